This design comes from an exercise in tuning for small area on the open sky130 flow, not from production work.
Only simulation tests tie the RTL to the original design; equivalence was not proved.
Order is by start time. A run may have started before the one above it ended, and the first run may already hold edits.
The series may have gaps, and a smaller design here may also do less where the tests do not look.
The flow treats the clock pin as an ideal source, which a real chip does not have.

File: flow/run.sh
#!/bin/bash
# synth_recipe.tcl (not shown) runs the flow's synth.tcl, then flattens the netlist and writes it again
# the make line also repeats each setting of config.mk as NAME=value (left out here)
make -C /OpenROAD-flow-scripts/flow DESIGN_CONFIG=/design/flow/config.mk WORK_HOME=/design/flow/orfs CLKGATE_MAP_FILE= SYNTH_SCRIPT=/design/flow/synth_recipe.tcl finish
File: flow/config.mk
export PLATFORM = sky130hd
export DESIGN_NAME = com_top
export DESIGN_NICKNAME = com_top
export VERILOG_FILES = /design/flow/design.v
export SDC_FILE = /design/flow/constraint.sdc
export NUM_CORES = 4
export LEC_CHECK = 0
export CAP_MARGIN = 20
export CORE_MARGIN = 2
export CORE_UTILIZATION = 40
export SLEW_MARGIN = 20
File: flow/constraint.sdc
create_clock -name core_clock -period 10.0 [get_ports {clk}]
set_input_delay 2.0000 -clock core_clock [delete_from_list [all_inputs] [get_ports {clk}]]
set_output_delay 2.0000 -clock core_clock [all_outputs]
set_load 0.01 [all_outputs]
File: flow/design.v
`timescale 1ns / 1ps
module lfsr_tmr #(parameter N = 14, K = 0, L1V = 0, L2V = 0, TV = 0, TM = 0) (
    input  clk,
    input  l1,
    output hit
    );
    reg [N-1:0] q;
    assign hit = ((q ^ TV) & TM) == 0;
    always @(posedge clk)
        if (l1)       q <= L1V;
        else if (hit) q <= L2V;
        else          q <= {~q[N-2:0], q[N-1] ^ q[K]};
endmodule
module com_top(
    input [10:0]    iSW,
    input           clk,
    input           rst,
    input           btn,
    output          rxd_out,
    input           txd_in,
    output          cts,
    input           rts,
    output [7:0]    iSEG,
    output [7:0]    iSEGSEL,
    output [10:0]    oLED
    );
    assign cts = 1'b0;
    reg  [2:0] ss;
    reg  [3:0] r;
    reg  [7:0] rxb;
    reg        err, p;
    wire       samp;
    wire       ridle = r == 4'd3;
    wire       start = ss[2] & ~ss[1];
    wire       rxv   = r == 4'd2;
    lfsr_tmr #(.N(14),.K(0),.L1V(14'd8057),.L2V(14'd0),.TV(14'd10054),.TM(14'd6143)) rxt (clk, ridle, samp);
    always @(posedge clk) begin
        ss <= rst ? 3'b111 : {ss[1:0], txd_in};
        if (rst)                     r <= 4'd3;
        else if (ridle)              r <= start ? 4'd7 : 4'd3;
        else if (samp | rxv)         r <= r + 4'd1;
        p <= ridle ? 1'b0 : p ^ (samp & txd_in);
        if (rst)
            err <= 1'b0;
        else if (samp & ((r == 4'd7 & txd_in) | (r == 4'd0 & ~(p ^ txd_in)) | (r == 4'd1 & ~txd_in)))
            err <= 1'b1;
    end
    genvar gi;
    generate for (gi = 0; gi < 8; gi = gi + 1) begin : rb
        always @(posedge clk)
            if (rst | (ridle & start))              rxb[gi] <= 1'b0;
            else if (samp & (r == 4'd8 + gi))       rxb[gi] <= txd_in;
    end endgenerate
    reg  [7:0] mydata;
    reg  [7:0] slot [0:3];
    reg  [1:0] rxp, txp;      
    reg        ovf;
    reg  [3:0] s;
    reg        pt;
    wire       tick;
    wire       tidle = s == 4'd4;
    wire       full  = txp == rxp;
    wire       empty = txp + 2'd1 == rxp;
    wire [7:0] tdat  = slot[txp];
    wire       dbit  = tdat[s[2:0]];
    lfsr_tmr #(.N(14),.K(0),.L1V(14'd14230),.L2V(14'd0),.TV(14'd10054),.TM(14'd6143)) txt (clk, rst, tick);
    always @(posedge clk) begin
        if (rst) begin
            mydata <= 8'd0;
            rxp <= 2'd0;
            txp <= 2'd3;
            ovf <= 1'b0;
        end
        else if (rxv) begin
            mydata <= rxb;
            if (!full) begin
                slot[rxp] <= rxb;
                rxp <= rxp + 2'd1;
                ovf <= 1'b0;
            end
            else
                ovf <= 1'b1;
        end
        else if (!empty & tidle) begin
            txp <= txp + 2'd1;
            ovf <= 1'b0;
        end
        if (rst)                      s <= 4'd4;
        else if (tidle)               s <= (!rxv & !empty) ? 4'd5 : 4'd4;
        else if (tick)                s <= (s == 4'd1) ? 4'd4 : s + 4'd1;
        pt <= s[3] ? pt ^ (tick & dbit) : (s == 4'd0) ? pt : 1'b1;
    end
    assign rxd_out = s[3] ? dbit : (s == 4'd7) ? 1'b0 : (s == 4'd0) ? pt : 1'b1;
    reg  [1:0] sel;
    wire       dtick;
    lfsr_tmr #(.N(17),.K(1),.L1V(17'd118479),.L2V(17'd84301),.TV(17'd98274),.TM(17'd131051)) dpt (clk, rst, dtick);
    always @(posedge clk)
        sel <= rst ? 2'd0 : sel + {1'b0, dtick};
    wire [3:0] nib = sel[1] ? 4'd0 : sel[0] ? mydata[7:4] : mydata[3:0];
    reg  [6:0] seg;
    always @(*)
        case (nib)
            4'd0: seg = 7'h40;  4'd1: seg = 7'h79;  4'd2: seg = 7'h24;  4'd3: seg = 7'h30;
            4'd4: seg = 7'h19;  4'd5: seg = 7'h12;  4'd6: seg = 7'h02;  4'd7: seg = 7'h78;
            4'd8: seg = 7'h00;  4'd9: seg = 7'h10;  4'd10: seg = 7'h08; 4'd11: seg = 7'h03;
            4'd12: seg = 7'h46; 4'd13: seg = 7'h21; 4'd14: seg = 7'h06; default: seg = 7'h0e;
        endcase
    assign iSEG    = {1'b1, seg};
    assign iSEGSEL = {4'b1111, ~(4'b0001 << sel)};
    assign oLED    = {ovf, err, rxb, rxd_out};
endmodule
==> run_results.csv, run 1 <==
group,metric,value,unit
clocking,cts_buffer_depth,2,
timing,fin_worst_skew,8.39,ps
clocking,post_cts_hold_buffer_count,0,
clocking,clock_latency,410,ps
global_route,grt_max_degree,53,
global_route,grt_pass1_vias,2933,
drt,dr.max_layer_used,"met4",
drt,drtAntennaViolNets,0,
yosys,yosys_warnings,4,
placement,dpl.hpwl,5.85,mm
worst_setup_path,critical_path_class,"flop to primary output",
yosys,syn_inst,426,
drt,wl_met1,4.08,mm
yosys,async_flop_share,0,
drt,routed_wirelength,8.76,mm
floorplanning,io_pins,45,
final_layout,syn2layout_area_growth,18.2,%
floorplanning,rows,39,
drt,wl_met3,298,um
worst_setup_path,cp_top_family,"multiplexers",
clocking,cts_tree,"yes",
drt,drtPass1Iterations,4,
worst_setup_path,cp_max_fo,9,
placement,port_buffers,25,
global_route,grt_pass1_wl,14.5,mm
floorplanning,die_h,113,um
timing,grt_setup_unrepaired,"false",
run,cap_viol_max_count,0,
placement,gp_congestion,0.747,
timing,finalSetupViolCount,0,
clocking,clk_pin_slew,50,ps
drt,wire_per_inst,14.6,um
worst_setup_path,critPathArrivalTime,3060,ps
worst_setup_path,max_stage_delay,660,ps
floorplanning,initial_core_util,0.412,
worst_setup_path,worstPathRequired,8000,ps
worst_setup_path,critPathBufInv,1,
timing,min_period_over_period,0.506,
drt,first_iter_violations,159,
final_layout,antenna_cells,0,
yosys,synth_area_leader_cell,"dfxtp_1",
timing,hold_violations,0,
final_layout,num-fill-cells,1022,
yosys,synth_edf_count,32,
timing,worst_pin_slew,882,ps
yosys,yosys_register_bits,116,
final_layout,final_nets,475,
clocking,clock-sinks,116,
yosys,yosys_most_used_dff,"dfxtp_1",
timing,tns,0,ps
clocking,cts_made_buffers,17,
worst_setup_path,cp-start-kind,"flop",
worst_setup_path,reg2reg_from,"txt.q[0]",
global_route,grt_overflow,0,
drt,route.vias.total,2963,
clocking,htree_levels,4,
timing,drv_slew,0,
drt,drc,0,
worst_setup_path,cp_common_cell,"mux4_2",
drt,vias_per_cell,4.94,
yosys,syn_area,0.00472,mm^2
global_route,antenna_found_initial,0,
worst_setup_path,crit_slowest_cell,"dfxtp_1",
status,status,"no timing/DRC/antenna violations",
drt,wl_met2,4.28,mm
yosys,synth.distinct_cells,55,
timing,min_period,5060,ps
timing,relSlewSlack,0.409,
yosys,syn_area_per_cell,11.1,um^2
yosys,seq_area_frac_synth,0.560,
worst_hold_path,hold_path_class,"flop to flop",
clocking,cts_resized,0,
floorplanning,dieArea,0.0127,mm^2
timing,fmaxAchievable,0.198,GHz
worst_hold_path,worstHoldStart,"dpt.q[2]",
final_layout,drive_above_1_share,0.114,
clocking,cts_setup_buffers,0,
worst_setup_path,path_cells,"mux4_2, mux4_2, or2_1, nand2_1, a21oi_1, clkdlybuf4s50_1",
global_route,grt_use_total,0.149,
floorplanning,core_area,0.0115,mm^2
worst_setup_path,worstSetupEndpointType,"primary output",
floorplanning,die_x,113,um
clocking,root_buffer,"clkbuf_16",
yosys,netlist_top_cells_area,"dfxtp_1 36%, edfxtp_1 20%, mux4_2 4.3%",
yosys,yosysTopAreaCellShare,0.356,
[through the flow]
stage | std cells | utilization | instance area [um^2] | hold slack (ps) | worst slack [ps]
CTS | 600 | 0.487 | 5580 | 365 | 4860
global placement | 568 | 0.437 | 5010 | 349 | 5340
floorplan | 430 | - | 4740 | 343 | 6020
detailed placement | 568 | 0.437 | 5010 | 354 | 5330
global route | 600 | 0.487 | 5580 | 387 | 4770
finish | 600 | 0.487 | 5580 | 365 | 4940
[cell families after synthesis]
kind of cell,count (synthesis),synth area share
AOI/OAI and AO/OA,52,0.0713
buffers and inverters,44,0.0448
DFF,116,0.560
and+or+nand+nor,158,0.179
muxes,27,0.0816
adders and majority gates,15,0.0397
other,2,0.00159
xor gates and xnor gates,12,0.0223
[Yosys cell counts, types with 2 or more instances]
| library cell | count |
|---|---|
| nor3b_1 | 2 |
| o21ai_0 | 10 |
| mux2i_1 | 16 |
| a21oi_1 | 20 |
| conb_1 | 2 |
| and2_1 | 5 |
| a31oi_1 | 2 |
| nor2_1 | 36 |
| nand4b_1 | 7 |
| buf_4 | 10 |
| nand2b_1 | 14 |
| nand2_1 | 41 |
| o22ai_1 | 4 |
| nor3_1 | 10 |
| o21bai_1 | 8 |
| inv_1 | 13 |
| nand4_1 | 7 |
| mux4_2 | 9 |
| or2b_1 | 2 |
| nor2b_1 | 2 |
| xnor2_1 | 11 |
| or2_2 | 7 |
| nand3_1 | 7 |
| edfxtp_1 | 32 |
| dfxtp_1 | 84 |
| ha_1 | 15 |
| nand3b_1 | 2 |
| nor4bb_1 | 3 |
| mux2_2 | 2 |
| clkbuf_1 | 18 |
[cells in the final DEF, fill, tap and decap left out, types with 7 or more instances in the layout]
cell type / synthesis / layout
mux4_2: 9 / 9
nor3_1: 10 / 10
o21bai_1: 8 / 8
nand2b_1: 14 / 14
xnor2_1: 11 / 11
clkbuf_16: 0 / 17
or2_2: 7 / 7
o21ai_0: 10 / 10
a21oi_1: 20 / 20
nand2_1: 41 / 41
edfxtp_1: 32 / 32
dfxtp_1: 84 / 84
nand3_1: 7 / 7
inv_1: 13 / 13
nand4_1: 7 / 7
clkdlybuf4s50_1: 0 / 25
mux2i_1: 16 / 16
ha_1: 15 / 15
nor2_1: 36 / 36
nand4b_1: 7 / 7
[sequential cells by signal, indices dropped and copies added (netlist names), 3 cells and up, named ones only]
signal and flops:
r 4, txt.q 14, mydata 8, dpt.q 17
rxt.q 14, ss 3, s 4, slot 32
rxb 8
[final timing paths]
path / endpoint / slack (ps) / cells after the start
worst max-delay path: rxd_out / 4940 / 6
worst min-delay path: dpt.q[3] / 360 / 1
worst max register to register: s[1] / 7560 / 5
worst min register to register: dpt.q[3] / 360 / 1
[worst register-to-register path, delay by kind of cell (launching register included)]
family / cells / cell delay (ps)
simple gates: 3 / 1620
flops: 1 / 330
compound gates: 2 / 420
[per-layer routing]
| layer | up-vias | track usage |
|---|---|---|
| met4 | 0 | 0.0756 |
| met1 | 1409 | 0.180 |
| li1 | 1515 | - |
| met3 | 7 | 0.0540 |
| met5 | - | 0 |
| met2 | 32 | 0.235 |
[area by class of cell]
cell class,count,area [um^2],area share
repair buffers,26,258,0.0462
clock inverters,3,40.0,0.00717
well taps,143,179,0.0321
clock buffers,29,531,0.0950
multi-input cells,270,1880,0.337
inverters,13,48.8,0.00874
flip-flops and latches,116,2640,0.473
Power of run 1 is not shown: the default activity estimate is doubtful for this run.
==> inputs of run 2 (changes only) <==
--- a/flow/config.mk
+++ b/flow/config.mk
@@ -9,3 +9,6 @@
 export CORE_MARGIN = 2
 export CORE_UTILIZATION = 40
+export CTS_BUF_LIST = sky130_fd_sc_hd__clkbuf_4
+export CTS_CLUSTER_DIAMETER = 100
+export CTS_CLUSTER_SIZE = 30
 export SLEW_MARGIN = 20
==> run 2 against run 1 <==
Compared with the run above:
- count of clock-buffer cells in the layout decreased by 6
- clock skew up 9.2 ps
- synthesized area unchanged
- setup slack got worse by 110 ps
- critical path depth unchanged
- register-to-register slack got worse by 20 ps
- final cell count is 0.17% higher
- non-clock buffer count stayed put
==> run_results.csv, run 2 <==
group,metric,value,unit
placement,dpl.hpwl,5.85,mm
worst_setup_path,ff2ff_setup_slack,7540,ps
drt,vias_per_cell,4.96,
timing,min_period_over_period,0.517,
clocking,clock-sinks,116,
timing,hold_violations,0,
yosys,ys_top_cells_by_count,"84 x dfxtp_1, 41 x nand2_1, 36 x nor2_1",
yosys,synth.distinct_cells,55,
yosys,syn_area_per_cell,11.1,um^2
yosys,syn_inst,426,
final_layout,largest_register_ffs,32,
final_layout,layout_common_cells,"84 x dfxtp_1, 41 x nand2_1, 36 x nor2_1",
final_layout,largestRegisters,"slot x32, dpt.q x17",
yosys,synth_top_family_by_area,"simple AND/OR/NAND/NOR gates",
status,status,"no timing/DRC/antenna violations",
clocking,clk_pin_slew,90,ps
final_layout,final_nets,475,
yosys,syn_area,0.00472,mm^2
global_route,grt_overflow,0,
final_layout,syn2layout_area_growth,11.2,%
placement,dp_cells,568,
yosys,netlist_top_cells_area,"dfxtp_1 36%, edfxtp_1 20%, mux4_2 4.3%",
floorplanning,dieArea,0.0127,mm^2
timing,relSlewSlack,0.405,
worst_setup_path,timing.rr.end,"slot[0][2]",
yosys,yosys_warnings,4,
global_route,grt_pass1_vias,2940,
timing,fmaxAchievable,0.194,GHz
placement,port_buffers,25,
drt,drc,0,
clocking,cts_tree,"yes",
timing,finalSetupViolCount,0,
placement,gp_congestion,0.747,
yosys,synth.most_common_cell,"dfxtp_1",
yosys,async_flop_share,0,
global_route,grt_max_degree,53,
timing,min_period,5170,ps
yosys,yosysTopAreaCellShare,0.356,
final_layout,postLayoutCellArea,0.00525,mm^2
final_layout,layout_commonest_cell,"dfxtp_1",
worst_setup_path,worstSetupEndpointType,"primary output",
timing,worst_pin_slew,888,ps
yosys,synth_simple_gate_area_share,0.179,
yosys,synthAdderAreaFrac,0.0397,
run,cap_viol_max_count,0,
final_layout,top_register,"slot",
timing,tns,0,ps
clocking,htree_levels,4,
floorplanning,core_area,0.0115,mm^2
global_route,antenna_found_initial,1,
final_layout,fin_cells,601,
drt,routed_wirelength,8.65,mm
floorplanning,rows,39,
worst_setup_path,cp_max_fo,9,
yosys,seq_area_frac_synth,0.560,
clocking,root_buffer,"clkbuf_4",
global_route,grt_use_total,0.147,
clocking,cts_setup_buffers,0,
drt,drtAntennaViolNets,0,
floorplanning,initial_core_util,0.412,
floorplanning,die_x,113,um
yosys,yosys_register_bits,116,
timing,fin_worst_skew,17.6,ps
worst_hold_path,hold_path_class,"flop to flop",
final_layout,drive_above_1_share,0.118,
floorplanning,io_pins,45,
placement,placed_area,0.00501,mm^2
worst_setup_path,worstRegToRegCells,5,
yosys,synth_xor_area_frac,0.0223,
yosys,synthMuxAreaShare,0.0816,
final_layout,post-route-util,0.458,
drt,first_iter_violations,179,
drt,route.vias.total,2981,
timing,drv_slew,0,
clocking,post_cts_hold_buffer_count,0,
clocking,cts_buffer_depth,2,
global_route,grt_pass1_wl,14.4,mm
worst_setup_path,critical_path_class,"flop to primary output",
timing,grt_setup_unrepaired,"false",
worst_hold_path,worstHoldStart,"dpt.q[2]",
clocking,cts_made_buffers,17,
clocking,clock_latency,510,ps
worst_hold_path,holdPathStages,1,
worst_setup_path,cp-start-kind,"flop",
yosys,synth_compound_area_frac,0.0713,
yosys,synth_area_leader_cell,"dfxtp_1",
worst_setup_path,critPathArrivalTime,3170,ps
drt,drtPass1Iterations,6,
worst_setup_path,reg2reg_from,"r[3]",
worst_setup_path,worstPathRequired,8000,ps
yosys,yosys_most_used_dff,"dfxtp_1",
floorplanning,die_h,113,um
clocking,cts_resized,0,
yosys,synth_edf_count,32,
drt,wire_per_inst,14.4,um
worst_hold_path,whs_endpoint,"dpt.q[3]",
[run 2: cell counts after synthesis]
Identical to the previous run, type by type.
[run 2: metal layers]
| layer | routed length, um | GRT usage | vias up | part of all wire |
|---|---|---|---|---|
| met4 | 151 | 0.0699 | 0 | 0.017 |
| met3 | 320 | 0.0556 | 10 | 0.037 |
| li1 | - | - | 1521 | - |
| met5 | 0 | 0 | - | 0 |
| met2 | 4170 | 0.232 | 41 | 0.48 |
| met1 | 4010 | 0.177 | 1409 | 0.46 |
[run 2: critical path: stages, from the launching register on]
cell and delay (ps):
dfxtp_1 680, mux4_2 580, mux4_2 490, or2_1 260, nand2_1 70, a21oi_1 90
clkdlybuf4s50_1 500
[run 2: worst max path at each step]
stage,endpoint,slack (ps)
floorplan,oLED[0],6020
global placement,oLED[0],5340
detailed placement,rxd_out,5330
CTS,rxd_out,4740
global route,oLED[0],4610
finish,rxd_out,4830
[run 2: cells by family (layout without fill, tap and decap cells)]
logic type,Yosys count,count (layout)
other,2,7
muxes,27,27
buffers and inverters,44,71
and+or+nand+nor,158,158
adders and majority gates,15,15
DFF,116,116
AOI/OAI and AO/OA,52,52
xor gates and xnor gates,12,12
[run 2: layout make-up]
cell class / count / area (um^2)
Clock inverter: 9 / 62.6
Antenna cell: 1 / 2.50
Sequential cell: 116 / 2640
Timing Repair Buffer: 26 / 258
Tap cell: 143 / 179
Multi-Input combinational cell: 270 / 1880
Inverter: 13 / 48.8
Clock buffer: 23 / 173
Fill cell: 1082 / 6220
[run 2: stage by stage]
| step | worst slack (ps) | hold WS (ps) |
|---|---|---|
| after CTS | 4740 | 375 |
| final | 4830 | 381 |
| after detailed placement | 5330 | 354 |
| after global placement | 5340 | 349 |
| after global routing | 4610 | 396 |
| after floorplan | 6020 | 343 |
Power of run 2 is not shown: the default activity estimate is doubtful for this run.
==> inputs of run 3 (changes only) <==
--- a/flow/config.mk
+++ b/flow/config.mk
@@ -9,6 +9,6 @@
 export CORE_MARGIN = 2
 export CORE_UTILIZATION = 40
-export CTS_BUF_LIST = sky130_fd_sc_hd__clkbuf_4
-export CTS_CLUSTER_DIAMETER = 100
-export CTS_CLUSTER_SIZE = 30
+export CTS_BUF_LIST = sky130_fd_sc_hd__clkbuf_8
+export CTS_CLUSTER_DIAMETER = 200
+export CTS_CLUSTER_SIZE = 60
 export SLEW_MARGIN = 20
==> run 3 against run 2 <==
Compared with the run above:
- synthesized area is the same
- non-clock buffer count unchanged
- critical path depth did not move
- global-route usage increased by 0.080 points
- die area stayed put
- via count decreased by 0.81%
- critical endpoint unchanged
- largest cell class unchanged
- highest routed layer unchanged
==> run_results.csv, run 3 <==
group,metric,value,unit
status,status,"no timing/DRC/antenna violations",
final_layout,drive_above_1_share,0.114,
drt,route.vias.total,2957,
timing,relSlewSlack,0.411,
yosys,yosys_warnings,4,
timing,fmaxAchievable,0.197,GHz
yosys,synth.distinct_cells,55,
timing,drv_slew,0,
drt,routed_wirelength,8.72,mm
clocking,cts_made_buffers,17,
placement,dpl.hpwl,5.85,mm
clocking,cts_resized,0,
drt,drtPass1Iterations,4,
yosys,seq_area_frac_synth,0.560,
placement,gp_congestion,0.747,
clocking,htree_levels,4,
timing,finalSetupViolCount,0,
worst_setup_path,worstPathRequired,8000,ps
worst_setup_path,path_cells,"mux4_2, mux4_2, or2_1, nand2_1, a21oi_1, clkdlybuf4s50_1",
floorplanning,dieArea,0.0127,mm^2
drt,first_iter_violations,163,
placement,port_buffers,25,
worst_setup_path,max_stage_delay,660,ps
drt,wire_per_inst,14.5,um
yosys,yosys_most_used_dff,"dfxtp_1",
final_layout,layout_commonest_cell,"dfxtp_1",
floorplanning,initial_core_util,0.412,
yosys,synth.most_common_cell,"dfxtp_1",
floorplanning,io_pins,45,
timing,min_period_over_period,0.507,
global_route,grt_pass1_vias,2922,
clocking,cts_tree,"yes",
worst_setup_path,critPathArrivalTime,3070,ps
clocking,cts_setup_buffers,0,
drt,drtAntennaViolNets,0,
yosys,yosysTopAreaCellShare,0.356,
global_route,grt_overflow,0,
yosys,yosys_register_bits,116,
final_layout,final_nets,475,
yosys,synth_edf_count,32,
floorplanning,rows,39,
global_route,antenna_found_initial,0,
yosys,async_flop_share,0,
clocking,cts_buffer_depth,2,
yosys,netlist_top_cells_area,"dfxtp_1 36%, edfxtp_1 20%, mux4_2 4.3%",
final_layout,syn2layout_area_growth,14.1,%
final_layout,num-fill-cells,1051,
worst_hold_path,hold_path_class,"flop to flop",
final_layout,largestRegisters,"slot x32, dpt.q x17",
clocking,clock_latency,430,ps
run,cap_viol_max_count,0,
worst_setup_path,worstSetupEndpointType,"primary output",
global_route,grt_use_total,0.148,
floorplanning,die_x,113,um
global_route,grt_pass1_wl,14.4,mm
worst_setup_path,cp-start-kind,"flop",
yosys,syn_area_per_cell,11.1,um^2
yosys,ys_top_cells_by_count,"84 x dfxtp_1, 41 x nand2_1, 36 x nor2_1",
floorplanning,core_area,0.0115,mm^2
timing,fin_worst_skew,10.2,ps
final_layout,top_register,"slot",
drt,drc,0,
clocking,clk_pin_slew,60,ps
timing,worst_pin_slew,879,ps
worst_setup_path,crit_slowest_cell,"dfxtp_1",
yosys,syn_inst,426,
final_layout,antenna_cells,0,
clocking,clock-sinks,116,
timing,min_period,5070,ps
clocking,root_buffer,"clkbuf_8",
worst_setup_path,critical_path_class,"flop to primary output",
final_layout,layout_common_cells,"84 x dfxtp_1, 41 x nand2_1, 36 x nor2_1",
timing,grt_setup_unrepaired,"false",
yosys,synth_area_leader_cell,"dfxtp_1",
final_layout,largest_register_ffs,32,
clocking,post_cts_hold_buffer_count,0,
drt,vias_per_cell,4.93,
yosys,syn_area,0.00472,mm^2
timing,hold_violations,0,
timing,tns,0,ps
global_route,grt_max_degree,53,
worst_setup_path,cp_max_fo,9,
floorplanning,die_h,113,um
worst_setup_path,cp_common_cell,"mux4_2",
==> run 3: cell families (layout without fill, tap and decap cells) <==
group | Yosys count | after routing | synth area share
simple gates | 158 | 158 | 0.179
flops | 116 | 116 | 0.560
compound gates | 52 | 52 | 0.0713
buf+inv | 44 | 71 | 0.0448
mux | 27 | 27 | 0.0816
fa+ha+maj | 15 | 15 | 0.0397
xor+xnor | 12 | 12 | 0.0223
other cells | 2 | 6 | 0.00159
==> run 3: worst max-delay path, delay by kind of cell, from the launching register on <==
family / cells / cell delay (ps)
multiplexers: 2 / 1060
flip-flops: 1 / 660
AND/OR/NAND/NOR: 2 / 320
AO/OA/AOI/OAI: 1 / 90
buffers and inverters: 1 / 500
==> run 3: stage by stage <==
step	utilization	instance area [um^2]	instances	setup WS, ps	hold WS [ps]
floorplan	-	4740	430	6020	343
global placement	0.437	5010	568	5340	349
detailed placement	0.437	5010	568	5330	354
CTS	0.470	5390	600	4850	368
global route	0.470	5390	600	4740	389
finish	0.470	5390	600	4930	371
==> run 3: final timing paths <==
kind | startpoint | to | slack [ps] | cells past startpoint
max | flop | rxd_out | 4930 | 6
min | dpt.q[2] | dpt.q[3] | 370 | 1
max reg2reg | txt.q[0] | s[1] | 7560 | 5
min reg2reg | dpt.q[2] | dpt.q[3] | 370 | 1
==> run 3: routing by layer <==
layer | track usage | vias up | routed length (um)
met3 | 0.0540 | 10 | 363
met5 | 0 | - | 0
met1 | 0.178 | 1392 | 4020
met2 | 0.232 | 39 | 4190
li1 | - | 1516 | -
met4 | 0.0772 | 0 | 155
==> run 3: final cells by class <==
cell class	count	area (um^2)	share of cell area
clock buffers	23	317	0.0587
clock inverters	9	62.6	0.0116
inverters	13	48.8	0.00905
multi-input cells	270	1880	0.349
flip-flops and latches	116	2640	0.490
well taps	143	179	0.0332
repair buffers	26	258	0.0478
Power of run 3 is not shown: the default activity estimate is doubtful for this run.
==> inputs of run 4 (changes only) <==
==> flow/flow/run.sh (new file) <==
#!/bin/bash
# Standard ORFS layout with smaller port buffers and a leaner clock tree
# (no dummy clock loads). Synthesis is the standard synthesis, unchanged.
set -euo pipefail
bash standard.sh \
  BUFFER_PORTS_ARGS="-buffer_cell sky130_fd_sc_hd__buf_1" \
  CTS_ARGS="-sink_clustering_enable -sink_clustering_size 40 -sink_clustering_max_diameter 200 -buf_list sky130_fd_sc_hd__clkbuf_8 -dont_use_dummy_load" \
  finish > make_finish.log 2>&1
==> flow/standard.sh (new file) <==
#!/bin/bash
# synth_recipe.tcl (not shown) runs the flow's synth.tcl, then flattens the netlist and writes it again
# the make line also repeats each setting of config.mk as NAME=value (left out here)
make -C /OpenROAD-flow-scripts/flow DESIGN_CONFIG=/design/flow/config.mk WORK_HOME=/design/flow/orfs CLKGATE_MAP_FILE= SYNTH_SCRIPT=/design/flow/synth_recipe.tcl "${@:-finish}"
--- a/flow/config.mk
+++ b/flow/config.mk
@@ -9,6 +9,3 @@
 export CORE_MARGIN = 2
 export CORE_UTILIZATION = 40
-export CTS_BUF_LIST = sky130_fd_sc_hd__clkbuf_8
-export CTS_CLUSTER_DIAMETER = 200
-export CTS_CLUSTER_SIZE = 60
 export SLEW_MARGIN = 20
removed: flow/run.sh
==> run 4 against run 3 <==
Compared with the run above:
- still clean on timing, DRC and antenna
- utilization decreased by 2.6 points
- critical path depth did not move
- worst hold slack worse by 7.0 ps
- sequential share of layout area grew 2.9 points
- count of clock-buffer cells in the layout decreased by 6
- flip-flop and latch count unchanged
- final cell count down 2.5%
- critical path type unchanged
==> run_results.csv, run 4 <==
group,metric,value,unit
status,status,"no timing/DRC/antenna violations",
clocking,cts_tree,"yes",
timing,hold_violations,0,
timing,grt_setup_unrepaired,"false",
drt,drc,0,
clocking,root_buffer,"clkbuf_8",
yosys,syn_area,0.00472,mm^2
timing,tns,0,ps
worst_hold_path,worstHoldStart,"dpt.q[2]",
worst_hold_path,hold_path_class,"flop to flop",
clocking,clock-sinks,116,
placement,port_buffers,25,
final_layout,num-fill-cells,1076,
run,cap_viol_max_count,0,
yosys,async_flop_share,0,
timing,worst_pin_slew,853,ps
clocking,clock_latency,420,ps
worst_setup_path,cp-start-kind,"flop",
timing,fmaxAchievable,0.213,GHz
worst_setup_path,cp_max_fo,9,
timing,relSlewSlack,0.427,
worst_setup_path,critPathArrivalTime,2710,ps
final_layout,multi_input_area,0.00188,mm^2
floorplanning,die_h,113,um
clocking,cts_resized,0,
final_layout,syn2layout_area_growth,7.79,%
worst_setup_path,reg2reg_from,"r[3]",
final_layout,layout_commonest_cell,"dfxtp_1",
yosys,yosys_warnings,4,
final_layout,top_register,"slot",
timing,drv_slew,0,
final_layout,final_nets,475,
yosys,syn_inst,426,
final_layout,antenna_cells,0,
clocking,cts_buffer_depth,2,
floorplanning,dieArea,0.0127,mm^2
drt,drtPass1Iterations,4,
worst_setup_path,worstSetupEndpointType,"primary output",
floorplanning,io_pins,45,
floorplanning,rows,39,
floorplanning,die_x,113,um
global_route,antenna_found_initial,0,
timing,finalSetupViolCount,0,
drt,wire_per_inst,14.5,um
clocking,cts_made_buffers,17,
placement,dp_cells,568,
global_route,grt_use_total,0.144,
placement,gp_congestion,0.820,
global_route,grt_max_degree,53,
yosys,yosys_most_used_dff,"dfxtp_1",
final_layout,largestRegisters,"slot x32, dpt.q x17",
yosys,synth_edf_count,32,
drt,vias_per_cell,5.04,
drt,route.vias.total,2949,
worst_setup_path,worstPathRequired,8000,ps
clocking,clk_pin_slew,60,ps
placement,dpl.hpwl,5.79,mm
floorplanning,core_area,0.0115,mm^2
yosys,ys_top_cells_by_count,"84 x dfxtp_1, 41 x nand2_1, 36 x nor2_1",
global_route,grt_pass1_vias,2923,
global_route,grt_overflow,0,
clocking,htree_levels,4,
timing,fin_worst_skew,17.4,ps
yosys,synth.most_common_cell,"dfxtp_1",
drt,drtAntennaViolNets,0,
final_layout,register_area,0.00264,mm^2
final_layout,largest_register_ffs,32,
drt,routed_wirelength,8.46,mm
timing,min_period,4710,ps
floorplanning,initial_core_util,0.412,
yosys,synth.distinct_cells,55,
timing,min_period_over_period,0.471,
clocking,post_cts_hold_buffer_count,0,
yosys,netlist_top_cells_area,"dfxtp_1 36%, edfxtp_1 20%, mux4_2 4.3%",
drt,first_iter_violations,93,
final_layout,fin_cells,585,
clocking,cts_setup_buffers,0,
final_layout,drive_above_1_share,0.0995,
yosys,yosysTopAreaCellShare,0.356,
worst_setup_path,critical_path_class,"flop to primary output",
final_layout,layout_common_cells,"84 x dfxtp_1, 41 x nand2_1, 36 x nor2_1",
yosys,syn_area_per_cell,11.1,um^2
yosys,synth_area_leader_cell,"dfxtp_1",
yosys,seq_area_frac_synth,0.560,
yosys,yosys_register_bits,116,
global_route,grt_pass1_wl,14.2,mm
==> run 4: changes by cell type in the layout (fill, tap and decap cells not counted), sizes merged <==
cell / change
buf: +24
bufinv: -1
clkinv: -2
inv: -6
clkbuf: -5
clkdlybuf4s50: -25
==> run 4: layout make-up <==
| class | count | area share |
|---|---|---|
| clock buffer | 17 | 0.0460 |
| inverter | 13 | 0.00959 |
| multi-input combinational | 270 | 0.370 |
| sequential | 116 | 0.519 |
| tap | 143 | 0.0352 |
| timing repair buffer | 26 | 0.0202 |
==> run 4: worst paths after layout <==
| path | end | slack (ps) | cells after the start |
|---|---|---|---|
| hold reg to reg | dpt.q[3] | 360 | 1 |
| setup reg to reg | slot[3][4] | 7600 | 5 |
| setup / recovery | rxd_out | 5290 | 6 |
| hold / removal | dpt.q[3] | 360 | 1 |
==> run 4: critical path: stages, from the launching register on <==
cell,delay (ps)
dfxtp_1,640
mux4_2,570
mux4_2,490
or2_1,260
nand2_1,80
a21oi_1,90
buf_1,150
==> run 4: through the flow <==
step,instance area [um^2],worst slack (ps),hold WS (ps),utilization
final,5090,5290,364,0.444
after CTS,5090,5230,364,0.444
after floorplan,4740,6020,343,-
after global placement,4860,5700,349,0.423
after detailed placement,4860,5690,353,0.423
after global routing,5090,5120,388,0.444
==> run 4: cell families (layout without fill, tap and decap cells) <==
| kind of cell | Yosys count | count (layout) | share of synthesized area |
|---|---|---|---|
| flip-flops | 116 | 116 | 0.560 |
| AND/OR/NAND/NOR | 158 | 158 | 0.179 |
| XOR/XNOR | 12 | 12 | 0.0223 |
| multiplexers | 27 | 27 | 0.0816 |
| AO/OA/AOI/OAI | 52 | 52 | 0.0713 |
| adder cells (fa/ha/maj) | 15 | 15 | 0.0397 |
| other | 2 | 6 | 0.00159 |
| buffers and inverters | 44 | 56 | 0.0448 |
==> run 4: per-layer routing <==
layer,global-route usage,part of all wire,vias to the layer above
met5,0,0,-
met4,0.0593,0.014,0
met3,0.0513,0.034,12
met2,0.233,0.49,35
met1,0.174,0.47,1400
li1,-,-,1502
Power of run 4 is not shown: the default activity estimate is doubtful for this run.
==> inputs of run 5 (changes only) <==
--- a/flow/design.v
+++ b/flow/design.v
@@ -53,5 +53,5 @@
     end endgenerate
     reg  [7:0] mydata;
-    reg  [7:0] slot [0:3];
+    reg  [7:0] slot0, slot1, slot2, slot3;
     reg  [1:0] rxp, txp;      
     reg        ovf;
@@ -62,5 +62,5 @@
     wire       full  = txp == rxp;
     wire       empty = txp + 2'd1 == rxp;
-    wire [7:0] tdat  = slot[txp];
+    wire [7:0] tdat  = txp[1] ? (txp[0] ? slot3 : slot2) : (txp[0] ? slot1 : slot0);
     wire       dbit  = tdat[s[2:0]];
     lfsr_tmr #(.N(14),.K(0),.L1V(14'd14230),.L2V(14'd0),.TV(14'd10054),.TM(14'd6143)) txt (clk, rst, tick);
@@ -75,5 +75,10 @@
             mydata <= rxb;
             if (!full) begin
-                slot[rxp] <= rxb;
+                case (rxp)
+                    2'd0: slot0 <= rxb;
+                    2'd1: slot1 <= rxb;
+                    2'd2: slot2 <= rxb;
+                    default: slot3 <= rxb;
+                endcase
                 rxp <= rxp + 2'd1;
                 ovf <= 1'b0;
==> flow/flow/run.sh (replaced) <==
#!/bin/bash
# The standard ORFS layout, with three knobs changed:
#  - ADDER_MAP_FILE empty: Yosys does not extract half adders (it otherwise maps
#    plain AND gates into ha cells whose sum output is unused); registers are
#    untouched, so the registers match the standard synthesis;
#  - port buffers are buf_1 instead of clkdlybuf4s50_1;
#  - the clock tree uses clkbuf_4 and no dummy clock loads.
# make's full output goes to make_finish.log; ORFS keeps each step's log in orfs/logs.
set -euo pipefail
bash standard.sh \
  ADDER_MAP_FILE= \
  BUFFER_PORTS_ARGS="-buffer_cell sky130_fd_sc_hd__buf_1" \
  CTS_ARGS="-sink_clustering_enable -buf_list sky130_fd_sc_hd__clkbuf_4 -dont_use_dummy_load" \
  finish > make_finish.log 2>&1
==> run 5 against run 4 <==
Compared with the run above:
- critical endpoint is now oLED[0]
- fmax is 5.6% lower
- largest cell class unchanged
- global-route usage is 0.91 points lower
- highest routed layer unchanged
- synthesized cell count is 1.4% lower
- clock skew is 15 ps higher
- sequential share of layout area is 2.3 points higher
==> run_results.csv, run 5 <==
group,metric,value,unit
status,status,"no timing/DRC/antenna violations",
placement,dp_cells,559,
drt,wire_per_inst,13.6,um
final_layout,layout_commonest_cell,"dfxtp_1",
yosys,async_flop_share,0,
final_layout,layout_common_cells,"82 x dfxtp_1, 42 x nor2_1, 40 x nand2_1",
yosys,synth_edf_count,32,
timing,worst_hold_slack,359,ps
clocking,cts_tree,"yes",
drt,vias_per_cell,5.19,
floorplanning,rows,38,
worst_hold_path,holdPathStages,1,
floorplanning,initial_core_util,0.414,
yosys,synth.most_common_cell,"dfxtp_1",
yosys,ys_top_cells_by_count,"82 x dfxtp_1, 42 x nor2_1, 40 x nand2_1",
drt,drtAntennaViolNets,0,
final_layout,postLayoutCellArea,0.00480,mm^2
clocking,cts_buffer_depth,2,
worst_setup_path,cp_max_fo,14,
clocking,clock-sinks,114,
timing,fmaxAchievable,0.201,GHz
global_route,grt_pass1_vias,2817,
global_route,grt_pass1_wl,13.5,mm
clocking,cts_setup_buffers,0,
clocking,cts_resized,0,
clocking,htree_levels,4,
worst_hold_path,hold_path_class,"flop to flop",
worst_setup_path,crit_path_start,"txp[0]",
timing,worst_pin_slew,941,ps
floorplanning,io_pins,45,
final_layout,largest_register_ffs,17,
yosys,syn_inst,420,
floorplanning,die_x,110,um
yosys,yosys_warnings,4,
final_layout,top_register,"dpt.q",
global_route,antenna_found_initial,0,
floorplanning,dieArea,0.0122,mm^2
yosys,yosysTopAreaCellShare,0.362,
clocking,post_cts_hold_buffer_count,0,
clocking,cts_made_buffers,17,
drt,drtPass1Iterations,5,
worst_hold_path,worstHoldStart,"rxt.q[8]",
drt,route.vias.total,2987,
worst_setup_path,worstPathRequired,8000,ps
timing,fin_worst_skew,32.1,ps
timing,min_period,4980,ps
run,cap_viol_max_count,0,
yosys,yosys_register_bits,114,
floorplanning,core_area,0.0109,mm^2
global_route,grt_overflow,0,
drt,drc,0,
placement,port_buffers,25,
timing,hold_violations,0,
final_layout,syn2layout_area_growth,5.97,%
global_route,grt_max_degree,56,
drt,routed_wirelength,7.85,mm
placement,gp_congestion,0.747,
clocking,clock_latency,470,ps
worst_setup_path,critical_path_class,"flop to primary output",
global_route,grt_use_total,0.135,
final_layout,antenna_cells,0,
yosys,synth_area_leader_cell,"dfxtp_1",
drt,first_iter_violations,155,
timing,finalSetupViolCount,0,
timing,min_period_over_period,0.498,
yosys,netlist_top_cells_area,"dfxtp_1 36%, edfxtp_1 21%, nor2_1 3.5%",
clocking,root_buffer,"clkbuf_4",
worst_setup_path,cp-start-kind,"flop",
final_layout,drive_above_1_share,0.106,
yosys,synth.distinct_cells,51,
timing,grt_setup_unrepaired,"false",
timing,relSlewSlack,0.372,
yosys,syn_area,0.00453,mm^2
yosys,yosys_most_used_dff,"dfxtp_1",
final_layout,fin_cells,576,
timing,tns,0,ps
yosys,syn_area_per_cell,10.8,um^2
worst_setup_path,reg2reg_from,"txp[0]",
final_layout,num-fill-cells,1069,
timing,drv_slew,0,
worst_setup_path,worstSetupEndpointType,"primary output",
floorplanning,die_h,110,um
final_layout,largestRegisters,"dpt.q x17, rxt.q x14, txt.q x14",
placement,placed_area,0.00467,mm^2
clocking,clk_pin_slew,90,ps
final_layout,final_nets,454,
placement,dpl.hpwl,5.29,mm
worst_setup_path,worstRegToRegCells,5,
yosys,seq_area_frac_synth,0.574,
worst_setup_path,critPathArrivalTime,2980,ps
## run 5: changes by cell type after synthesis, moves of 5 or more
cell    delta
nor2_1     +6
inv_1      -8
or3_1      +6
ha_1      -15
nor4_1     +6
xor2_1     +5
and2_1     -5
## run 5: path summary, 6_finish.rpt
| check | end | slack (ps) |
|---|---|---|
| max | oLED[0] | 5020 |
| min | rxt.q[9] | 360 |
| max reg2reg | pt | 7420 |
| min reg2reg | rxt.q[9] | 360 |
## run 5: routing by layer
metal	wire length (um)	global-route usage
met3	360	0.0450
met2	3860	0.217
met1	3580	0.175
met4	49	0.0325
met5	0	0
## run 5: critical path, cell delays in order (launching register included)
cell,delay (ps)
dfxtp_1,780
mux4_1,650
mux4_2,470
or2_1,250
a31o_2,250
buf_1,120
## run 5: area by class of cell
type,count,area [um^2],share of cell area
inverter,5,18.8,0.00391
sequential,114,2600,0.542
clock buffer,17,128,0.0266
tap,140,175,0.0365
multi-input combinational,271,1750,0.365
timing repair buffer,29,125,0.0261
## run 5: logic make-up (layout without fill, tap and decap cells)
group | Yosys count | after routing | share of synthesized area
and+or+nand+nor | 169 | 169 | 0.196
DFF | 114 | 114 | 0.574
AOI/OAI and AO/OA | 55 | 55 | 0.0743
buffers and inverters | 39 | 51 | 0.0423
muxes | 25 | 25 | 0.0804
xor gates and xnor gates | 16 | 16 | 0.0309
other | 2 | 6 | 0.00166
## run 5: through the flow
step                      setup WS [ps]  utilization
after floorplan                    5980            -
after detailed placement           5470        0.427
after global routing               4820        0.439
after global placement             5480        0.427
final                              5020        0.439
after CTS                          4940        0.439
Power of run 5 is not shown: the default activity estimate is doubtful for this run.
==> inputs of run 6 (changes only) <==
==> flow/run.sh (new file) <==
#!/bin/bash
# synth_recipe.tcl (not shown) runs the flow's synth.tcl, then flattens the netlist and writes it again
# the make line also repeats each setting of config.mk as NAME=value (left out here)
make -C /OpenROAD-flow-scripts/flow DESIGN_CONFIG=/design/flow/config.mk WORK_HOME=/design/flow/orfs CLKGATE_MAP_FILE= SYNTH_SCRIPT=/design/flow/synth_recipe.tcl finish
--- a/flow/config.mk
+++ b/flow/config.mk
@@ -9,3 +9,4 @@
 export CORE_MARGIN = 2
 export CORE_UTILIZATION = 40
+export CTS_BUF_LIST = sky130_fd_sc_hd__clkbuf_4
 export SLEW_MARGIN = 20
removed: flow/flow/run.sh
removed: flow/standard.sh
==> run 6 against run 5 <==
Compared with the run above:
- still clean on timing, DRC and antenna
- non-clock buffer count fell by 2
- via count increased by 1.3%
- global-route usage up 0.69 points
- synthesized area is 2.8% higher
- count of clock-buffer cells in the layout unchanged
- worst hold slack gained 14 ps
- design area increased by 9.9%
- routed wire length is 7.6% higher
- setup slack worse by 350 ps
- first-iteration DRC count fell by 8.4%
==> run_results.csv, run 6 <==
group,metric,value,unit
status,status,"no timing/DRC/antenna violations",
floorplanning,io_pins,45,
drt,route.vias.total,3026,
run,cap_viol_max_count,0,
yosys,synth_simple_gate_area_share,0.181,
global_route,grt_util_met2,0.238,
floorplanning,die_x,112,um
worst_setup_path,worstSetupEndpointType,"primary output",
global_route,grt_max_degree,52,
timing,fin_ws,4670,ps
placement,dpl.hpwl,5.65,mm
yosys,seq_area_frac_synth,0.559,
final_layout,largest_register_ffs,17,
yosys,netlist_top_cells_area,"dfxtp_1 35%, edfxtp_1 21%, ha_1 4.0%",
timing,fmaxAchievable,0.188,GHz
yosys,synth.distinct_cells,54,
drt,drtAntennaViolNets,0,
yosys,yosys_warnings,4,
final_layout,antenna_cells,0,
yosys,syn_area,0.00466,mm^2
global_route,grt_overflow,0,
floorplanning,dieArea,0.0125,mm^2
timing,finalSetupViolCount,0,
timing,relSlewSlack,0.412,
floorplanning,initial_core_util,0.410,
placement,dp_slack,5160,ps
worst_setup_path,critical_path_class,"flop to primary output",
final_layout,top_register,"dpt.q",
yosys,yosysTopAreaCellShare,0.352,
final_layout,drive_above_1_share,0.110,
clocking,htree_levels,4,
timing,drv_slew,0,
yosys,synth_xor_area_frac,0.0207,
final_layout,layout_common_cells,"82 x dfxtp_1, 39 x nand2_1, 37 x nor2_1",
timing,worst_pin_slew,877,ps
clocking,root_buffer,"clkbuf_4",
global_route,grt_pass1_wl,14.0,mm
yosys,synth_edf_count,32,
yosys,async_flop_share,0,
global_route,met1_usage,0.166,
drt,wire_per_inst,14.1,um
timing,grt_setup_unrepaired,"false",
yosys,synth_top_family_by_area,"simple AND/OR/NAND/NOR gates",
yosys,syn_inst,423,
placement,gp_congestion,0.879,
drt,routed_wirelength,8.45,mm
drt,vias_per_cell,5.05,
clocking,cts_buffer_depth,2,
final_layout,fin_cells,599,
yosys,syn_area_per_cell,11.0,um^2
worst_setup_path,worstRegToRegCells,5,
clocking,clock_latency,500,ps
worst_hold_path,holdPathStages,1,
placement,port_buffers,25,
final_layout,syn2layout_area_growth,13.3,%
yosys,yosys_most_used_dff,"dfxtp_1",
final_layout,final_nets,474,
timing,min_period_over_period,0.533,
worst_setup_path,cp_max_fo,14,
floorplanning,core_area,0.0114,mm^2
global_route,grt_use_total,0.141,
timing,min_period,5330,ps
global_route,grt_pass1_vias,2955,
yosys,ys_top_cells_by_count,"82 x dfxtp_1, 39 x nand2_1, 37 x nor2_1",
final_layout,post-route-util,0.464,
global_route,grtUsageMet3,0.0425,
worst_setup_path,worstPathRequired,8000,ps
yosys,synthMuxAreaShare,0.0798,
clocking,cts_resized,0,
yosys,synthAdderAreaFrac,0.0403,
final_layout,largestRegisters,"dpt.q x17, rxt.q x14, txt.q x14",
placement,dp_cells,567,
timing,fin_worst_skew,16.5,ps
timing,hold_violations,0,
floorplanning,rows,39,
timing,tns,0,ps
clocking,cts_tree,"yes",
clocking,cts_made_buffers,17,
floorplanning,die_h,112,um
clocking,cts_setup_buffers,0,
worst_hold_path,hold_path_class,"flop to flop",
global_route,grt_busiest_layer,"met2",
clocking,clock-sinks,114,
yosys,synth.most_common_cell,"dfxtp_1",
drt,drtPass1Iterations,4,
worst_setup_path,cp-start-kind,"flop",
drt,first_iter_violations,142,
clocking,clk_pin_slew,100,ps
final_layout,layout_commonest_cell,"dfxtp_1",
drt,drc,0,
yosys,synth_area_leader_cell,"dfxtp_1",
global_route,antenna_found_initial,0,
yosys,synth_compound_area_frac,0.0757,
clocking,post_cts_hold_buffer_count,0,
yosys,yosys_register_bits,114,
worst_setup_path,critPathArrivalTime,3330,ps
-- run 6: cell types whose count changed in the layout (fill, tap and decap cells not counted), sizes merged, moves of 5 or more --
cell / change
nand4b: +5
ha: +15
clkinv: +7
clkdlybuf4s50: +25
inv: +8
nor2: -5
buf: -26
nor4: -5
and2: +5
-- run 6: kinds of logic after synthesis --
family / after synthesis
AOI/OAI and AO/OA: 57
xor gates and xnor gates: 11
adders and majority gates: 15
buffers and inverters: 41
DFF: 114
muxes: 25
other: 2
and+or+nand+nor: 158
-- run 6: area by class of cell --
type                            instances  area [um^2]
Fill cell                            1073         6090
Timing Repair Buffer                   27          265
Tap cell                              143          179
Inverter                               11         41.3
Multi-Input combinational cell        272         1880
Clock buffer                           17          128
Sequential cell                       114         2600
Clock inverter                         15          184
-- run 6: layer usage --
metal  vias up  share of wire  wire length, um
li1       1517              -                -
met4         0          0.018              148
met3        12          0.032              273
met1      1452           0.46             3870
met2        45           0.49             4160
met5         -              0                0
-- run 6: path summary, 6_finish.rpt --
path              startpoint       end  slack [ps]
setup reg to reg      txp[0]        pt        7520
hold reg to reg     dpt.q[2]  dpt.q[3]         370
hold / removal      dpt.q[2]  dpt.q[3]         370
setup / recovery      txp[0]   rxd_out        4670
-- run 6: metrics by stage --
step                hold slack, ps  area (um^2)
CTS                            377         5280
floorplan                      343         4670
detailed placement             350         4970
global route                   384         5280
global placement               348         4970
finish                         373         5280
-- run 6: worst max-delay path, stage by stage (launching register included) --
cell and delay [ps]:
dfxtp_1 730, mux4_1 660, mux4_2 490, or2_1 250
a31o_1 230, clkdlybuf4s50_1 470
Power of run 6 is not shown: the default activity estimate is doubtful for this run.
==> inputs of run 7 (changes only) <==
--- a/flow/design.v
+++ b/flow/design.v
@@ -63,5 +63,6 @@
     wire       empty = txp + 2'd1 == rxp;
     wire [7:0] tdat  = txp[1] ? (txp[0] ? slot3 : slot2) : (txp[0] ? slot1 : slot0);
-    wire       dbit  = tdat[s[2:0]];
+    wire [3:0] bsel = {slot3[s[2:0]], slot2[s[2:0]], slot1[s[2:0]], slot0[s[2:0]]};
+    wire       dbit  = bsel[txp];
     lfsr_tmr #(.N(14),.K(0),.L1V(14'd14230),.L2V(14'd0),.TV(14'd10054),.TM(14'd6143)) txt (clk, rst, tick);
     always @(posedge clk) begin
==> flow/flow/run.sh (new file) <==
#!/bin/bash
# The standard ORFS layout, with these knobs changed:
#  - synthesis maps the logic with an area-only ABC script (flow/abc_area_map.script)
#    instead of ORFS's delay-driven one; the flip-flops are mapped by the
#    standard synthesis steps before ABC runs, so the registers are unchanged;
#  - ADDER_MAP_FILE empty: Yosys does not extract half adders (it otherwise maps
#    plain AND gates into ha cells whose sum output is unused);
#  - port buffers are buf_1 instead of clkdlybuf4s50_1;
#  - the clock tree uses clkbuf_4 and no dummy clock loads.
# make's full output goes to make_finish.log; ORFS keeps each step's log in orfs/logs.
set -euo pipefail
rm -rf scripts_local
cp -r "$FLOW_HOME/scripts" scripts_local
cp flow/abc_area_map.script scripts_local/abc_speed.script
bash standard.sh \
  SCRIPTS_DIR="$PWD/scripts_local" \
  ADDER_MAP_FILE= \
  BUFFER_PORTS_ARGS="-buffer_cell sky130_fd_sc_hd__buf_1" \
  CTS_ARGS="-sink_clustering_enable -buf_list sky130_fd_sc_hd__clkbuf_4 -dont_use_dummy_load" \
  finish > make_finish.log 2>&1
==> flow/flow/abc_area_map.script (new file) <==
strash
dch -f
map -a -B 0
==> flow/standard.sh (new file) <==
#!/bin/bash
# synth_recipe.tcl (not shown) runs the flow's synth.tcl, then flattens the netlist and writes it again
# the make line also repeats each setting of config.mk as NAME=value (left out here)
make -C /OpenROAD-flow-scripts/flow DESIGN_CONFIG=/design/flow/config.mk WORK_HOME=/design/flow/orfs CLKGATE_MAP_FILE= SYNTH_SCRIPT=/design/flow/synth_recipe.tcl "${@:-finish}"
--- a/flow/config.mk
+++ b/flow/config.mk
@@ -9,4 +9,3 @@
 export CORE_MARGIN = 2
 export CORE_UTILIZATION = 40
-export CTS_BUF_LIST = sky130_fd_sc_hd__clkbuf_4
 export SLEW_MARGIN = 20
removed: flow/run.sh
==> run 7 against run 6 <==
Compared with the run above:
- first-iteration DRC count grew 30%
- synthesized cell count grew 2.4%
- global-route usage grew 1.5 points
- still clean on timing, DRC and antenna
- setup slack gained 830 ps
- fmax grew 19%
- flip-flop and latch count is the same
- highest routed layer unchanged
- non-clock buffer count grew 2
- utilization shrank 1.8 points
==> run_results.csv, run 7 <==
group,metric,value,unit
clocking,clock_latency,460,ps
floorplanning,core_area,0.0102,mm^2
drt,route.vias.total,3117,
drt,drc,0,
clocking,clock-sinks,114,
global_route,antenna_found_initial,0,
drt,drtAntennaViolNets,0,
floorplanning,rows,37,
placement,port_buffers,25,
final_layout,top_register,"dpt.q",
timing,hold_violations,0,
global_route,grt_use_total,0.156,
yosys,syn_area,0.00419,mm^2
yosys,synth_edf_count,32,
final_layout,antenna_cells,0,
floorplanning,die_x,106,um
timing,min_period,4500,ps
timing,tns,0,ps
final_layout,syn2layout_area_growth,8.81,%
floorplanning,initial_core_util,0.410,
yosys,ys_top_cells_by_count,"82 x dfxtp_1, 58 x nor2_1, 51 x nand2_1",
timing,worst_pin_slew,900,ps
worst_setup_path,ff2ff_setup_slack,7120,ps
yosys,yosys_warnings,4,
worst_setup_path,cp-start-kind,"flop",
floorplanning,dieArea,0.0113,mm^2
placement,gp_congestion,0.813,
worst_setup_path,critPathArrivalTime,2500,ps
yosys,netlist_top_cells_area,"dfxtp_1 39%, edfxtp_1 23%, nor2_1 5.2%",
placement,dpl.hpwl,5.76,mm
yosys,synth.distinct_cells,29,
yosys,seq_area_frac_synth,0.621,
global_route,grt_pass1_vias,2920,
final_layout,largestRegisters,"dpt.q x17, rxt.q x14, txt.q x14",
yosys,yosysTopAreaCellShare,0.392,
global_route,grt_max_degree,36,
worst_setup_path,cp_max_fo,9,
floorplanning,die_h,106,um
status,status,"no timing/DRC/antenna violations",
yosys,yosys_most_used_dff,"dfxtp_1",
final_layout,layout_commonest_cell,"dfxtp_1",
timing,fin_worst_skew,36.5,ps
clocking,htree_levels,4,
clocking,cts_made_buffers,17,
yosys,syn_inst,433,
timing,drv_slew,0,
worst_setup_path,worstPathRequired,8000,ps
clocking,post_cts_hold_buffer_count,0,
drt,wire_per_inst,13.6,um
drt,vias_per_cell,5.11,
timing,relSlewSlack,0.396,
worst_hold_path,holdPathStages,1,
final_layout,largest_register_ffs,17,
clocking,cts_setup_buffers,0,
clocking,clk_pin_slew,90,ps
yosys,syn_area_per_cell,9.68,um^2
clocking,cts_tree,"yes",
worst_setup_path,worstRegToRegCells,8,
clocking,root_buffer,"clkbuf_4",
final_layout,layout_common_cells,"82 x dfxtp_1, 58 x nor2_1, 51 x nand2_1",
timing,fmaxAchievable,0.222,GHz
timing,min_period_over_period,0.450,
drt,routed_wirelength,8.28,mm
run,cap_viol_max_count,0,
yosys,async_flop_share,0,
global_route,grt_pass1_wl,13.7,mm
drt,first_iter_violations,184,
floorplanning,io_pins,45,
timing,grt_setup_unrepaired,"false",
worst_setup_path,worstSetupEndpointType,"primary output",
clocking,cts_buffer_depth,2,
worst_setup_path,critical_path_class,"flop to primary output",
drt,drtPass1Iterations,4,
timing,finalSetupViolCount,0,
worst_hold_path,whs_endpoint,"dpt.q[3]",
clocking,cts_resized,0,
worst_hold_path,worstHoldStart,"dpt.q[2]",
worst_hold_path,hold_path_class,"flop to flop",
yosys,yosys_register_bits,114,
final_layout,final_nets,492,
yosys,synth_area_leader_cell,"dfxtp_1",
global_route,grt_overflow,0,
final_layout,drive_above_1_share,0.0464,
worst_setup_path,timing.rr.end,"slot1[4]",
yosys,synth.most_common_cell,"dfxtp_1",
worst_setup_path,reg2reg_from,"r[1]",
## run 7: logic make-up (layout without fill, tap and decap cells)
logic type | after synthesis | after routing | synth area share
AOI/OAI and AO/OA | 113 | 113 | 0.164
DFF | 114 | 114 | 0.621
xor gates and xnor gates | 7 | 7 | 0.0146
and+or+nand+nor | 144 | 144 | 0.143
buffers and inverters | 53 | 90 | 0.0555
other | 2 | 6 | 0.00179
## run 7: final cells by class
type                            count  area [um^2]
Multi-Input combinational cell    270         1370
Inverter                           44          165
Fill cell                         989         5670
Tap cell                          136          170
Timing Repair Buffer               29          124
Sequential cell                   114         2600
Clock buffer                       17          128
## run 7: per-layer routing
layer / wire length (um) / GRT usage
met5: 0 / 0
met4: 132 / 0.0705
met3: 224 / 0.0429
met2: 4030 / 0.256
met1: 3890 / 0.191
## run 7: how the worst max path moves through the flow
stage	start	end	slack, ps	cells after the start
2_1_floorplan	sel[0]	iSEG[4]	6340	7
3_3_place_gp	s[0]	rxd_out	6000	9
3_5_place_dp	s[0]	oLED[0]	5920	9
4_1_cts	s[0]	oLED[0]	5390	9
5_1_grt	s[0]	rxd_out	5230	9
6_report	s[0]	oLED[0]	5500	9
## run 7: worst max-delay path, cell delays in order, from the launching register on
cell and delay, ps:
dfxtp_1 390, clkinv_1 160, nor2_1 580, a22oi_1 160, nand3_1 170, a32oi_1 120
nand2_1 100, nand3_1 70, o21ai_0 120, buf_1 180
## run 7: metrics by stage
stage | std cells | hold slack [ps] | area (um^2) | worst slack (ps) | utilization
final | 610 | 384 | 4560 | 5500 | 0.446
after global routing | 610 | 398 | 4560 | 5230 | 0.446
after CTS | 610 | 390 | 4560 | 5390 | 0.446
after detailed placement | 593 | 367 | 4430 | 5920 | 0.433
after global placement | 593 | 357 | 4430 | 6000 | 0.433
after floorplan | 437 | 352 | 4210 | 6340 | -
Power of run 7 is not shown: the default activity estimate is doubtful for this run.
==> inputs of run 8 (changes only) <==
--- a/flow/flow/run.sh
+++ b/flow/flow/run.sh
@@ -7,7 +7,11 @@
 #    plain AND gates into ha cells whose sum output is unused);
 #  - port buffers are buf_1 instead of clkdlybuf4s50_1;
-#  - the clock tree uses clkbuf_4 and no dummy clock loads.
+#  - global placement is not timing driven (it only added buffers);
+#  - the clock tree is built by flow/mytree.tcl before CTS runs: the clock sinks are
+#    split into 4 groups by position, each driven by one clock buffer fed from the
+#    clock port; CTS is then told to leave those nets alone.
 # make's full output goes to make_finish.log; ORFS keeps each step's log in orfs/logs.
 set -euo pipefail
+export MY_NCLK=4 MY_CLKBUF=sky130_fd_sc_hd__clkbuf_16
 rm -rf scripts_local
 cp -r "$FLOW_HOME/scripts" scripts_local
@@ -17,4 +21,5 @@
   ADDER_MAP_FILE= \
   BUFFER_PORTS_ARGS="-buffer_cell sky130_fd_sc_hd__buf_1" \
-  CTS_ARGS="-sink_clustering_enable -buf_list sky130_fd_sc_hd__clkbuf_4 -dont_use_dummy_load" \
+  CTS_ARGS="-buf_list sky130_fd_sc_hd__clkbuf_16 -dont_use_dummy_load" \
+  PRE_CTS_TCL="$PWD/flow/mytree.tcl" \
   finish > make_finish.log 2>&1
==> flow/flow/mytree.tcl (new file) <==
# Manual clock tree: k-means the clock sinks into NCLK groups by position and
# give each group one clock buffer driven straight from the clock port.
set nclk [expr {[info exists ::env(MY_NCLK)] ? $::env(MY_NCLK) : 4}]
set bufm [expr {[info exists ::env(MY_CLKBUF)] ? $::env(MY_CLKBUF) : "sky130_fd_sc_hd__clkbuf_16"}]
set block [ord::get_db_block]
set db [ord::get_db]
set master [$db findMaster $bufm]
set clknet [$block findNet clk]
set sinks {}
foreach it [$clknet getITerms] {
  set inst [$it getInst]
  lassign [$inst getLocation] x y
  set x [expr {$x + [[$inst getMaster] getWidth] / 2}]
  lappend sinks [list $it $x $y]
}
set n [llength $sinks]
puts "mytree: $n sinks, $nclk buffers of $bufm"
# k-means, seeded with sinks spread along x
set sorted [lsort -integer -index 1 $sinks]
set cent {}
for {set g 0} {$g < $nclk} {incr g} {
  set s [lindex $sorted [expr {int(($g + 0.5) * $n / $nclk)}]]
  lappend cent [list [lindex $s 1] [lindex $s 2]]
}
for {set iter 0} {$iter < 50} {incr iter} {
  set asg {}
  foreach s $sinks {
    set best 0; set bd 1e30
    for {set g 0} {$g < $nclk} {incr g} {
      lassign [lindex $cent $g] cx cy
      set d [expr {abs([lindex $s 1] - $cx) + abs([lindex $s 2] - $cy)}]
      if {$d < $bd} { set bd $d; set best $g }
    }
    lappend asg $best
  }
  set new {}
  for {set g 0} {$g < $nclk} {incr g} {
    set sx 0; set sy 0; set c 0
    foreach s $sinks a $asg { if {$a == $g} { set sx [expr {$sx + [lindex $s 1]}]; set sy [expr {$sy + [lindex $s 2]}]; incr c } }
    if {$c > 0} { lappend new [list [expr {$sx / $c}] [expr {$sy / $c}]] } else { lappend new [lindex $cent $g] }
  }
  set cent $new
}
set skip {}
for {set g 0} {$g < $nclk} {incr g} {
  lassign [lindex $cent $g] cx cy
  set inst [odb::dbInst_create $block $master "myclkbuf_$g"]
  $inst setLocation [expr {int($cx)}] [expr {int($cy)}]
  $inst setPlacementStatus PLACED
  set net [odb::dbNet_create $block "myclknet_$g"]
  $net setSigType CLOCK
  set c 0
  foreach s $sinks a $asg { if {$a == $g} { set it [lindex $s 0]; $it disconnect; $it connect $net; incr c } }
  [$inst findITerm A] connect $clknet
  [$inst findITerm X] connect $net
  puts "mytree: buffer $g at $cx $cy drives $c sinks"
  lappend skip "myclknet_$g"
}
lappend skip clk
set_cts_config -skip_nets $skip
--- a/flow/config.mk
+++ b/flow/config.mk
@@ -8,4 +8,5 @@
 export CAP_MARGIN = 20
 export CORE_MARGIN = 2
-export CORE_UTILIZATION = 40
+export CORE_UTILIZATION = 60
+export GPL_TIMING_DRIVEN = 0
 export SLEW_MARGIN = 20
==> run 8 against run 7 <==
Compared with the run above:
- global-route usage increased by 4.9 points
- clock skew is 22 ps lower
- utilization grew 22 points
- final cell count decreased by 7.5%
- synthesized cell count is the same
- fmax is 6.1% higher
- largest cell class unchanged
==> run_results.csv, run 8 <==
group,metric,value,unit
status,status,"no timing/DRC/antenna violations",
floorplanning,die_h,87.6,um
final_layout,postLayoutCellArea,0.00455,mm^2
yosys,netlist_top_cells_area,"dfxtp_1 39%, edfxtp_1 23%, nor2_1 5.2%",
timing,drv_slew,0,
placement,port_buffers,25,
worst_setup_path,cp_top_family,"simple AND/OR/NAND/NOR gates",
final_layout,syn2layout_area_growth,8.60,%
worst_setup_path,timing.rr.end,"slot1[2]",
final_layout,layout_common_cells,"82 x dfxtp_1, 58 x nor2_1, 51 x nand2_1",
worst_setup_path,crit_slowest_cell,"nor2_1",
clocking,clk_pin_slew,110,ps
yosys,syn_inst,433,
global_route,grt_use_total,0.205,
worst_hold_path,worstHoldStart,"dpt.q[2]",
worst_setup_path,worstSetupEndpointType,"primary output",
floorplanning,dieArea,0.00767,mm^2
clocking,post_cts_hold_buffer_count,0,
placement,dp_cells,560,
final_layout,drive_above_1_share,0.0406,
worst_hold_path,whs_endpoint,"dpt.q[3]",
global_route,grt_max_degree,36,
drt,route.vias.total,3114,
timing,finalSetupViolCount,0,
drt,routed_wirelength,7.93,mm
timing,grt_setup_unrepaired,"false",
floorplanning,core_area,0.00679,mm^2
drt,drtPass1Iterations,4,
timing,min_period_over_period,0.424,
floorplanning,io_pins,45,
worst_setup_path,crit_path_start,"s[1]",
final_layout,num-fill-cells,557,
clocking,clock_latency,170,ps
final_layout,final_nets,486,
final_layout,post-route-util,0.670,
floorplanning,rows,30,
worst_setup_path,critPathBufInv,3,
floorplanning,initial_core_util,0.617,
yosys,yosysTopAreaCellShare,0.392,
timing,tns,0,ps
final_layout,fin_cells,564,
yosys,yosys_warnings,4,
worst_setup_path,critPathArrivalTime,2240,ps
yosys,synth.most_common_cell,"dfxtp_1",
timing,min_period,4240,ps
placement,placed_area,0.00445,mm^2
worst_setup_path,ff2ff_setup_slack,6950,ps
drt,drtAntennaViolNets,0,
worst_setup_path,worstPathRequired,8000,ps
yosys,synth_area_leader_cell,"dfxtp_1",
worst_setup_path,path_cells,"clkinv_1, nor2_1, a22oi_1, a31oi_1, a32oi_1, nand2_1, nand3_1, o21ai_0, buf_4, buf_1",
drt,wire_per_inst,14.1,um
final_layout,largestRegisters,"dpt.q x17, rxt.q x14, txt.q x14",
worst_setup_path,cp_max_fo,9,
global_route,antenna_found_initial,0,
timing,fin_worst_skew,14.8,ps
yosys,seq_area_frac_synth,0.621,
final_layout,top_register,"dpt.q",
global_route,grt_pass1_vias,2747,
yosys,async_flop_share,0,
yosys,synth.distinct_cells,29,
final_layout,antenna_cells,0,
yosys,yosys_register_bits,114,
run,cap_viol_max_count,0,
final_layout,multi_input_area,0.00139,mm^2
final_layout,register_area,0.00260,mm^2
placement,dpl.hpwl,5.68,mm
yosys,yosys_most_used_dff,"dfxtp_1",
worst_hold_path,holdPathStages,1,
drt,first_iter_violations,197,
global_route,grt_overflow,0,
worst_setup_path,reg2reg_from,"r[1]",
worst_setup_path,max_stage_delay,520,ps
worst_setup_path,cp-start-kind,"flop",
drt,vias_per_cell,5.52,
worst_setup_path,critical_path_class,"flop to primary output",
global_route,grt_pass1_wl,12.9,mm
yosys,syn_area_per_cell,9.68,um^2
yosys,synth_edf_count,32,
worst_hold_path,hold_path_class,"flop to flop",
final_layout,largest_register_ffs,17,
timing,hold_violations,0,
final_layout,layout_commonest_cell,"dfxtp_1",
yosys,syn_area,0.00419,mm^2
timing,relSlewSlack,0.419,
timing,worst_pin_slew,866,ps
floorplanning,die_x,87.6,um
yosys,ys_top_cells_by_count,"82 x dfxtp_1, 58 x nor2_1, 51 x nand2_1",
clocking,cts_resized,0,
placement,gp_congestion,0.793,
timing,fmaxAchievable,0.236,GHz
drt,drc,0,
clocking,cts_setup_buffers,0,
worst_setup_path,worstRegToRegCells,8,
[run 8: worst max path at each step]
stage / endpoint / slack (ps) / depth (start not counted)
after floorplan: iSEG[4] / 6340 / 7
after global placement: rxb[7] / 5670 / 4
after detailed placement: rxb[0] / 5600 / 4
after CTS: rxb[0] / 5590 / 4
after global routing: oLED[0] / 5580 / 10
final: oLED[0] / 5760 / 10
[run 8: worst reg2reg max path, delay by kind of cell (launching register included)]
kind	cells	cell delay, ps
buf+inv	2	350
simple gates	6	1950
flops	1	380
[run 8: kinds of logic (layout without fill, tap and decap cells)]
kind of cell / after synthesis / count (layout) / synth area share
AO/OA/AOI/OAI: 113 / 113 / 0.164
XOR/XNOR: 7 / 7 / 0.0146
buffers and inverters: 53 / 84 / 0.0555
flip-flops: 114 / 114 / 0.621
other: 2 / 6 / 0.00179
AND/OR/NAND/NOR: 144 / 144 / 0.143
[run 8: stage by stage]
stage	hold slack (ps)	worst slack [ps]
floorplan	352	6340
global placement	362	5670
detailed placement	358	5600
CTS	364	5590
global route	396	5580
finish	385	5760
[run 8: cell type report]
type	instances	area share
Buffer	13	0.0368
Inverter	44	0.0363
Multi-Input combinational cell	270	0.305
Sequential cell	114	0.572
Tap cell	96	0.0264
Timing Repair Buffer	27	0.0234
[run 8: per-layer routing]
metal  vias up  routed length (um)  GRT usage
li1       1577                   -          -
met1      1475                3690      0.295
met2        52                3840      0.347
met3        10                 267     0.0151
met4         0                 134     0.0406
met5         -                   0          0
Power of run 8 is not shown: the default activity estimate is doubtful for this run.
==> inputs of run 9 (changes only) <==
--- a/flow/flow/run.sh
+++ b/flow/flow/run.sh
@@ -20,4 +20,5 @@
   SCRIPTS_DIR="$PWD/scripts_local" \
   ADDER_MAP_FILE= \
+  REMOVE_ABC_BUFFERS=1 \
   BUFFER_PORTS_ARGS="-buffer_cell sky130_fd_sc_hd__buf_1" \
   CTS_ARGS="-buf_list sky130_fd_sc_hd__clkbuf_16 -dont_use_dummy_load" \
==> run 9 against run 8 <==
Compared with the run above:
- still clean
- utilization is 1.1 points lower
- register-to-register slack better by 110 ps
- critical path depth is 6 lower
- clock skew is 3.4 ps higher
- fmax is 4.7% lower
- synthesized area stayed put
- synthesized cell count stayed put
- global-route usage is 0.30 points higher
- critical path type is now input port to flop
- largest cell class unchanged
==> run_results.csv, run 9 <==
group,metric,value,unit
clocking,clock_latency,170,ps
timing,hold_violations,0,
final_layout,largest_register_ffs,17,
drt,wire_per_inst,14.1,um
timing,finalSetupViolCount,0,
final_layout,multi_input_area,0.00139,mm^2
yosys,synth_edf_count,32,
drt,vias_per_cell,5.45,
timing,grt_setup_unrepaired,"false",
timing,min_period_over_period,0.445,
global_route,grt_use_total,0.208,
worst_setup_path,cp-start-kind,"input port",
timing,drv_slew,0,
yosys,syn_area_per_cell,9.68,um^2
worst_setup_path,critPathArrivalTime,4460,ps
global_route,grt_pass1_vias,2697,
floorplanning,core_area,0.00679,mm^2
floorplanning,die_x,87.6,um
final_layout,antenna_cells,0,
worst_hold_path,hold_path_class,"flop to flop",
yosys,yosys_most_used_dff,"dfxtp_1",
final_layout,layout_commonest_cell,"dfxtp_1",
timing,min_period,4450,ps
final_layout,top_register,"dpt.q",
yosys,synth.most_common_cell,"dfxtp_1",
floorplanning,io_pins,45,
drt,route.vias.total,3022,
floorplanning,initial_core_util,0.617,
global_route,antenna_found_initial,0,
clocking,cts_resized,0,
yosys,yosys_warnings,4,
yosys,async_flop_share,0,
yosys,synth_area_leader_cell,"dfxtp_1",
placement,port_buffers,25,
timing,tns,0,ps
timing,relSlewSlack,0.347,
yosys,synth.distinct_cells,29,
final_layout,syn2layout_area_growth,6.81,%
drt,routed_wirelength,7.82,mm
yosys,seq_area_frac_synth,0.621,
yosys,yosysTopAreaCellShare,0.392,
timing,fin_worst_skew,18.2,ps
worst_setup_path,worstPathRequired,10020,ps
yosys,syn_area,0.00419,mm^2
final_layout,register_area,0.00260,mm^2
status,status,"no timing/DRC/antenna violations",
global_route,grt_pass1_wl,13.0,mm
clocking,clk_pin_slew,100,ps
worst_setup_path,cp_max_fo,35,
final_layout,drive_above_1_share,0.0197,
timing,fmaxAchievable,0.225,GHz
yosys,syn_inst,433,
final_layout,num-fill-cells,574,
run,cap_viol_max_count,0,
floorplanning,die_h,87.6,um
drt,drc,0,
floorplanning,rows,30,
clocking,post_cts_hold_buffer_count,0,
floorplanning,dieArea,0.00767,mm^2
global_route,grt_overflow,0,
placement,gp_congestion,0.877,
yosys,yosys_register_bits,114,
drt,first_iter_violations,189,
placement,dpl.hpwl,5.52,mm
final_layout,layout_common_cells,"82 x dfxtp_1, 58 x nor2_1, 51 x nand2_1",
drt,drtPass1Iterations,4,
worst_setup_path,critical_path_class,"input port to flop",
timing,worst_pin_slew,974,ps
worst_setup_path,worstSetupEndpointType,"flop",
drt,drtAntennaViolNets,0,
global_route,grt_max_degree,36,
final_layout,largestRegisters,"dpt.q x17, rxt.q x14, txt.q x14",
clocking,cts_setup_buffers,0,
final_layout,final_nets,476,
yosys,ys_top_cells_by_count,"82 x dfxtp_1, 58 x nor2_1, 51 x nand2_1",
yosys,netlist_top_cells_area,"dfxtp_1 39%, edfxtp_1 23%, nor2_1 5.2%",
-- run 9: changes by cell type in the layout (fill, tap and decap cells not counted) --
cell   delta
buf_4    -10
-- run 9: layout make-up --
cell class,instances,area share
flip-flops and latches,114,0.581
well taps,96,0.0268
repair buffers,26,0.0221
inverters,44,0.0369
multi-input cells,270,0.311
plain buffers,4,0.0224
-- run 9: worst max-delay path, cell delays in order --
cell and delay [ps]:
buf_1 690, clkinv_1 1070, nand2_1 600, a311oi_1 90
-- run 9: final timing paths --
check | from | to | slack [ps] | depth (start not counted)
worst max-delay path | rst | rxb[7] | 5550 | 4
worst min-delay path | dpt.q[4] | dpt.q[5] | 390 | 1
worst max register to register | r[1] | slot1[3] | 7060 | 8
worst min register to register | dpt.q[4] | dpt.q[5] | 390 | 1
-- run 9: routing by layer --
| layer | part of all wire | vias to the layer above | global-route usage |
|---|---|---|---|
| met3 | 0.034 | 8 | 0.0141 |
| met5 | 0 | - | 0 |
| met4 | 0.014 | 0 | 0.0280 |
| met2 | 0.46 | 61 | 0.342 |
| met1 | 0.49 | 1396 | 0.316 |
| li1 | - | 1557 | - |
-- run 9: logic make-up (layout without fill, tap and decap cells) --
kind of cell | Yosys count | count (layout) | synth area share
simple gates | 144 | 144 | 0.143
flops | 114 | 114 | 0.621
compound gates | 113 | 113 | 0.164
buf+inv | 53 | 74 | 0.0555
xor+xnor | 7 | 7 | 0.0146
other cells | 2 | 6 | 0.00179
-- run 9: per-stage QoR --
stage,instance area (um^2),instances,utilization,hold WS (ps),setup WS [ps]
floorplan,4140,428,-,352,6340
global placement,4350,549,0.641,359,5580
detailed placement,4380,550,0.644,367,5410
CTS,4480,554,0.659,373,5410
global route,4480,554,0.659,414,5360
finish,4480,554,0.659,395,5550
Power of run 9 is not shown: the default activity estimate is doubtful for this run.
==> inputs of run 10 (changes only) <==
--- a/flow/flow/run.sh
+++ b/flow/flow/run.sh
@@ -7,5 +7,7 @@
 #    plain AND gates into ha cells whose sum output is unused);
 #  - port buffers are buf_1 instead of clkdlybuf4s50_1;
-#  - global placement is not timing driven (it only added buffers);
+#  - global placement is not timing driven (it only added buffers), and the
+#    buffers ABC left are removed at floorplan instead;
+#  - the constant outputs share one tie cell per value (no tie fanout repair);
 #  - the clock tree is built by flow/mytree.tcl before CTS runs: the clock sinks are
 #    split into 4 groups by position, each driven by one clock buffer fed from the
@@ -21,4 +23,5 @@
   ADDER_MAP_FILE= \
   REMOVE_ABC_BUFFERS=1 \
+  SKIP_REPAIR_TIE_FANOUT=1 \
   BUFFER_PORTS_ARGS="-buffer_cell sky130_fd_sc_hd__buf_1" \
   CTS_ARGS="-buf_list sky130_fd_sc_hd__clkbuf_16 -dont_use_dummy_load" \
==> run 10 against run 9 <==
Compared with the run above:
- setup slack better by 230 ps
- synthesized cell count unchanged
- highest routed layer unchanged
- synthesized area is the same
- fmax grew 5.6%
- register-to-register slack got worse by 160 ps
- via count increased by 1.0%
- worst hold slack got worse by 6.5 ps
- flip-flop and latch count is the same
- sequential share of layout area rose by 0.065 points
- design area shrank 0.11%
- first-iteration DRC count grew 13%
- die area is the same
==> run_results.csv, run 10 <==
group,metric,value,unit
worst_setup_path,crit_slowest_cell,"clkinv_1",
global_route,grt_overflow,0,
global_route,grt_max_degree,36,
worst_setup_path,path_cells,"buf_1, clkinv_1, o21ai_0, nor2_1",
worst_setup_path,critical_path_class,"input port to flop",
worst_setup_path,cp-start-kind,"input port",
yosys,synth_area_leader_cell,"dfxtp_1",
final_layout,num-fill-cells,582,
status,status,"no timing/DRC/antenna violations",
worst_setup_path,critPathArrivalTime,4250,ps
floorplanning,die_h,87.6,um
floorplanning,initial_core_util,0.617,
placement,gp_congestion,0.814,
clocking,cts_setup_buffers,0,
clocking,cts_resized,0,
timing,hold_violations,0,
clocking,clk_pin_slew,110,ps
yosys,synth.distinct_cells,29,
global_route,grt_pass1_vias,2769,
drt,first_iter_violations,214,
yosys,syn_area_per_cell,9.68,um^2
drt,routed_wirelength,7.93,mm
worst_setup_path,worstPathRequired,10040,ps
yosys,synth_edf_count,32,
final_layout,top_register,"dpt.q",
run,cap_viol_max_count,0,
worst_setup_path,worstSetupEndpointType,"flop",
final_layout,layout_common_cells,"82 x dfxtp_1, 58 x nor2_1, 51 x nand2_1",
final_layout,antenna_cells,0,
final_layout,drive_above_1_share,0.0220,
final_layout,post-route-util,0.658,
timing,finalSetupViolCount,0,
yosys,syn_inst,433,
worst_hold_path,hold_path_class,"flop to flop",
timing,drv_slew,0,
final_layout,final_nets,473,
worst_setup_path,critPathBufInv,2,
timing,tns,0,ps
clocking,post_cts_hold_buffer_count,0,
floorplanning,rows,30,
yosys,yosysTopAreaCellShare,0.392,
yosys,async_flop_share,0,
timing,min_period_over_period,0.421,
placement,dpl.hpwl,5.71,mm
global_route,antenna_found_initial,0,
timing,fin_ws,5790,ps
drt,drc,0,
timing,worst_pin_slew,950,ps
floorplanning,core_area,0.00679,mm^2
timing,fmaxAchievable,0.237,GHz
timing,min_period,4210,ps
worst_setup_path,cp_max_fo,35,
floorplanning,dieArea,0.00767,mm^2
drt,drtAntennaViolNets,0,
yosys,netlist_top_cells_area,"dfxtp_1 39%, edfxtp_1 23%, nor2_1 5.2%",
yosys,seq_area_frac_synth,0.621,
yosys,synth.most_common_cell,"dfxtp_1",
drt,vias_per_cell,5.54,
floorplanning,io_pins,45,
drt,drtPass1Iterations,4,
placement,dp_slack,5570,ps
yosys,yosys_most_used_dff,"dfxtp_1",
final_layout,layout_commonest_cell,"dfxtp_1",
yosys,yosys_warnings,4,
global_route,grt_use_total,0.209,
yosys,yosys_register_bits,114,
clocking,clock_latency,170,ps
timing,grt_setup_unrepaired,"false",
yosys,ys_top_cells_by_count,"82 x dfxtp_1, 58 x nor2_1, 51 x nand2_1",
placement,port_buffers,25,
timing,relSlewSlack,0.361,
drt,route.vias.total,3053,
timing,fin_worst_skew,26.8,ps
final_layout,largestRegisters,"dpt.q x17, rxt.q x14, txt.q x14",
worst_setup_path,max_stage_delay,960,ps
global_route,grt_pass1_wl,13.0,mm
final_layout,largest_register_ffs,17,
final_layout,syn2layout_area_growth,6.69,%
worst_setup_path,cp_top_family,"buffers and inverters",
floorplanning,die_x,87.6,um
drt,wire_per_inst,14.4,um
yosys,syn_area,0.00419,mm^2
run 10: path summary, 6_finish.rpt:
kind,from,cells past startpoint,slack (ps),endpoint
setup / recovery,rst,4,5790,txt.q[0]
hold / removal,dpt.q[2],1,390,dpt.q[3]
setup reg to reg,r[1],8,6900,slot1[7]
hold reg to reg,dpt.q[2],1,390,dpt.q[3]
run 10: metal layers:
layer  global-route usage  vias up  part of all wire
met5                    0        -                 0
met1                0.302     1448              0.48
met4               0.0168        0            0.0068
met3               0.0151        6             0.029
li1                     -     1556                 -
met2                0.364       43              0.48
run 10: cells by family after synthesis:
| kind of cell | count (synthesis) | share of synthesized area |
|---|---|---|
| flops | 114 | 0.621 |
| buf+inv | 53 | 0.0555 |
| compound gates | 113 | 0.164 |
| other cells | 2 | 0.00179 |
| xor+xnor | 7 | 0.0146 |
| simple gates | 144 | 0.143 |
run 10: worst reg2reg max path, stage by stage, from the launching register on:
cell and delay (ps):
dfxtp_1 370, clkinv_1 120, nor2_1 340, nand2_1 470, nor2_1 340, clkinv_1 220
nor2_1 180, nand2_1 80, nor2_1 580
run 10: layout make-up:
cell class | count | area, um^2 | area share
tap | 96 | 120 | 0.0269
multi-input combinational | 266 | 1380 | 0.307
sequential | 114 | 2600 | 0.582
buffer | 4 | 100 | 0.0224
timing repair buffer | 27 | 109 | 0.0243
inverter | 44 | 165 | 0.0369
run 10: per-stage QoR:
step	cells	hold slack (ps)	cell area, um^2
floorplan	424	352	4120
global placement	545	359	4340
detailed placement	547	365	4370
CTS	551	366	4470
global route	551	411	4470
finish	551	388	4470
Power of run 10 is not shown: the default activity estimate is doubtful for this run.
==> inputs of run 11 (changes only) <==
--- a/flow/config.mk
+++ b/flow/config.mk
@@ -6,7 +6,7 @@
 export NUM_CORES = 4
 export LEC_CHECK = 0
-export CAP_MARGIN = 20
+export CAP_MARGIN = 0
 export CORE_MARGIN = 2
 export CORE_UTILIZATION = 60
 export GPL_TIMING_DRIVEN = 0
-export SLEW_MARGIN = 20
+export SLEW_MARGIN = 0
==> run 11 against run 10 <==
Compared with the run above:
- design area decreased by 0.34%
- global-route usage about the same
- critical path depth unchanged
- via count decreased by 0.85%
- critical path type unchanged
- critical endpoint is now txt.q[3]
- highest routed layer unchanged
==> run_results.csv, run 11 <==
group,metric,value,unit
status,status,"no timing/DRC/antenna violations",
timing,fin_ws,5690,ps
timing,min_period_over_period,0.431,
worst_setup_path,worstSetupEndpointType,"flop",
yosys,syn_area,0.00419,mm^2
yosys,synth_edf_count,32,
final_layout,final_nets,471,
clocking,cts_setup_buffers,0,
clocking,post_cts_hold_buffer_count,0,
worst_setup_path,worstPathRequired,10030,ps
yosys,ys_top_cells_by_count,"82 x dfxtp_1, 58 x nor2_1, 51 x nand2_1",
timing,worst_hold_slack,391,ps
global_route,grt_use_total,0.209,
worst_setup_path,ff2ff_setup_slack,6880,ps
placement,dp_slack,5570,ps
worst_setup_path,crit_slowest_cell,"clkinv_1",
worst_setup_path,critical_path_class,"input port to flop",
global_route,antenna_found_initial,0,
yosys,seq_area_frac_synth,0.621,
clocking,clock_latency,170,ps
timing,hold_violations,0,
clocking,cts_resized,0,
worst_setup_path,cp_max_fo,35,
global_route,grt_overflow,0,
timing,relSlewSlack,0.306,
final_layout,largest_register_ffs,17,
global_route,grt_pass1_vias,2790,
floorplanning,io_pins,45,
yosys,netlist_top_cells_area,"dfxtp_1 39%, edfxtp_1 23%, nor2_1 5.2%",
drt,drtAntennaViolNets,0,
timing,tns,0,ps
yosys,syn_inst,433,
final_layout,post-route-util,0.656,
worst_hold_path,holdPathStages,1,
worst_setup_path,cp_top_family,"buffers and inverters",
timing,min_period,4310,ps
drt,first_iter_violations,221,
timing,grt_setup_unrepaired,"false",
worst_setup_path,critPathBufInv,2,
yosys,yosysTopAreaCellShare,0.392,
final_layout,layout_commonest_cell,"dfxtp_1",
floorplanning,initial_core_util,0.617,
clocking,clk_pin_slew,110,ps
drt,drc,0,
yosys,synth.distinct_cells,29,
timing,worst_pin_slew,1030,ps
worst_setup_path,max_stage_delay,1000,ps
drt,route.vias.total,3027,
yosys,async_flop_share,0,
global_route,grt_max_degree,36,
floorplanning,rows,30,
timing,finalSetupViolCount,0,
yosys,yosys_register_bits,114,
worst_setup_path,crit_cells,4,
final_layout,syn2layout_area_growth,6.33,%
drt,drtPass1Iterations,4,
yosys,synth.most_common_cell,"dfxtp_1",
placement,port_buffers,25,
run,cap_viol_max_count,0,
placement,dpl.hpwl,5.65,mm
yosys,yosys_most_used_dff,"dfxtp_1",
yosys,syn_area_per_cell,9.68,um^2
worst_setup_path,critPathArrivalTime,4340,ps
final_layout,drive_above_1_share,0.0177,
timing,drv_slew,0,
timing,fin_worst_skew,18.1,ps
final_layout,largestRegisters,"dpt.q x17, rxt.q x14, txt.q x14",
worst_setup_path,path_cells,"buf_1, clkinv_1, o21ai_0, nor2_1",
final_layout,antenna_cells,0,
worst_setup_path,worstRegToRegCells,8,
yosys,synth_area_leader_cell,"dfxtp_1",
placement,gp_congestion,0.814,
floorplanning,dieArea,0.00767,mm^2
global_route,grt_pass1_wl,13.2,mm
worst_setup_path,cp-start-kind,"input port",
floorplanning,die_x,87.6,um
timing,fmaxAchievable,0.232,GHz
final_layout,layout_common_cells,"82 x dfxtp_1, 58 x nor2_1, 51 x nand2_1",
drt,vias_per_cell,5.51,
floorplanning,core_area,0.00679,mm^2
final_layout,top_register,"dpt.q",
drt,routed_wirelength,7.90,mm
worst_hold_path,hold_path_class,"flop to flop",
floorplanning,die_h,87.6,um
yosys,yosys_warnings,4,
drt,wire_per_inst,14.4,um
[run 11: cell count changes in the layout (fill, tap and decap cells not counted), sizes merged]
cell / previous run / this run
buf: 27 / 25
[run 11: metal layers]
| metal | wire length (um) | track usage |
|---|---|---|
| met5 | 0 | 0 |
| met4 | 112 | 0.0252 |
| met3 | 189 | 0.00943 |
| met2 | 3740 | 0.366 |
| met1 | 3860 | 0.300 |
[run 11: kinds of logic (layout without fill, tap and decap cells)]
group,Yosys count,count (layout),synth area share
xor+xnor,7,7,0.0146
compound gates,113,113,0.164
simple gates,144,144,0.143
buf+inv,53,73,0.0555
other cells,2,2,0.00179
flops,114,114,0.621
[run 11: worst reg2reg max path: cells and delay by family (launching register included)]
family	cells	cell delay (ps)
AND/OR/NAND/NOR	6	2020
flip-flops	1	390
buffers and inverters	2	340
[run 11: path summary, 6_finish.rpt]
path | startpoint | end
setup / recovery | rst | txt.q[3]
hold / removal | dpt.q[2] | dpt.q[3]
setup reg to reg | r[1] | slot1[5]
hold reg to reg | dpt.q[2] | dpt.q[3]
[run 11: stage by stage]
step | cells | cell area, um^2
6_report | 549 | 4460
5_1_grt | 549 | 4460
4_1_cts | 549 | 4460
3_5_place_dp | 545 | 4360
3_3_place_gp | 545 | 4340
2_1_floorplan | 424 | 4120
[run 11: cell type report]
type / instances / area, um^2
Timing Repair Buffer: 25 / 93.8
Sequential cell: 114 / 2600
Buffer: 4 / 100
Multi-Input combinational cell: 266 / 1380
Tap cell: 96 / 120
Fill cell: 589 / 2340
Inverter: 44 / 165
Power of run 11 is not shown: the default activity estimate is doubtful for this run.

-- separate check: timing with driven ports --
The flow's constraints put no driver on any port. The routed layouts listed below were extracted and timed again, unchanged, in two steps. Step 1 (the two cells are an assumption about what drives the block):
set clk [get_ports {clk}]
set_driving_cell -lib_cell sky130_fd_sc_hd__clkbuf_16 $clk
set_driving_cell -lib_cell sky130_fd_sc_hd__buf_2 [delete_from_list [all_inputs] $clk]
Step 2 times the ports against the registers' clock, not the clock port: input delays grow and output delays shrink by t, the midpoint of the rising clock arrivals with the driver on. Slacks: ideal ports / drivers / drivers and shift; pairs: ideal ports / drivers.
| run | shift t [ns] | slack for setup (ns) | hold WS [ns] | latest minus earliest clock arrival (ns) | slew at the worst register clock pin (ns) |
|---|---|---|---|---|---|
| run 1 | 0.445 | 4.945 / 4.905 / 5.349 | 0.365 / 0.365 / 0.365 | 0.010 / 0.009 | 0.05 / 0.05 |
| run 2 | 0.529 | 4.834 / 4.803 / 5.332 | 0.381 / 0.381 / 0.381 | 0.024 / 0.024 | 0.10 / 0.10 |
| run 3 | 0.462 | 4.931 / 4.895 / 5.357 | 0.371 / 0.371 / 0.371 | 0.011 / 0.010 | 0.07 / 0.07 |
| run 4 | 0.445 | 5.294 / 5.261 / 5.706 | 0.364 / 0.364 / 0.364 | 0.018 / 0.018 | 0.06 / 0.06 |
| run 5 | 0.483 | 5.017 / 4.987 / 5.470 | 0.359 / 0.359 / 0.359 | 0.042 / 0.042 | 0.11 / 0.11 |
| run 6 | 0.525 | 4.670 / 4.640 / 5.165 | 0.373 / 0.373 / 0.373 | 0.019 / 0.018 | 0.12 / 0.12 |
| run 7 | 0.473 | 5.504 / 5.474 / 5.947 | 0.384 / 0.384 / 0.384 | 0.037 / 0.036 | 0.10 / 0.10 |
| run 8 | 0.235 | 5.762 / 5.686 / 5.616 | 0.385 / 0.385 / 0.385 | 0.015 / 0.016 | 0.11 / 0.11 |
| run 9 | 0.237 | 5.554 / 5.604 / 5.367 | 0.395 / 0.395 / 0.395 | 0.019 / 0.018 | 0.11 / 0.11 |
| run 10 | 0.231 | 5.788 / 5.789 / 5.602 | 0.388 / 0.388 / 0.388 | 0.028 / 0.027 | 0.11 / 0.11 |
| run 11 | 0.236 | 5.686 / 5.731 / 5.495 | 0.391 / 0.391 / 0.391 | 0.019 / 0.019 | 0.11 / 0.11 |
After both steps setup and hold are still met in every run listed. The setup slack of run 11, which loses most, moves by +0.045 ns with the drivers and by -0.191 ns with both steps.
